This design comes from an exercise in tuning for small area on the open sky130 flow, not from production work. The RTL was checked by simulation tests, not by an equivalence proof against the original design. Runs are listed by start time; runs that overlapped did not see each other's results, and the first one shown may already differ from the original design. Some runs may be left out. An edit can pass the tests and still lose a function that they never use. Power and IR drop assume default switching activity.

## flow/run.sh

```bash
#!/bin/bash
# synth_recipe.tcl (not shown) runs the flow's synth.tcl, then flattens the netlist and writes it again
# the make line also repeats each setting of config.mk as NAME=value (left out here)
make -C /OpenROAD-flow-scripts/flow DESIGN_CONFIG=/design/flow/config.mk WORK_HOME=/design/flow/orfs CLKGATE_MAP_FILE= SYNTH_SCRIPT=/design/flow/synth_recipe.tcl finish
```

## flow/config.mk

```make
export PLATFORM = sky130hd
export DESIGN_NAME = core
export DESIGN_NICKNAME = core
export VERILOG_FILES = /design/flow/design.v
export SDC_FILE = /design/flow/constraint.sdc
export NUM_CORES = 4
export LEC_CHECK = 0
export CAP_MARGIN = 20
export CORE_MARGIN = 2
export CORE_UTILIZATION = 40
export SLEW_MARGIN = 20
```

## flow/constraint.sdc

```tcl
create_clock -name core_clock -period 20.0 [get_ports {clk}]
set_input_delay 4.0000 -clock core_clock [delete_from_list [all_inputs] [get_ports {clk}]]
set_output_delay 4.0000 -clock core_clock [all_outputs]
set_load 0.01 [all_outputs]
```

## flow/design.v

```verilog
`timescale 1ns / 1ps
module alu (
    input wire [5:0] alucode,
    input wire [31:0] op1,
    input wire [31:0] op2,
    output reg [31:0] alu_result,
    output reg br_taken
);
    wire signed [31:0] signed_op1;
    wire signed [31:0] signed_op2;
    reg signed [31:0] signed_alu_result;
    assign signed_op1 = op1;
    assign signed_op2 = op2;
    always @* begin
        signed_alu_result = 32'd0;
        case (alucode)
            6'd0: begin
                alu_result = op2;
                br_taken = 1'b0;
            end
            6'd1, 6'd2: begin
                alu_result = op2 + 32'd4;
                br_taken = 1'b1;
            end
            6'd3: begin
                alu_result = 32'd0;
                br_taken = (op1 == op2);
            end
            6'd4: begin
                alu_result = 32'd0;
                br_taken = (op1 != op2);
            end
            6'd5: begin
                alu_result = 32'd0;
                br_taken = (signed_op1 < signed_op2);
            end
            6'd6: begin
                alu_result = 32'd0;
                br_taken = (signed_op1 >= signed_op2);
            end
            6'd7: begin
                alu_result = 32'd0;
                br_taken = (op1 < op2);
            end
            6'd8: begin
                alu_result = 32'd0;
                br_taken = (op1 >= op2);
            end
            6'd9, 6'd10, 6'd11, 6'd12, 6'd13, 6'd14, 6'd15, 6'd16: begin
                alu_result = op1 + op2;
                br_taken = 1'b0;
            end
            6'd17: begin
                alu_result = op1 + op2;
                br_taken = 1'b0;
            end
            6'd18: begin
                alu_result = op1 - op2;
                br_taken = 1'b0;
            end 
            6'd19: begin
                alu_result = (signed_op1 < signed_op2) ? 32'd1 : 32'd0;
                br_taken = 1'b0;
            end
            6'd20: begin
                alu_result = (op1 < op2) ? 32'd1 : 32'd0;
                br_taken = 1'b0;
            end
            6'd21: begin
                alu_result = op1 ^ op2;
                br_taken = 1'b0;
            end
            6'd22: begin
                alu_result = op1 | op2;
                br_taken = 1'b0;
            end
            6'd23: begin
                alu_result = op1 & op2;
                br_taken = 1'b0;
            end
            6'd24: begin
                alu_result = op1 << op2[4:0];
                br_taken = 1'b0;
            end
            6'd25: begin
                alu_result = op1 >> op2[4:0];
                br_taken = 1'b0;
            end
            6'd26: begin
                signed_alu_result = signed_op1 >>> signed_op2[4:0];
                alu_result = signed_alu_result;
                br_taken = 1'b0;
            end
            default: begin
                alu_result = 32'd0;
                br_taken = 1'b0;
            end
        endcase
    end
endmodule
module decode (
	input clk,
	input rst,
    input [31:0] if_instr,
	input [31:0] pc,
	output reg[31:0] id_instr,
    output reg [4:0] dec_srcreg1_num,
    output reg [4:0] dec_srcreg2_num,
    output reg [4:0] dec_dstreg_num,
    output reg [31:0] dec_imm,
    output reg [5:0] dec_alucode,
    output reg[1:0] dec_aluop1_type,
    output reg [1:0] dec_aluop2_type,
    output reg dec_reg_we,
    output reg dec_is_load,
    output reg dec_is_store,
	output reg [31:0] id_pc,
	output [6:0] opcode,
	output reg [6:0] dec_opcode
);
    wire [2:0] funct3;
    wire [4:0] funct5;
    wire [4:0] rd;
	wire [4:0]srcreg1_num;
	wire [4:0]srcreg2_num;
	wire [4:0]dstreg_num;
	wire [31:0] imm;
    reg [2:0] op_type;
    reg dst_type;
	reg [5:0] alucode;
	reg [1:0] aluop1_type;
	reg [1:0] aluop2_type;
	reg reg_we;
	reg is_load;
	reg is_store;
always @(posedge clk)
begin
     id_instr <= if_instr;
	 id_pc <= pc;
	 dec_srcreg1_num <=srcreg1_num;
   dec_srcreg2_num <=srcreg2_num ;
   dec_dstreg_num <=dstreg_num;
   dec_imm <=imm ;
     dec_alucode<=alucode;
     dec_aluop1_type<=aluop1_type;
     dec_aluop2_type<=aluop2_type;
     dec_reg_we<=reg_we;
     dec_is_load<=is_load;
    dec_is_store<=is_store;
   dec_opcode<=opcode;
	 end
    assign opcode =if_instr[6:0];
    assign funct3 = if_instr[14:12];
    assign funct5 = if_instr[31:27];
    assign rd = if_instr[11:7];
    assign srcreg1_num = (op_type == 3'd1 || op_type == 3'd2) ? 5'd0 : if_instr[19:15];
    assign srcreg2_num = (op_type == 3'd1 || op_type == 3'd2 || op_type == 3'd3) ? 5'd0 : if_instr[24:20];
    assign dstreg_num = (dst_type == 1'd1) ? rd : 5'd0;
    assign imm = (op_type == 3'd1) ? {if_instr[31:12], 12'd0} :
                 (op_type == 3'd2) ? {{11{if_instr[31]}}, if_instr[31], if_instr[19:12], if_instr[20], if_instr[30:21], 1'd0} :
                 (op_type == 3'd3) ? {{20{if_instr[31]}}, if_instr[31:20]} :
                 (op_type == 3'd4) ? {{19{if_instr[31]}}, if_instr[31], if_instr[7], if_instr[30:25], if_instr[11:8], 1'd0} :
                 (op_type == 3'd5) ? {{20{if_instr[31]}}, if_instr[31:25], if_instr[11:7]} : 32'd0;
    always @(*) begin
        case (opcode)
            7'b0110111: begin
                alucode  =  6'd0;
                reg_we   =  1'b1;
                is_load  =  1'b0;
                is_store =  1'b0;
                aluop1_type = 2'd0;
                aluop2_type = 2'd2;
                op_type  =  3'd1;
                dst_type =  1'd1;
            end
            7'b0010111: begin
                alucode  =  6'd17;
                reg_we   =  1'b1;
                is_load  =  1'b0;
                is_store =  1'b0;
                aluop1_type = 2'd2;
                aluop2_type = 2'd3;
                op_type  =  3'd1;
                dst_type =  1'd1;
            end
            7'b1101111: begin
                alucode  =  6'd1;
                is_load  =  1'b0;
                is_store =  1'b0;
                aluop1_type = 2'd0;
                aluop2_type = 2'd3;
                op_type  =  3'd2;
                dst_type =  1'd1;
                case (rd)
                    5'b00000: begin
                        reg_we = 1'b0;
                    end
                    default: begin
                        reg_we = 1'b1;
                    end
                endcase
            end
            7'b1100111: begin
                alucode  =  6'd2;
                reg_we   =  1'b1;
                is_load  =  1'b0;
                is_store =  1'b0;
                aluop1_type = 2'd1;
                aluop2_type = 2'd3;
                op_type  =  3'd3;
                dst_type =  1'd1;
                case (rd)
                    5'b00000: begin
                        reg_we = 1'b0;
                    end
                    default: begin
                        reg_we = 1'b1;
                    end
                endcase
            end
            7'b1100011: begin                          
                case (funct3)
                    3'b000: begin   
                        alucode  =  6'd3;
                        reg_we   =  1'b0;
                        is_load  =  1'b0;
                        is_store =  1'b0;
                        aluop1_type = 2'd1;
                        aluop2_type = 2'd1;
                        op_type  =  3'd4;
                        dst_type =  1'd0;
                    end
                    3'b001: begin   
                        alucode  =  6'd4;
                        reg_we   =  1'b0;
                        is_load  =  1'b0;
                        is_store =  1'b0;
                        aluop1_type = 2'd1;
                        aluop2_type = 2'd1;
                        op_type  =  3'd4;
                        dst_type =  1'd0;
                    end
                    3'b100: begin   
                        alucode  =  6'd5;
                        reg_we   =  1'b0;
                        is_load  =  1'b0;
                        is_store =  1'b0;
                        aluop1_type = 2'd1;
                        aluop2_type = 2'd1;
                        op_type  =  3'd4;
                        dst_type =  1'd0;
                    end
                    3'b101: begin   
                        alucode  =  6'd6;
                        reg_we   =  1'b0;
                        is_load  =  1'b0;
                        is_store =  1'b0;
                        aluop1_type = 2'd1;
                        aluop2_type = 2'd1;
                        op_type  =  3'd4;
                        dst_type =  1'd0;
                    end
                    3'b110: begin   
                        alucode  =  6'd7;
                        reg_we   =  1'b0;
                        is_load  =  1'b0;
                        is_store =  1'b0;
                        aluop1_type = 2'd1;
                        aluop2_type = 2'd1;
                        op_type  =  3'd4;
                        dst_type =  1'd0;
                    end
                    3'b111: begin   
                        alucode  =  6'd8;
                        reg_we   =  1'b0;
                        is_load  =  1'b0;
                        is_store =  1'b0;
                        aluop1_type = 2'd1;
                        aluop2_type = 2'd1;
                        op_type  =  3'd4;
                        dst_type =  1'd0;
                    end
                    default: begin
                        alucode  =  6'd63;
                        reg_we   =  1'b0;
                        is_load  =  1'b0;
                        is_store =  1'b0;
                        aluop1_type =  2'd0;
                        aluop2_type =  2'd0;
                        op_type  =  3'd0;
                        dst_type =  1'd0;
                    end
                endcase
            end
            7'b0000011: begin                          
                case (funct3)
                    3'b000: begin   
                        alucode  =  6'd9;
                        reg_we   =  1'b1;
                        is_load  =  1'b1;
                        is_store =  1'b0;
                        aluop1_type = 2'd1;
                        aluop2_type = 2'd2;
                        op_type  =  3'd3;
                        dst_type =  1'd1;
                    end
                    3'b001: begin   
                        alucode  =  6'd10;
                        reg_we   =  1'b1;
                        is_load  =  1'b1;
                        is_store =  1'b0;
                        aluop1_type = 2'd1;
                        aluop2_type = 2'd2;
                        op_type  =  3'd3;
                        dst_type =  1'd1;
                    end
                    3'b010: begin   
                        alucode  =  6'd11;
                        reg_we   =  1'b1;
                        is_load  =  1'b1;
                        is_store =  1'b0;
                        aluop1_type = 2'd1;
                        aluop2_type = 2'd2;
                        op_type  =  3'd3;
                        dst_type =  1'd1;
                    end
                    3'b100: begin   
                        alucode  =  6'd12;
                        reg_we   =  1'b1;
                        is_load  =  1'b1;
                        is_store =  1'b0;
                        aluop1_type = 2'd1;
                        aluop2_type = 2'd2;
                        op_type  =  3'd3;
                        dst_type =  1'd1;
                    end
                    3'b101: begin   
                        alucode  =  6'd13;
                        reg_we   =  1'b1;
                        is_load  =  1'b1;
                        is_store =  1'b0;
                        aluop1_type = 2'd1;
                        aluop2_type = 2'd2;
                        op_type  =  3'd3;
                        dst_type =  1'd1;
                    end
                    default: begin
                        alucode  =  6'd63;
                        reg_we   =  1'b0;
                        is_load  =  1'b0;
                        is_store =  1'b0;
                        aluop1_type =  2'd0;
                        aluop2_type =  2'd0;
                        op_type  =  3'd0;
                        dst_type =  1'd0;
                    end
                endcase
            end
            7'b0100011: begin                          
                case (funct3)
                    3'b000: begin   
                        alucode  =  6'd14;
                        reg_we   =  1'b0;
                        is_load  =  1'b0;
                        is_store =  1'b1;
                        aluop1_type = 2'd1;
                        aluop2_type = 2'd2;
                        op_type  =  3'd5;
                        dst_type =  1'd0;
                    end
                    3'b001: begin   
                        alucode  =  6'd15;
                        reg_we   =  1'b0;
                        is_load  =  1'b0;
                        is_store =  1'b1;
                        aluop1_type = 2'd1;
                        aluop2_type = 2'd2;
                        op_type  =  3'd5;
                        dst_type =  1'd0;
                    end
                    3'b010: begin   
                        alucode  =  6'd16;
                        reg_we   =  1'b0;
                        is_load  =  1'b0;
                        is_store =  1'b1;
                        aluop1_type = 2'd1;
                        aluop2_type = 2'd2;
                        op_type  =  3'd5;
                        dst_type =  1'd0;
                    end
                    default: begin
                        alucode  =  6'd63;
                        reg_we   =  1'b0;
                        is_load  =  1'b0;
                        is_store =  1'b0;
                        aluop1_type =  2'd0;
                        aluop2_type =  2'd0;
                        op_type  =  3'd0;
                        dst_type =  1'd0;
                    end
                endcase
            end                             
            7'b0010011: begin                          
                case (funct3)
                    3'b000: begin   
                        alucode  =  6'd17;
                        reg_we   =  1'b1;
                        is_load  =  1'b0;
                        is_store =  1'b0;
                        aluop1_type = 2'd1;
                        aluop2_type = 2'd2;
                        op_type  =  3'd3;
                        dst_type =  1'd1;
                    end
                    3'b010: begin   
                        alucode  =  6'd19;
                        reg_we   =  1'b1;
                        is_load  =  1'b0;
                        is_store =  1'b0;
                        aluop1_type = 2'd1;
                        aluop2_type = 2'd2;
                        op_type  =  3'd3;
                        dst_type =  1'd1;
                    end
                    3'b011: begin   
                        alucode  =  6'd20;
                        reg_we   =  1'b1;
                        is_load  =  1'b0;
                        is_store =  1'b0;
                        aluop1_type = 2'd1;
                        aluop2_type = 2'd2;
                        op_type  =  3'd3;
                        dst_type =  1'd1;
                    end
                    3'b100: begin   
                        alucode  =  6'd21;
                        reg_we   =  1'b1;
                        is_load  =  1'b0;
                        is_store =  1'b0;
                        aluop1_type = 2'd1;
                        aluop2_type = 2'd2;
                        op_type  =  3'd3;
                        dst_type =  1'd1;
                    end
                    3'b110: begin   
                        alucode  =  6'd22;
                        reg_we   =  1'b1;
                        is_load  =  1'b0;
                        is_store =  1'b0;
                        aluop1_type = 2'd1;
                        aluop2_type = 2'd2;
                        op_type  =  3'd3;
                        dst_type =  1'd1;
                    end
                    3'b111: begin   
                        alucode  =  6'd23;
                        reg_we   =  1'b1;
                        is_load  =  1'b0;
                        is_store =  1'b0;
                        aluop1_type = 2'd1;
                        aluop2_type = 2'd2;
                        op_type  =  3'd3;
                        dst_type =  1'd1;
                    end
                    3'b001: begin   
                        alucode  =  6'd24;
                        reg_we   =  1'b1;
                        is_load  =  1'b0;
                        is_store =  1'b0;
                        aluop1_type = 2'd1;
                        aluop2_type = 2'd2;
                        op_type  =  3'd3;
                        dst_type =  1'd1;
                    end
                    3'b101: begin
                        case (funct5[3])
                            1'b0: begin   
                                alucode  =  6'd25;
                                reg_we   =  1'b1;
                                is_load  =  1'b0;
                                is_store =  1'b0;
                                aluop1_type = 2'd1;
                                aluop2_type = 2'd2;
                                op_type  =  3'd3;
                                dst_type =  1'd1;
                            end
                            1'b1: begin   
                                alucode  =  6'd26;
                                reg_we   =  1'b1;
                                is_load  =  1'b0;
                                is_store =  1'b0;
                                aluop1_type = 2'd1;
                                aluop2_type = 2'd2;
                                op_type  =  3'd3;
                                dst_type =  1'd1;
                            end
                        endcase
                    end
                endcase
            end
            7'b0110011: begin                          
                case (funct3)
                    3'b000: begin
                        case (funct5[3])
                            1'b0: begin   
                                alucode  =  6'd17;
                                reg_we   =  1'b1;
                                is_load  =  1'b0;
                                is_store =  1'b0;
                                aluop1_type = 2'd1;
                                aluop2_type = 2'd1;
                                op_type  =  3'd6;
                                dst_type =  1'd1;
                            end
                            1'b1: begin   
                                alucode  =  6'd18;
                                reg_we   =  1'b1;
                                is_load  =  1'b0;
                                is_store =  1'b0;
                                aluop1_type = 2'd1;
                                aluop2_type = 2'd1;
                                op_type  =  3'd6;
                                dst_type =  1'd1;
                            end
                        endcase
                    end
                    3'b001: begin   
                        alucode  =  6'd24;
                        reg_we   =  1'b1;
                        is_load  =  1'b0;
                        is_store =  1'b0;
                        aluop1_type = 2'd1;
                        aluop2_type = 2'd1;
                        op_type  =  3'd6;
                        dst_type =  1'd1;
                    end
                    3'b010: begin   
                        alucode  =  6'd19;
                        reg_we   =  1'b1;
                        is_load  =  1'b0;
                        is_store =  1'b0;
                        aluop1_type = 2'd1;
                        aluop2_type = 2'd1;
                        op_type  =  3'd6;
                        dst_type =  1'd1;
                    end                                
                    3'b011: begin   
                        alucode  =  6'd20;
                        reg_we   =  1'b1;
                        is_load  =  1'b0;
                        is_store =  1'b0;
                        aluop1_type = 2'd1;
                        aluop2_type = 2'd1;
                        op_type  =  3'd6;
                        dst_type =  1'd1;
                    end
                    3'b100: begin   
                        alucode  =  6'd21;
                        reg_we   =  1'b1;
                        is_load  =  1'b0;
                        is_store =  1'b0;
                        aluop1_type = 2'd1;
                        aluop2_type = 2'd1;
                        op_type  =  3'd6;
                        dst_type =  1'd1;
                    end
                    3'b101: begin
                        case (funct5[3])
                            1'b0: begin   
                                alucode  =  6'd25;
                                reg_we   =  1'b1;
                                is_load  =  1'b0;
                                is_store =  1'b0;
                                aluop1_type = 2'd1;
                                aluop2_type = 2'd1;
                                op_type  =  3'd6;
                                dst_type =  1'd1;
                            end
                            1'b1: begin   
                                alucode  =  6'd26;
                                reg_we   =  1'b1;
                                is_load  =  1'b0;
                                is_store =  1'b0;
                                aluop1_type = 2'd1;
                                aluop2_type = 2'd1;
                                op_type  =  3'd6;
                                dst_type =  1'd1;
                            end
                        endcase
                    end
                    3'b110: begin   
                        alucode  =  6'd22;
                        reg_we   =  1'b1;
                        is_load  =  1'b0;
                        is_store =  1'b0;
                        aluop1_type = 2'd1;
                        aluop2_type = 2'd1;
                        op_type  =  3'd6;
                        dst_type =  1'd1;
                    end
                    3'b111: begin   
                        alucode  =  6'd23;
                        reg_we   =  1'b1;
                        is_load  =  1'b0;
                        is_store =  1'b0;
                        aluop1_type = 2'd1;
                        aluop2_type = 2'd1;
                        op_type  =  3'd6;
                        dst_type =  1'd1;
                    end
                endcase
            end
            default: begin
                alucode  =  6'd63;
                reg_we   =  1'b0;
                is_load  =  1'b0;
                is_store =  1'b0;
                aluop1_type =  2'd0;
                aluop2_type =  2'd0;
                op_type  =  3'd0;
                dst_type =  1'd0;
            end
        endcase
    end
endmodule
`timescale 1ns / 1ps
module dmem #(parameter byte_num = 2'b00) (
    input wire clk,
    input wire we,
    input wire [31:0] addr,
    input wire [7:0] wr_data,
    output wire [7:0] rd_data
);
    reg [7:0] mem [0:63];   
    reg [13:0] addr_sync;   
    always @(posedge clk) begin
        if (we) mem[addr[7:2]] <= wr_data;   
        addr_sync <= addr[15:2];   
    end
    assign rd_data = mem[addr[7:2]];
endmodule
`timescale 1ns / 1ps
module exec(
	input clk,
	input rst,
	input [31:0] id_pc,
	input [31:0] ex_instr,
	input [31:0] ex_r0_val,
	input [31:0] ex_r1_val,
	input [31:0] ex_imm,
	input [6:0] ex_opcode,
	input [4:0] ex_srcreg1_num,
	input [4:0] ex_srcreg2_num,
	input [4:0] ex_dstreg_num,
	input [5:0] ex_alucode,
	input [1:0] ex_aluop1_type,
	input [1:0] ex_aluop2_type,
	input   ex_reg_we,
	input   ex_is_load,
	input   ex_is_store,
	output	[31:0] alu_result,
	output 	[31:0] ex_store_value,
	output 	 br_taken,
	output [31:0] ex_br_addr,
	output reg [31:0] ex_PC
	);
	wire [31:0] alu_op1;
	wire [31:0] alu_op2;
	wire [5:0] alu_alucode;
always @ (posedge clk)begin 
ex_PC<=id_pc;
end
assign 	 ex_store_value = ((ex_alucode == 6'd16) || (ex_alucode == 6'd15) || (ex_alucode == 6'd14)) ? ex_r1_val : 32'd0;
assign alu_alucode = ex_alucode;
    assign alu_op1 = (ex_aluop1_type == 2'd1) ? ex_r0_val :
                     (ex_aluop1_type == 2'd2) ? ex_imm :
                     (ex_aluop1_type == 2'd3) ? ex_PC: 32'd0;
    assign alu_op2 = (ex_aluop2_type == 2'd1) ? ex_r1_val :
                     (ex_aluop2_type == 2'd2) ? ex_imm :
                     (ex_aluop2_type == 2'd3) ? ex_PC : 32'd0;
assign ex_br_addr = (ex_alucode==6'd1) ? ex_PC+ ex_imm :
                        (ex_alucode==6'd2) ? ex_r0_val + ex_imm :
                        ((ex_alucode==6'd3) || (ex_alucode==6'd4) || (ex_alucode==6'd5) ||
                         (ex_alucode==6'd6) || (ex_alucode==6'd7) || (ex_alucode==6'd8)) ? ex_PC + ex_imm : 32'd0;
alu alu (
    .alucode(alu_alucode),
    .op1(alu_op1),
    .op2(alu_op2),
    .alu_result(alu_result),
    .br_taken(br_taken)
);
endmodule
`timescale 1ns / 1ps
module fetch(
	input wire clk,
	input wire rst,
	input wire stall_flow,
	input wire stall_raw,
	input wire ex_br_taken,
	input [31:0] branch_pc,
	output [63:0]instr,
	output reg [31:0] PC,
	output [9:0] imem_addr,
	input [63:0] imem_rdata
    );
wire [63:0] dout;
wire [31:0] addr; 
wire [31:0] next_pc;
assign instr=rst? 0 : dout;
always @(posedge clk ) begin
        if (rst) begin
            PC <= 32'd0;
        end 
		else begin
				PC <= stall_flow ? PC : ex_br_taken ? branch_pc: PC+8;
        end
    end
assign addr = PC>>3;
assign imem_addr = addr[9:0];
assign dout = imem_rdata;
endmodule
`timescale 1ns / 1ps
module flow_control(
input clk,
input rst,
input [31:0] id_instr1,
input [6:0]	 dec_opcode_1,
input [4:0]  dec_srcreg1_num_1,
input [4:0]  dec_srcreg2_num_1,
input [4:0]  dec_dstreg_num_1,
input [31:0] dec_imm_1,
input [5:0]  dec_alucode_1,
input [1:0]  dec_aluop1_type_1,
input [1:0]  dec_aluop2_type_1,
input [31:0] out1,
input [31:0] out2,
input   dec_reg_we_1,
input   dec_is_load_1,
input   dec_is_store_1,
input [31:0] id_instr2,
input [6:0]	 dec_opcode_2,
input [4:0]  dec_srcreg1_num_2,
input [4:0]  dec_srcreg2_num_2,
input [4:0]  dec_dstreg_num_2,
input [31:0] dec_imm_2,
input [5:0]  dec_alucode_2,
input [1:0]  dec_aluop1_type_2,
input [1:0]  dec_aluop2_type_2,
input [31:0] out3,
input [31:0] out4,
input   dec_reg_we_2,
input   dec_is_load_2,
input   dec_is_store_2,
input ex_br_taken,
input [6:0] mem_opcode,
input mem_br_taken,
output reg [31:0] ex_instr,
output reg[6:0] ex_opcode,
output reg[4:0]  ex_srcreg1_num,
output reg[4:0]  ex_srcreg2_num,
output reg[4:0]  ex_dstreg_num,
output reg[31:0] ex_imm,
output reg[5:0]  ex_alucode,
output reg[1:0]  ex_aluop1_type,
output reg[1:0]  ex_aluop2_type,
output reg[31:0] r0_val,
output reg[31:0] r1_val,
output reg   ex_reg_we,
output reg   ex_is_load,
output reg  ex_is_store,
output reg stall
    );
	reg one;
	reg two;
	reg start;
    always @(posedge clk)begin
	if (rst ) begin 
	stall <= 1 ;
	one <= 0;
	two <= 0 ;
	ex_instr <= 0;
	ex_opcode <= dec_opcode_1;
	ex_srcreg1_num <= dec_srcreg1_num_1;
	ex_srcreg2_num <= dec_srcreg1_num_1;
	ex_dstreg_num <= dec_dstreg_num_1;
	ex_imm <= dec_imm_1;
	ex_alucode <= dec_alucode_1;
	ex_aluop1_type <= dec_aluop1_type_1;
	ex_aluop2_type <= dec_aluop2_type_1;
	r0_val <= out1;
	r1_val <= out2;
	ex_reg_we <= 0;
	ex_is_load <= 0;
	ex_is_store <= 0;
	start <= 1;
	end
	else if (one ==0 && two==0  ) begin 
	one <= 1;
	two <= 1;
	stall <= 1;
	ex_instr <= id_instr1;
	ex_opcode <= dec_opcode_1;
	ex_srcreg1_num <= dec_srcreg1_num_1;
	ex_srcreg2_num <= dec_srcreg1_num_1;
	ex_dstreg_num <= dec_dstreg_num_1;
	ex_imm <= dec_imm_1;
	ex_alucode <= dec_alucode_1;
	ex_aluop1_type <= dec_aluop1_type_1;
	ex_aluop2_type <= dec_aluop2_type_1;
	r0_val <= out1;
	r1_val <= out2;
	ex_reg_we <= dec_reg_we_1;
	ex_is_load <= dec_is_load_1;
	ex_is_store <= dec_is_store_1;
	end
	else if (one && two &&   dec_opcode_2!=7'b1100011 && ex_opcode!=7'b1100011 && mem_opcode!=7'b1100011)begin
	one <= 0;
	stall <= 0;
	ex_instr <= id_instr2;
	ex_opcode <= dec_opcode_2;
	ex_srcreg1_num <= dec_srcreg1_num_2;
	ex_srcreg2_num <= dec_srcreg1_num_2;
	ex_dstreg_num <= dec_dstreg_num_2;
	ex_imm <= dec_imm_2;
	ex_alucode <= dec_alucode_2;
	ex_aluop1_type <= dec_aluop1_type_2;
	ex_aluop2_type <= dec_aluop2_type_2;
	r0_val <= out3;
	r1_val <= out4;
	ex_reg_we <= dec_reg_we_2;
	ex_is_load <= dec_is_load_2;
	ex_is_store <= dec_is_store_2;
    end
	else if (one==0 && two  && dec_opcode_2!=7'b1100011 && ex_opcode!=7'b1100011 && mem_opcode!=7'b1100011)begin 
	stall <= 1;
	one <= 1;
	two <= 1;
	ex_instr <= id_instr1;
	ex_opcode <= dec_opcode_1;
	ex_srcreg1_num <= dec_srcreg1_num_1;
	ex_srcreg2_num <= dec_srcreg1_num_1;
	ex_dstreg_num <= dec_dstreg_num_1;
	ex_imm <= dec_imm_1;
	ex_alucode <= dec_alucode_1;
	ex_aluop1_type <= dec_aluop1_type_1;
	ex_aluop2_type <= dec_aluop2_type_1;
	r0_val <= out1;
	r1_val <= out2;
	ex_reg_we <= dec_reg_we_1;
	ex_is_load <= dec_is_load_1;
	ex_is_store <= dec_is_store_1;
	end
	else if (one==0 && two && dec_opcode_2==7'b1100011)begin
	stall <= 0;
	one <= 1;
	two <= 1;
	ex_instr <= id_instr1;
	ex_opcode <= dec_opcode_1;
	ex_srcreg1_num <= dec_srcreg1_num_1;
	ex_srcreg2_num <= dec_srcreg1_num_1;
	ex_dstreg_num <= dec_dstreg_num_1;
	ex_imm <= dec_imm_1;
	ex_alucode <= dec_alucode_1;
	ex_aluop1_type <= dec_aluop1_type_1;
	ex_aluop2_type <= dec_aluop2_type_1;
	r0_val <= out1;
	r1_val <= out2;
	ex_reg_we <= dec_reg_we_1;
	ex_is_load <= dec_is_load_1;
	ex_is_store <= dec_is_store_1;
	end
	else if (one && two && dec_opcode_2==7'b1100011)begin
	stall <= 0;
	one <= 0;
	two <= 1;
	ex_instr <= id_instr2;
	ex_opcode <= dec_opcode_2;
	ex_srcreg1_num <= dec_srcreg1_num_2;
    ex_srcreg2_num <= dec_srcreg1_num_2;
    ex_dstreg_num <= dec_dstreg_num_2;
    ex_imm <= dec_imm_2;
	ex_alucode <= dec_alucode_2;
	ex_aluop1_type <= dec_aluop1_type_2;
	ex_aluop2_type <= dec_aluop2_type_2;
    r0_val <= out3;
    r1_val <= out4;
	ex_reg_we <= dec_reg_we_2;
	ex_is_load <= dec_is_load_2;
    ex_is_store <= dec_is_store_2;
	end
	else if (ex_opcode==7'b1100011)begin
	if(ex_br_taken) begin
		stall <= 1;
	one <= 1;
	two <= 1;
	ex_instr <= id_instr1;
	ex_opcode <= dec_opcode_1;
	ex_srcreg1_num <= dec_srcreg1_num_1;
	ex_srcreg2_num <= dec_srcreg1_num_1;
	ex_dstreg_num <= dec_dstreg_num_1;
	ex_imm <= dec_imm_1;
	ex_alucode <= dec_alucode_1;
	ex_aluop1_type <= dec_aluop1_type_1;
	ex_aluop2_type <= dec_aluop2_type_1;
	r0_val <= out1;
	r1_val <= out2;
	ex_reg_we <= dec_reg_we_1;
	ex_is_load <= dec_is_load_1;
	ex_is_store <= dec_is_store_1;
    end
	else begin 
	stall <= 1;
	one <= 1;
	two <= 1;
	ex_instr <= id_instr2;
	ex_opcode <= dec_opcode_2;
	ex_srcreg1_num <= dec_srcreg1_num_2;
	ex_srcreg2_num <= dec_srcreg1_num_2;
	ex_dstreg_num <= dec_dstreg_num_2;
	ex_imm <= dec_imm_2;
	ex_alucode <= dec_alucode_2;
	ex_aluop1_type <= dec_aluop1_type_2;
	ex_aluop2_type <= dec_aluop2_type_2;
	r0_val <= out3;
	r1_val <= out4;
	ex_reg_we <= dec_reg_we_2;
	ex_is_load <= dec_is_load_2;
	ex_is_store <= dec_is_store_2;
	end
	end
	else if (mem_opcode==7'b1100011)begin
	if(mem_br_taken) begin
	stall <= 0;
	one <= 0;
	two <= 1;
	ex_instr <= id_instr1;
	ex_opcode <= dec_opcode_1;
	ex_srcreg1_num <= dec_srcreg1_num_1;
	ex_srcreg2_num <= dec_srcreg1_num_1;
	ex_dstreg_num <= dec_dstreg_num_1;
	ex_imm <= dec_imm_1;
	ex_alucode <= dec_alucode_1;
	ex_aluop1_type <= dec_aluop1_type_1;
	ex_aluop2_type <= dec_aluop2_type_1;
	r0_val <= out1;
	r1_val <= out2;
	ex_reg_we <= dec_reg_we_1;
	ex_is_load <= dec_is_load_1;
	ex_is_store <= dec_is_store_1;
    end
	else begin
	stall <= 0;
	one <= 0;
	two <= 1;
	ex_instr <= id_instr2;
	ex_opcode <= dec_opcode_2;
	ex_srcreg1_num <= dec_srcreg1_num_2;
	ex_srcreg2_num <= dec_srcreg1_num_2;
	ex_dstreg_num <= dec_dstreg_num_2;
	ex_imm <= dec_imm_2;
	ex_alucode <= dec_alucode_2;
	ex_aluop1_type <= dec_aluop1_type_2;
	ex_aluop2_type <= dec_aluop2_type_2;
	r0_val <= out3;
	r1_val <= out4;
	ex_reg_we <= dec_reg_we_2;
	ex_is_load <= dec_is_load_2;
	ex_is_store <= dec_is_store_2;
	end
	end
	end
endmodule
`timescale 1ns / 1ps
module forward_unit(
input [4:0]dec_dstreg_num_1,
input [4:0]dec_srcreg1_num_1,
input [4:0]dec_srcreg2_num_1,
input [5:0]dec_alucode_1,
input [4:0]dec_dstreg_num_2,
input [4:0]dec_srcreg1_num_2,
input [4:0]dec_srcreg2_num_2,
input [5:0]dec_alucode_2,
input [4:0]ex_dstreg_num,
input [4:0]ex_srcreg1_num,
input [4:0]ex_srcreg2_num,
input [5:0]ex_alucode,
input [4:0]mem_dstreg_num,
input [4:0]mem_srcreg1_num,
input [4:0]mem_srcreg2_num,
input [5:0]mem_alucode,
input [4:0]wb_dstreg_num,
output reg [1:0] a_forward_1,
output reg  [1:0] b_forward_1,
output reg [1:0] c_forward_1,
output reg [1:0] a_forward_2,
output reg  [1:0] b_forward_2,
output reg [1:0] c_forward_2
    );
	 always @(*) begin 
	 a_forward_1=0; b_forward_1=0; c_forward_1=0;
		 if ( dec_srcreg1_num_1==ex_dstreg_num && dec_srcreg2_num_1 !=ex_dstreg_num && ex_dstreg_num!=0) begin
		 a_forward_1=1;
		 end
		 if ( dec_srcreg2_num_1==ex_dstreg_num && dec_srcreg1_num_1!=ex_dstreg_num && ex_dstreg_num!=0) begin
		 a_forward_1=2;
		 end
		  if ( dec_srcreg2_num_1==ex_dstreg_num && dec_srcreg1_num_1 == ex_dstreg_num && ex_dstreg_num!=0) begin
		 a_forward_1=3;
		 end
		 if ( (dec_srcreg2_num_1 != ex_dstreg_num && dec_srcreg1_num_1 !=ex_dstreg_num )|| ex_dstreg_num==0 ) begin
		 a_forward_1=0;
		 end 
		 if ( dec_srcreg1_num_1==mem_dstreg_num && dec_srcreg2_num_1 !=mem_dstreg_num && mem_dstreg_num!=0 ) begin
		 b_forward_1=1;
		 end
		 if ( dec_srcreg2_num_1==mem_dstreg_num && dec_srcreg1_num_1!=mem_dstreg_num && mem_dstreg_num!=0) begin
		 b_forward_1=2;
		 end
		 if ( dec_srcreg2_num_1==mem_dstreg_num && dec_srcreg1_num_1 == mem_dstreg_num && mem_dstreg_num!=0) begin
		 b_forward_1=3;
		 end
		 if  ((dec_srcreg2_num_1 != mem_dstreg_num && dec_srcreg1_num_1 !=mem_dstreg_num )|| mem_dstreg_num==0) begin
		 b_forward_1=0;
		 end
		  if ( dec_srcreg1_num_1==wb_dstreg_num && dec_srcreg2_num_1 !=wb_dstreg_num && wb_dstreg_num!=0 ) begin
		 c_forward_1=1;
		 end
		 if ( dec_srcreg2_num_1==wb_dstreg_num && dec_srcreg1_num_1!=wb_dstreg_num && wb_dstreg_num!=0) begin
		 c_forward_1=2;
		 end
		 if ( dec_srcreg2_num_1==wb_dstreg_num && dec_srcreg1_num_1 == wb_dstreg_num && wb_dstreg_num!=0) begin
		 c_forward_1=3;
		 end
		 if  ((dec_srcreg2_num_1 != wb_dstreg_num && dec_srcreg1_num_1 !=wb_dstreg_num )|| wb_dstreg_num==0) begin
		 c_forward_1=0;
		 end
	 end
	 always @(*) begin 
	 a_forward_2=0; b_forward_2=0; c_forward_2=0;
		 if ( dec_srcreg1_num_2==ex_dstreg_num && dec_srcreg2_num_2 !=ex_dstreg_num && ex_dstreg_num!=0) begin
		 a_forward_2=1;
		 end
		 if ( dec_srcreg2_num_2==ex_dstreg_num && dec_srcreg1_num_2!=ex_dstreg_num && ex_dstreg_num!=0) begin
		 a_forward_2=2;
		 end
		  if ( dec_srcreg2_num_2==ex_dstreg_num && dec_srcreg1_num_2 == ex_dstreg_num && ex_dstreg_num!=0) begin
		 a_forward_2=3;
		 end
		 if ( (dec_srcreg2_num_2 != ex_dstreg_num && dec_srcreg1_num_2 !=ex_dstreg_num )|| ex_dstreg_num==0 ) begin
		 a_forward_2=0;
		 end 
		 if ( dec_srcreg1_num_2==mem_dstreg_num && dec_srcreg2_num_2 !=mem_dstreg_num && mem_dstreg_num!=0 ) begin
		 b_forward_2=1;
		 end
		 if ( dec_srcreg2_num_2==mem_dstreg_num && dec_srcreg1_num_2!=mem_dstreg_num && mem_dstreg_num!=0) begin
		 b_forward_2=2;
		 end
		 if ( dec_srcreg2_num_2==mem_dstreg_num && dec_srcreg1_num_2 == mem_dstreg_num && mem_dstreg_num!=0) begin
		 b_forward_2=3;
		 end
		 if  ((dec_srcreg2_num_2 != mem_dstreg_num && dec_srcreg1_num_2 !=mem_dstreg_num )|| mem_dstreg_num==0) begin
		 b_forward_2=0;
		 end
		  if ( dec_srcreg1_num_2==wb_dstreg_num && dec_srcreg2_num_2 !=wb_dstreg_num && wb_dstreg_num!=0 ) begin
		 c_forward_2=1;
		 end
		 if ( dec_srcreg2_num_2==wb_dstreg_num && dec_srcreg1_num_2!=wb_dstreg_num && wb_dstreg_num!=0) begin
		 c_forward_2=2;
		 end
		 if ( dec_srcreg2_num_2==wb_dstreg_num && dec_srcreg1_num_2 == wb_dstreg_num && wb_dstreg_num!=0) begin
		 c_forward_2=3;
		 end
		 if  ((dec_srcreg2_num_2 != wb_dstreg_num && dec_srcreg1_num_2 !=wb_dstreg_num )|| wb_dstreg_num==0) begin
		 c_forward_2=0;
		 end
	 end
endmodule
`timescale 1ns / 1ps
module gpi (
    input wire clk,
    input wire rst_n,
    input wire [7:0] wr_data,
    output reg [7:0] gpi_out
);
    always @(posedge clk) begin
        if (!rst_n) begin
	        gpi_out <= 8'b00000000;
        end else begin
	        gpi_out <= wr_data;
        end
    end
endmodule 
`timescale 1ns / 1ps
module gpo (
    input wire clk,
    input wire rst_n,
    input wire we,
    input wire [7:0] wr_data,
    output reg [7:0] gpo_out
);
    always @(posedge clk) begin
        if (!rst_n) begin
	        gpo_out <= 8'b00000000;
        end else begin
            if (we) begin
	            gpo_out <= wr_data;
            end
        end
    end
endmodule
`timescale 1ns / 1ps
module hardware_counter (
    input wire clk,
    input wire rst_n,
    output wire [31:0] hc_out
);
    reg [31:0] cycles;
    assign hc_out = cycles;
    always @(posedge clk) begin
        if (!rst_n) begin
            cycles <= 32'd0;
        end else begin
            cycles <= cycles + 1;
        end
    end
endmodule 
`timescale 1ns / 1ps
module mem_access(
input clk,
input rst,
input [31:0]ex_instr,
input [4:0] ex_srcreg1_num,
input [4:0] ex_srcreg2_num,
input [4:0] ex_dstreg_num,
input [5:0]ex_alucode,
input [1:0]ex_aluop1_type,
input [1:0]ex_aluop2_type,
input ex_reg_we,
input ex_is_load,
input ex_is_store,
input [31:0]ex_PC,
input [31:0]ex_alu_result,
input [31:0] ex_store_value,
input [31:0]gpi_value,
input [31:0]gpo_value,
input [7:0] uart_rd_data,
input  [31:0] hc_value,
input ex_br_taken,
input [6:0] ex_opcode,
output reg 	[31:0]mem_instr,
output reg	[4:0]mem_srcreg1_num,
output reg  [4:0]mem_srcreg2_num,
output reg  [4:0]mem_dstreg_num,
output reg  [5:0]mem_alucode,
output reg  [1:0]mem_aluop1_type,
output reg  [1:0]mem_aluop2_type,
output reg      mem_reg_we,
output reg      mem_is_store,
output reg	[31:0]mem_PC,
output reg	[31:0]mem_alu_result,
output  [31:0] mem_load_value, 
output reg      mem_is_load,
output reg mem_br_taken,
output reg [6:0] mem_opcode
    );
	wire [31:0] mem_dmem_addr;
	reg [31:0]  mem_store_value;
    wire [3:0] dmem_we;
    wire [7:0] dmem_wr_data [3:0]; 
    wire [7:0] dmem_rd_data [3:0];
	wire[31:0] uart_value;
	   assign uart_value = {24'd0, uart_rd_data};
always @(posedge clk)
begin
mem_instr<=ex_instr;
mem_srcreg1_num<=ex_srcreg1_num;
mem_srcreg2_num<=ex_srcreg2_num;
mem_dstreg_num<=ex_dstreg_num;
mem_alucode<=ex_alucode;
mem_aluop1_type<=ex_aluop1_type;
mem_aluop2_type<=ex_aluop2_type;
mem_reg_we<=ex_reg_we;
mem_is_load<=ex_is_load;
mem_is_store<=ex_is_store;
mem_PC<=ex_PC;
mem_alu_result<=ex_alu_result;
mem_store_value <=ex_store_value;
mem_br_taken<=ex_br_taken;
mem_opcode<=ex_opcode;
end
assign mem_dmem_addr = mem_alu_result ;
function [3:0] dmem_we_sel(
        input is_store,
        input [5:0] alucode,
        input [1:0] alu_result
    );
        begin
            if (is_store) begin
                case (alucode)
                    6'd16: dmem_we_sel = 4'b1111;
                    6'd15: begin
                        case (alu_result)
                            2'b00: dmem_we_sel = 4'b0011;
                            2'b01: dmem_we_sel = 4'b0110;
                            2'b10: dmem_we_sel = 4'b1100;
                            default: dmem_we_sel = 4'b0000;
                        endcase
                    end
                    6'd14: begin
                        case (alu_result)
                            2'b00: dmem_we_sel = 4'b0001;
                            2'b01: dmem_we_sel = 4'b0010;
                            2'b10: dmem_we_sel = 4'b0100;
                            2'b11: dmem_we_sel = 4'b1000;
                        endcase
                    end                    
                    default: dmem_we_sel = 4'b0000;
                endcase
            end else begin
                dmem_we_sel = 4'b0000;
            end
        end
    endfunction
	function [31:0] dmem_wr_data_sel(
        input is_store,
        input [5:0] alucode,
        input [1:0] alu_result,
        input [31:0] store_value
    );
        begin
            if (is_store) begin
                case (alucode)
                    6'd16: dmem_wr_data_sel = store_value;
                    6'd15: begin
                        case (alu_result)
                            2'b00: dmem_wr_data_sel = {16'd0, store_value[15:0]};
                            2'b01: dmem_wr_data_sel = {8'd0, store_value[15:0], 8'd0};
                            2'b10: dmem_wr_data_sel = {store_value[15:0], 16'd0};
                            default: dmem_wr_data_sel = {16'd0, store_value[15:0]};
                        endcase
                    end
                    6'd14: begin
                        case (alu_result)
                            2'b00: dmem_wr_data_sel = {24'd0, store_value[7:0]};
                            2'b01: dmem_wr_data_sel = {16'd0, store_value[7:0], 8'd0};
                            2'b10: dmem_wr_data_sel = {8'd0, store_value[7:0], 16'd0};
                            2'b11: dmem_wr_data_sel = {store_value[7:0], 24'd0};
                        endcase
                    end                    
                    default: dmem_wr_data_sel = store_value;
                endcase
            end else begin
                dmem_wr_data_sel = 32'd0;
            end
        end
    endfunction
    assign dmem_we = (mem_dmem_addr <= 32'h10000) ? dmem_we_sel(mem_is_store, mem_alucode, mem_alu_result[1:0]) : 4'd0;
    assign {dmem_wr_data[3], dmem_wr_data[2], dmem_wr_data[1], dmem_wr_data[0]} = dmem_wr_data_sel(mem_is_store, mem_alucode, mem_alu_result[1:0], mem_store_value);
dmem #(.byte_num(2'b00)) dmem_0 (
        .clk(clk),
        .we(dmem_we[0]),
        .addr(mem_dmem_addr),
        .wr_data(dmem_wr_data[0]),
        .rd_data(dmem_rd_data[0])
    );
    dmem #(.byte_num(2'b01)) dmem_1 (
        .clk(clk),
        .we(dmem_we[1]),
        .addr(mem_dmem_addr),
        .wr_data(dmem_wr_data[1]),
        .rd_data(dmem_rd_data[1])
    );
    dmem #(.byte_num(2'b10)) dmem_2 (
        .clk(clk),
        .we(dmem_we[2]),
        .addr(mem_dmem_addr),
        .wr_data(dmem_wr_data[2]),
        .rd_data(dmem_rd_data[2])
    );
    dmem #(.byte_num(2'b11)) dmem_3 (
        .clk(clk),
        .we(dmem_we[3]),
        .addr(mem_dmem_addr),
        .wr_data(dmem_wr_data[3]),
        .rd_data(dmem_rd_data[3])
    );	
	function [31:0] load_value_sel(
        input is_load,
        input [5:0] alucode,
        input [31:0] alu_result,
        input [7:0] dmem_rd_data_0, dmem_rd_data_1, dmem_rd_data_2, dmem_rd_data_3,
        input [31:0] gpi_value,
        input [31:0] gpo_value,
		 input [31:0] uart_value,
		 input [31:0] hc_value
    );
        begin
            if (is_load) begin
                case (alucode)
                    6'd11: begin
					 if (alu_result == 32'h20010) begin
                            load_value_sel = hc_value;
                        end else if (alu_result == 32'h20030) begin
                            load_value_sel = uart_value;
                       end else if (alu_result == 32'h20040) begin
                            load_value_sel = gpi_value;
                        end else if (alu_result == 32'h20050) begin
                            load_value_sel = gpo_value;
                        end else begin
                            load_value_sel = {dmem_rd_data_3, dmem_rd_data_2, dmem_rd_data_1, dmem_rd_data_0};
                        end
                    end
                    6'd10: begin
                        case (alu_result[1:0])
                            2'b00: load_value_sel = {{16{dmem_rd_data_1[7]}}, dmem_rd_data_1, dmem_rd_data_0};
                            2'b01: load_value_sel = {{16{dmem_rd_data_2[7]}}, dmem_rd_data_2, dmem_rd_data_1};
                            2'b10: load_value_sel = {{16{dmem_rd_data_3[7]}}, dmem_rd_data_3, dmem_rd_data_2};
                            default: load_value_sel = {{16{dmem_rd_data_1[7]}}, dmem_rd_data_1, dmem_rd_data_0};
                        endcase
                    end
                    6'd9: begin
                        case (alu_result[1:0])
                            2'b00: load_value_sel = {{24{dmem_rd_data_0[7]}}, dmem_rd_data_0};
                            2'b01: load_value_sel = {{24{dmem_rd_data_1[7]}}, dmem_rd_data_1};
                            2'b10: load_value_sel = {{24{dmem_rd_data_2[7]}}, dmem_rd_data_2};
                            2'b11: load_value_sel = {{24{dmem_rd_data_3[7]}}, dmem_rd_data_3};
                        endcase
                    end
                    6'd13: begin
                        case (alu_result[1:0])
                            2'b00: load_value_sel = {16'd0, dmem_rd_data_1, dmem_rd_data_0};
                            2'b01: load_value_sel = {16'd0, dmem_rd_data_2, dmem_rd_data_1};
                            2'b10: load_value_sel = {16'd0, dmem_rd_data_3, dmem_rd_data_2};
                            default: load_value_sel = {16'd0, dmem_rd_data_1, dmem_rd_data_0};
                        endcase
                    end
                    6'd12: begin
                        case (alu_result[1:0])
                            2'b00: load_value_sel = {24'd0, dmem_rd_data_0};
                            2'b01: load_value_sel = {24'd0, dmem_rd_data_1};
                            2'b10: load_value_sel = {24'd0, dmem_rd_data_2};
                            2'b11: load_value_sel = {24'd0, dmem_rd_data_3};
                        endcase
                    end 
                    default: load_value_sel = {dmem_rd_data_3, dmem_rd_data_2, dmem_rd_data_1, dmem_rd_data_0};
                endcase
            end else begin
                load_value_sel = 32'd0;
            end
        end
    endfunction
    assign mem_load_value = load_value_sel(mem_is_load, mem_alucode, mem_alu_result, dmem_rd_data[0],
                                          dmem_rd_data[1], dmem_rd_data[2], dmem_rd_data[3],  gpi_value, gpo_value,uart_value , hc_value);
endmodule
module riscv_regfile
(
    input clk,
	input wire  we,
    input wire [4:0]  rd0,
    input wire [4:0]  rd1,
	input wire [4:0] rd2,
    input wire [4:0] rd3,
    input wire [4:0] dreg_num,
    input wire [31:0] dreg_val,
    output wire[ 31:0]  r0_val,
    output wire [ 31:0]  r1_val,
	output wire[ 31:0]  r2_val,
	output wire[ 31:0]  r3_val
);
 reg [31:0] regfile [0:31]; 
always @(posedge clk)
	begin
        if (we) regfile[dreg_num] <= dreg_val;
    end
    assign r0_val = (rd0 == 5'd0) ? 32'd0 : regfile[rd0];
	assign r1_val = (rd1 == 5'd0) ? 32'd0 : regfile[rd1];
	assign r2_val = (rd2 == 5'd0) ? 32'd0 : regfile[rd2];
	assign r3_val = (rd3 == 5'd0) ? 32'd0 : regfile[rd3];
endmodule
`timescale 1ns / 1ps
module stall_gen(
input [4:0]ex_dstreg_num,
input [4:0]dec_srcreg1_num_1,
input [4:0]dec_srcreg2_num_1,
input [4:0]dec_srcreg1_num_2,
input [4:0]dec_srcreg2_num_2,
input [5:0]ex_alucode,
output stall_raw_1,
output stall_raw_2
    );
assign stall_raw_1 = ((ex_dstreg_num==dec_srcreg1_num_1 || ex_dstreg_num==dec_srcreg2_num_1 ) && (ex_alucode  ==  6'd9 || ex_alucode  == 6'd10 || ex_alucode  ==  6'd11||ex_alucode  ==6'd12 ||ex_alucode  ==6'd13 )) ? 1:0;
assign stall_raw_2 = ((ex_dstreg_num==dec_srcreg1_num_2 || ex_dstreg_num==dec_srcreg2_num_2) && (ex_alucode  ==  6'd9 || ex_alucode  == 6'd10 || ex_alucode  ==  6'd11||ex_alucode  ==6'd12 ||ex_alucode  ==6'd13 )) ? 1:0;
endmodule
`timescale 1ns / 1ps
module uart (
   input wire clk,
   input wire rst_n,
   input wire [7:0] wr_data,
   input wire wr_en,
   output reg uart_tx
);
    wire uart_clk;
    reg [28:0] val;
    wire [28:0] next_val;
    wire [28:0] delta;
    reg [3:0] bit_count;
    reg [8:0] shift_reg;
    wire en_seq;
    assign delta = val[28] ? (115200) : (115200 - 45000000);  
    assign next_val = val + delta;
    assign uart_clk = ~val[28];   
    always @(posedge clk) begin
        if (!rst_n) begin
            val <= 29'b0;
        end else begin
            val <= next_val;
        end
    end
    always @(posedge clk) begin
        if (!rst_n) begin
            bit_count <= 4'd0;
        end else begin
            if (wr_en && (!en_seq)) begin
                bit_count <= 4'd11;   
            end else if (uart_clk && en_seq) begin
                bit_count <= bit_count - 4'd1;
            end
        end
    end
    assign en_seq = (bit_count != 4'd0);   
    always @(posedge clk) begin
        if (!rst_n) begin
            shift_reg <= 9'd0;
        end else begin
            if (wr_en && (!en_seq)) begin
                shift_reg <= {wr_data[7:0], 1'd0};   
            end else if (uart_clk && en_seq) begin
                shift_reg <= {1'd1, shift_reg[8:1]};
            end
        end
    end
    always @(posedge clk) begin
        if (!rst_n) begin
            uart_tx <= 1'b1;
        end else begin
            if (uart_clk && en_seq) begin
                uart_tx <= shift_reg[0];
            end
        end
    end
endmodule 
`timescale 1ns / 1ps
module uart_rx(
    input wire clk,
    input wire rst_n,
    input wire uart_rx,
    output reg [7:0] rd_data,
    output reg rd_en
);
    wire uart_clk;
    reg [28:0] val;
    wire [28:0] next_val;
    wire [28:0] delta;
    reg [2:0] edge_shift_reg;
    wire rd_begin;
    reg [3:0] bit_count;
    wire en_seq;
    reg [10:0] shift_reg;
    reg reception;
    wire data_valid;
    assign delta = val[28] ? (115200) : (115200 - 45000000);  
    assign next_val = val + delta;
    assign uart_clk = ~val[28];   
    always @(posedge clk) begin
        if (!rst_n) begin
            val <= 29'b0;
        end else if (rd_begin) begin
            val <= -22500000;   
        end else if (en_seq) begin
            val <= next_val;
        end else begin
            val <= 29'b0;
        end
    end
    always @(posedge clk) begin
        if (!rst_n) begin
            edge_shift_reg[2:0] <= 3'd0;
        end else begin
            edge_shift_reg[2:0] <= {edge_shift_reg[1:0], uart_rx};
        end
    end
    assign rd_begin = ((edge_shift_reg[2:1] == 2'b10) && (en_seq == 1'b0));
    always @(posedge clk) begin
        if (!rst_n) begin
            bit_count <= 4'd0;
        end else begin
            if (rd_begin && (!en_seq)) begin
                bit_count <= 4'd11;   
            end else if (uart_clk && en_seq) begin
                bit_count <= bit_count - 4'd1;
            end
        end
    end
    assign en_seq = (bit_count != 4'd0);   
    always @(posedge clk) begin
        if (!rst_n) begin
            shift_reg <= 11'd0;   
        end else if (uart_clk && en_seq) begin
            shift_reg <= {edge_shift_reg[2], shift_reg[10:1]};   
        end
    end
    always @(posedge clk) begin
        if (!rst_n) begin
            reception <= 1'b0;
        end else if (uart_clk && en_seq) begin
            if (bit_count == 4'd1) begin
                reception <= 1'b1;
            end else begin
                reception <= 1'b0;
            end
        end
    end
    assign data_valid = ((shift_reg[0] == 1'b0) && (shift_reg[10:9] == 2'b11));   
    always @(posedge clk) begin
        if (!rst_n) begin
            rd_data <= 8'd0;
        end else if (reception && data_valid) begin
            rd_data <= shift_reg[8:1];   
        end else begin     
            rd_data <= rd_data;
        end
    end
    always @(posedge clk) begin
        if (!rst_n) begin
            rd_en <= 1'b0;
        end else if (reception && data_valid) begin
            rd_en <= 1'b1;   
        end else begin
            rd_en <= 1'b0;        
        end
    end
endmodule
`timescale 1ns / 1ps
module write_back(
input clk,
input rst,
input [31:0]mem_instr,
input [31:0]mem_pc,
input [4:0] mem_dstreg_num,
input [5:0] mem_alucode,
input [31:0] mem_alu_result,
input mem_reg_we,
input mem_is_load,
input [31:0] mem_load_value,
output reg [31:0]wb_instr,
output reg [4:0] wb_dstreg_num,
output wire [31:0] wb_dstreg_value,
output reg [31:0] wb_pc,
output reg wb_reg_we
);
reg [4:0] wb_alucode;
reg [31:0] wb_alu_result;
reg wb_is_load ;
reg [31:0] wb_load_value;
always @(posedge clk )
begin
wb_reg_we <= mem_reg_we;
            wb_dstreg_num <= mem_dstreg_num;
            wb_is_load <= mem_is_load;
            wb_alucode <= mem_alucode;
            wb_alu_result <= mem_alu_result;
			wb_load_value <= mem_load_value;
			wb_instr<=mem_instr;
			wb_pc<=mem_pc;
end
assign wb_dstreg_value = wb_is_load ? wb_load_value : wb_alu_result;
endmodule
`timescale 1ns / 1ps
module core(
	input clk,
	input rst,
	input wire [3:0] gpi_in,
    output wire [3:0] gpo_out,
	output wire [31:0] wb_instr,
	input wire uart_rx,
	output wire uart_tx,
	output [31:0]wb_pc,
	output wire [9:0] imem_addr,
	input wire [63:0] imem_rdata,
	output wire wb_we,
	output wire [4:0] wb_rd,
	output wire [31:0] wb_rd_value
	    );
wire [63:0] if_instr;
wire [31:0] ex_instr;
wire [31:0] mem_instr;
wire [31:0] id_instr_2;
wire [31:0] id_instr_1;
wire [4:0] dec_srcreg1_num_1;
wire [4:0] dec_srcreg2_num_1;
wire [4:0] dec_dstreg_num_1;
wire [31:0] dec_imm_1;
wire [5:0] dec_alucode_1;
wire [1:0] dec_aluop1_type_1;
wire [1:0] dec_aluop2_type_1;
wire dec_reg_we_1;
wire dec_is_load_1;
wire dec_is_store_1;
wire [4:0] dec_srcreg1_num_2;
wire [4:0] dec_srcreg2_num_2;
wire [4:0] dec_dstreg_num_2;
wire [31:0] dec_imm_2;
wire [5:0] dec_alucode_2;
wire [1:0] dec_aluop1_type_2;
wire [1:0] dec_aluop2_type_2;
wire dec_reg_we_2;
wire dec_is_load_2;
wire dec_is_store_2;
wire [31:0] dec_r0_val;
wire [31:0] dec_r1_val;
wire [31:0] dec_r2_val;
wire [31:0] dec_r3_val;
wire [31:0] r0_val;
wire [31:0] r1_val;
wire [31:0] pc;
wire [31:0] id_pc;
wire [31:0] ex_pc;
wire [31:0] mem_pc;
wire [31:0] ex_store_value;
wire [4:0] ex_srcreg1_num;
wire [4:0] ex_srcreg2_num;
wire [4:0] ex_dstreg_num;
wire [5:0] ex_alucode;
wire [31:0] ex_imm;
wire [1:0] ex_aluop1_type;
wire [1:0] ex_aluop2_type;
wire [4:0] mem_srcreg1_num;
wire [4:0] mem_srcreg2_num;
wire [4:0] mem_dstreg_num;
wire [5:0] mem_alucode;
wire [1:0] mem_aluop1_type;
wire [1:0] mem_aluop2_type;
wire ex_reg_we;
wire ex_is_load;
wire ex_is_store;
wire [31:0] ex_alu_result;
wire [31:0] mem_alu_result;
wire [31:0] mem_load_value;
wire ex_br_taken;
wire [31:0] wb_dstreg_value;
wire [4:0] wb_dstreg_num;
wire [31:0] reg_wb_dstreg_value;
wire [4:0] reg_wb_dstreg_num;
wire [6:0] dec_opcode_1;
wire [6:0] dec_opcode_2;
wire [6:0] ex_opcode;
wire [6:0] mem_opcode;
wire [6:0] opcode_1;
wire [6:0] opcode_2;
wire [7:0] gpi_data_in;
wire [7:0] gpi_data_out;
wire [31:0] gpi_value;
wire gpo_we;
wire [7:0] gpo_data_in;
wire [7:0] gpo_data_out;
wire [31:0] gpo_value;
wire [31:0] hc_value;
    wire uart_we;
    wire [7:0] uart_data_in;
    wire uart_data_out;
    wire uart_rd_en;
    wire [7:0] uart_rd_data;
  assign gpi_data_in = {4'd0, gpi_in};  
    assign gpo_data_in = ex_store_value[7:0];
    assign gpo_we = ((ex_alu_result == 32'h20050) && ex_is_store) ? 1'b1 : 1'b0;
    assign gpo_out = gpo_data_out[3:0];  
    assign gpi_value = {28'd0, gpi_data_out[3:0]};
    assign gpo_value = {28'd0, gpo_data_out[3:0]};
    assign uart_data_in = ex_store_value[7:0];
    assign uart_we = ((ex_alu_result == 32'h20020) && ex_is_store) ? 1'b1 : 1'b0;
    assign uart_tx = uart_data_out;
wire [1:0] a_forward_1;
wire [1:0] b_forward_1;
wire [1:0] c_forward_1;
wire [1:0] a_forward_2;
wire [1:0] b_forward_2;
wire [1:0] c_forward_2;
wire stall_branch;
wire stall_raw_1;
wire stall_raw_2;
wire [6:0] opcode;
wire wb_reg_we;
wire reg_wb_reg_we;
reg [31:0]out1;
reg [31:0]out2;
reg [31:0]out3;
reg [31:0]out4;
wire out;
wire [31:0] ex_br_addr;
hardware_counter hardware_counter_0 (
        .clk(clk),
        .rst_n(~rst),
        .hc_out(hc_value)
    );
    uart uart_0 (
        .clk(clk),
        .rst_n(~rst),
        .wr_data(uart_data_in),
        .wr_en(uart_we),
        .uart_tx(uart_data_out)
    );
    uart_rx uart_rx_0 (
        .clk(clk),
        .rst_n(~rst),
        .uart_rx(uart_rx),
        .rd_data(uart_rd_data),
        .rd_en(uart_rd_en)
    );
   gpi gpi_0 (
		.clk(clk),
		.rst_n(~rst),
		.wr_data(gpi_data_in),
		.gpi_out(gpi_data_out)
    );
    gpo gpo_0 (
		.clk(clk),
		.rst_n(~rst),
		.we(gpo_we),
		.wr_data(gpo_data_in),
		.gpo_out(gpo_data_out)
    );
assign reg_wb_reg_we=wb_reg_we;
assign reg_wb_dstreg_num=wb_dstreg_num;
assign reg_wb_dstreg_value=wb_dstreg_value;
wire [4:0] reg_dec_srcreg1_num_1;
wire [4:0] reg_dec_srcreg2_num_1;
wire [4:0] reg_dec_srcreg1_num_2;
wire [4:0] reg_dec_srcreg2_num_2;
assign reg_dec_srcreg1_num_1=dec_srcreg1_num_1;
assign reg_dec_srcreg2_num_1=dec_srcreg2_num_1;
assign reg_dec_srcreg1_num_2=dec_srcreg1_num_2;
assign reg_dec_srcreg2_num_2=dec_srcreg2_num_2;
riscv_regfile regf(
	.clk(clk),
	.we(reg_wb_reg_we),
    .rd0(reg_dec_srcreg1_num_1),
    .rd1(reg_dec_srcreg2_num_1),
	.rd2(reg_dec_srcreg1_num_2),
	.rd3(reg_dec_srcreg2_num_2),
    .dreg_num(reg_wb_dstreg_num),
    .dreg_val(reg_wb_dstreg_value),
    .r0_val(dec_r0_val),
    .r1_val(dec_r1_val),
	.r2_val(dec_r2_val),
	.r3_val(dec_r3_val)
);
fetch fetch(
        .clk(clk),
        .rst(rst),
		.stall_flow(stall_flow),
		.stall_raw(stall_raw),
		.ex_br_taken(ex_br_taken),
		.branch_pc(ex_br_addr),
		.instr(if_instr),
		.PC(pc),
		.imem_addr(imem_addr),
		.imem_rdata(imem_rdata)
    );
decode decode1(
		.clk(clk),
		.rst(rst),
		.if_instr(if_instr[63:32]),
		.pc(pc),
		.id_instr(id_instr_1),
        .dec_srcreg1_num(dec_srcreg1_num_1),
        .dec_srcreg2_num(dec_srcreg2_num_1),
        .dec_dstreg_num(dec_dstreg_num_1),
        .dec_imm(dec_imm_1),
        .dec_alucode(dec_alucode_1),
        .dec_aluop1_type(dec_aluop1_type_1),
        .dec_aluop2_type(dec_aluop2_type_1),
        .dec_reg_we(dec_reg_we_1),
        .dec_is_load(dec_is_load_1),
        .dec_is_store(dec_is_store_1),
		.id_pc(id_pc)	,
		.opcode(opcode_1),
		.dec_opcode(dec_opcode_1)
    );
	decode decode2(
		.clk(clk),
		.rst(rst),
		.if_instr(if_instr[31:0]),
		.pc(pc),
		.id_instr(id_instr_2),
        .dec_srcreg1_num(dec_srcreg1_num_2),
        .dec_srcreg2_num(dec_srcreg2_num_2),
        .dec_dstreg_num(dec_dstreg_num_2),
        .dec_imm(dec_imm_2),
        .dec_alucode(dec_alucode_2),
        .dec_aluop1_type(dec_aluop1_type_2),
        .dec_aluop2_type(dec_aluop2_type_2),
        .dec_reg_we(dec_reg_we_2),
        .dec_is_load(dec_is_load_2),
        .dec_is_store(dec_is_store_2),
		.id_pc(id_pc_2)	,
		.opcode(opcode_2),
		.dec_opcode(dec_opcode_2)
    );
	flow_control flow(
	.clk(clk),
	.rst(rst),
	.id_instr1(id_instr_1),
	.dec_opcode_1(dec_opcode_1),
	.dec_srcreg1_num_1(dec_srcreg1_num_1),
    .dec_srcreg2_num_1(dec_srcreg2_num_1),
    .dec_dstreg_num_1(dec_dstreg_num_1),
    .dec_imm_1(dec_imm_1),
    .dec_alucode_1(dec_alucode_1),
    .dec_aluop1_type_1(dec_aluop1_type_1),
    .dec_aluop2_type_1(dec_aluop2_type_1),
	.out1(out1),
	.out2(out2),
    .dec_reg_we_1(dec_reg_we_1),
    .dec_is_load_1(dec_is_load_1),
    .dec_is_store_1(dec_is_store_1),
	.id_instr2(id_instr_2),
	.dec_opcode_2(dec_opcode_2),
	.dec_srcreg1_num_2(dec_srcreg1_num_2),
    .dec_srcreg2_num_2(dec_srcreg2_num_2),
    .dec_dstreg_num_2(dec_dstreg_num_2),
    .dec_imm_2(dec_imm_2),
    .dec_alucode_2(dec_alucode_2),
    .dec_aluop1_type_2(dec_aluop1_type_2),
    .dec_aluop2_type_2(dec_aluop2_type_2),
	.out3(out3),
	.out4(out4),
    .dec_reg_we_2(dec_reg_we_2),
    .dec_is_load_2(dec_is_load_2),
    .dec_is_store_2(dec_is_store_2),
	.ex_br_taken(ex_br_taken),
    .mem_opcode(mem_opcode),
	.mem_br_taken(mem_br_taken),
	.ex_instr(ex_instr),
    .ex_opcode(ex_opcode),
	.ex_srcreg1_num(ex_srcreg1_num),
    .ex_srcreg2_num(ex_srcreg2_num),
    .ex_dstreg_num(ex_dstreg_num),
    .ex_imm(ex_imm),
    .ex_alucode(ex_alucode),
    .ex_aluop1_type(ex_aluop1_type),
    .ex_aluop2_type(ex_aluop2_type),
	.r0_val(r0_val),
	.r1_val(r1_val),
    .ex_reg_we(ex_reg_we),
    .ex_is_load(ex_is_load),
    .ex_is_store(ex_is_store),
    .stall(stall_flow)
	);
exec exec(
        .clk(clk),
        .rst(rst),
	    .id_pc(id_pc),
	    .ex_instr(ex_instr),
		.ex_r0_val(r0_val),
		.ex_r1_val(r1_val),
		.ex_imm(ex_imm),
		.ex_opcode(ex_opcode),
	    .ex_srcreg1_num(ex_srcreg1_num),
        .ex_srcreg2_num(ex_srcreg2_num),
        .ex_dstreg_num(ex_dstreg_num),
        .ex_alucode(ex_alucode),
        .ex_aluop1_type(ex_aluop1_type),
        .ex_aluop2_type(ex_aluop2_type),
        .ex_reg_we(ex_reg_we),
        .ex_is_load(ex_is_load),
        .ex_is_store(ex_is_store),
		.alu_result(ex_alu_result),
		.ex_store_value(ex_store_value),
		.br_taken(ex_br_taken),
		.ex_br_addr(ex_br_addr),
		.ex_PC(ex_pc)
    );
mem_access mem_access(.clk(clk),
		.rst(rst),
		.ex_instr(ex_instr),
		.ex_srcreg1_num(ex_srcreg1_num),
        .ex_srcreg2_num(ex_srcreg2_num),
        .ex_dstreg_num(ex_dstreg_num),
        .ex_alucode(ex_alucode),
        .ex_aluop1_type(ex_aluop1_type),
        .ex_aluop2_type(ex_aluop2_type),
        .ex_reg_we(ex_reg_we),
        .ex_is_load(ex_is_load),
        .ex_is_store(ex_is_store),
		.ex_PC(ex_pc),
		.ex_alu_result(ex_alu_result),
		.ex_store_value(ex_store_value),
		.gpi_value(gpi_value),
		.gpo_value(gpo_value),
		.uart_rd_data(uart_rd_data),
		.hc_value(hc_value),
		.ex_br_taken(ex_br_taken),
		.ex_opcode(ex_opcode),
		.mem_instr(mem_instr),
	    .mem_srcreg1_num(mem_srcreg1_num),
        .mem_srcreg2_num(mem_srcreg2_num),
        .mem_dstreg_num(mem_dstreg_num),
        .mem_alucode(mem_alucode),
        .mem_aluop1_type(mem_aluop1_type),
        .mem_aluop2_type(mem_aluop2_type),
        .mem_reg_we(mem_reg_we),
        .mem_is_store(mem_is_store),
		.mem_PC(mem_pc),
		.mem_alu_result(mem_alu_result),
		.mem_load_value(mem_load_value),
		.mem_is_load(mem_is_load),
		.mem_br_taken(mem_br_taken),
		.mem_opcode(mem_opcode)
		);
write_back write_back (
	.clk(clk),
	.rst(rst),
	.mem_instr(mem_instr),
	.mem_pc(mem_pc),
	.mem_dstreg_num(mem_dstreg_num),
	.mem_alucode(mem_alucode),
	.mem_alu_result(mem_alu_result),
	.mem_reg_we(mem_reg_we),
	.mem_is_load(mem_is_load),
	.mem_load_value(mem_load_value),
	.wb_instr(wb_instr),
	.wb_dstreg_num(wb_dstreg_num),
	.wb_dstreg_value(wb_dstreg_value),
	.wb_pc(wb_pc),
	.wb_reg_we(wb_reg_we)
	);
forward_unit forward (
	.dec_dstreg_num_1(dec_dstreg_num_1),
	.dec_srcreg1_num_1(dec_srcreg1_num_1),
	.dec_srcreg2_num_1(dec_srcreg2_num_1),
	.dec_alucode_1(dec_alucode_1),
	.dec_dstreg_num_2(dec_dstreg_num_2),
	.dec_srcreg1_num_2(dec_srcreg1_num_2),
	.dec_srcreg2_num_2(dec_srcreg2_num_2),
	.dec_alucode_2(dec_alucode_2),
	.ex_dstreg_num(ex_dstreg_num),
	.ex_srcreg1_num(ex_srcreg1_num),
	.ex_srcreg2_num(ex_srcreg2_num),
	.ex_alucode(ex_alucode),
	.mem_dstreg_num(mem_dstreg_num),
	.mem_srcreg1_num(mem_srcreg1_num),
	.mem_srcreg2_num(mem_srcreg2_num),
	.mem_alucode(mem_alucode),
	.wb_dstreg_num(wb_dstreg_num),
	.a_forward_1(a_forward_1),
	.b_forward_1(b_forward_1),
	.c_forward_1(c_forward_1),
	.a_forward_2(a_forward_2),
	.b_forward_2(b_forward_2),
	.c_forward_2(c_forward_2)
	);
stall_gen stall_gen(	
	.ex_dstreg_num(ex_dstreg_num),
	.dec_srcreg1_num_1(dec_srcreg1_num_1),
	.dec_srcreg2_num_1(dec_srcreg2_num_1),
	.dec_srcreg1_num_2(dec_srcreg1_num_2),
	.dec_srcreg2_num_2(dec_srcreg2_num_2),
	.ex_alucode(ex_alucode),
	.stall_raw_1(stall_raw_1),
	.stall_raw_2(stall_raw_2)
	);
wire [31:0] mem_fwd_value;
assign mem_fwd_value = mem_is_load ? mem_load_value : mem_alu_result;
	always @(*)  begin
	out1 = a_forward_1[0] ? ex_alu_result : b_forward_1[0] ? mem_fwd_value : c_forward_1[0] ? wb_dstreg_value : dec_r0_val;
	out2 = a_forward_1[1] ? ex_alu_result : b_forward_1[1] ? mem_fwd_value : c_forward_1[1] ? wb_dstreg_value : dec_r1_val;
	out3 = a_forward_2[0] ? ex_alu_result : b_forward_2[0] ? mem_fwd_value : c_forward_2[0] ? wb_dstreg_value : dec_r2_val;
	out4 = a_forward_2[1] ? ex_alu_result : b_forward_2[1] ? mem_fwd_value : c_forward_2[1] ? wb_dstreg_value : dec_r3_val;
	end
assign wb_we = wb_reg_we;
assign wb_rd = wb_dstreg_num;
assign wb_rd_value = wb_dstreg_value;
		endmodule
```

==> summary.txt, run 1 <==
Status
  • Status: timing/DRC/antenna clean

Final layout
  • Most frequent cells in the layout: edfxtp_1, nor2_1, mux2i_1
  • Post-route cell area: 215,000 um2
  • Largest register by flop count: regf.regfile
  • Most common cell after layout, fill and taps aside: edfxtp_1
  • Syn-to-layout area delta: 11.8%
  • Ratio of cells with drive above 1 in the final layout: 0.179
  • Fin util: 0.449
  • Max reg flops: 1,024
  • Nets: 14,474

Synthesis
  • Register area share after synthesis: 0.574
  • Synth Register Bits: 3,920
  • Syn_area_per_cell: 13.5 um2
  • Yosys warns: 27
  • Synth Instances: 14,283
  • Synth unique cells: 118
  • Post-Syn Area: 192,000 um2
  • EDFF count, synth: 3,190
  • Async set or reset register ratio after synthesis: 0
  • Most common flop cell mapped by yosys: edfxtp_1
  • Post-synth net total: 14,567

Min path
  • Hold depth: 0
  • Hold EP: write_back.wb_pc[12]
  • Hold Path Class: reg -> reg
  • Min-delay src: mem_access.mem_PC[12]

Critical path
  • Worst path cell trace: buf_4 -> and2b_4 -> a22oi_4 -> buf_4 -> buf_4 -> ha_1 -> nor2b_1 -> o31a_1 -> o211ai_1 -> o21ai_0 -> o211ai_1 -> and3_1 -> o311ai_0 -> a32oi_1 -> a2bb2oi_4 -> buf_4 -> o31ai_4 -> buf_4 -> nand2_1 -> o22ai_1 -> a2111oi_0
  • Worst reg2reg startpoint: flow.ex_aluop2_type[0]
  • Worst path bufs/invs: 5
  • Worst reg2reg path depth: 21
  • Arrival @ worst endpoint: 9.94 ns
  • Maximum fanout along the worst path: 81
  • Startpoint Class: register
  • CP endpoint kind: register
  • Largest stage delay on the critical path: 0.76 ns
  • WS Path Type: reg -> reg
  • Worst path slowest cell: o21ai_0
  • Levels on crit path: 21
  • CP required: 20.73 ns
  • R2R Path End: flow.r0_val[11]
  • Cell family with most CP delay: compound AO/OA/AOI/OAI gates
  • Worst R2R Setup Slack: 10.79 ns
  • Most common cell on crit path: buf_4

Timing
  • Pins Over Slew Limit: 0
  • Setup violations, final: 0
  • Setup TNS: 0 ns
  • Crit share post-route: 0.460
  • Slew @ Worst Pin: 1.31 ns
  • Max_slew headroom: 0.117
  • Post-route minimum period: 9.21 ns
  • Hold violation total from the final report: 0
  • Max Clk Rate: 109 MHz
  • Unrepaired setup endpoints after global routing: no
  • Clock skew after layout: 0.118 ns

Clock tree
  • Worst-path clk slew: 0.07 ns
  • # clock sinks: 3,920
  • Post-CTS Resized: 0
  • Worst skew pair latency: 1.10 ns
  • Hold-fix buffers, CTS: 0
  • CTS buffer count: 410
  • Setup repair bufs after CTS: 0
  • CTS tree: done
  • Clock Tree Buf Depth: 4
  • Root Driver: clkbuf_16
  • H-tree depth: 5

Floorplan
  • IO Count: 188
  • Rows: 254
  • Core region area: 479,000 um2
  • Die Y: 698 um
  • Die W: 698 um
  • Initial core utilization: 0.402
  • Die footprint: 487,000 um2

Power
  • Leak: 73.8 nW
  • Total power: 20.5 mW
  • PwrDens: 95.0 nW/um2
  • Max rail drop VDD: 81.2 uV

Global routing
  • Largest net degree at the start of global routing: 101
  • Vias in the first global route: 132,395
  • First-pass GRT wire length: 1,070,000 um
  • Gr usage total: 0.309
  • GRT overflow: 0
  • Initial antenna violation count: 65

Route
  • Drt via density: 6.74
  • DR vias: 141,375
  • DRT Pass-1 Iters: 8
  • DR DRC count: 0
  • Drt total wl: 780,000 um
  • Detail Route Antenna Nets: 0
  • Routed wire per std cell: 37.2 um
  • Initial DRC count: 22,942

Placement
  • Post-DP Area: 202,000 um2
  • Post-DP HPWL: 503,000 um
  • Gpl congestion: 0.991
  • IO buf count: 187

Run
  • MaxCap Viol Count: 0
## synth_stat cells, drive strengths merged (26+ instances only)
cell type,number,area share
edfxtp,3190,0.50
nor2,1008,0.020
mux2i,949,0.050
mux4,904,0.11
nand2,881,0.017
dfxtp,730,0.076
clkbuf,713,0.014
o21ai,673,0.018
a21oi,600,0.016
a221oi,456,0.021
buf,424,0.011
mux2,417,0.024
a22oi,335,0.013
inv,244,0.0048
nand3,215,0.0056
ha,207,0.013
o22ai,197,0.0064
a211oi,142,0.0056
o221ai,136,0.0062
o211ai,135,0.0053
nor3,126,0.0034
a22o,123,0.0056
xnor2,111,0.0051
xor2,104,0.0047
a221o,99,0.0051
nor2b,79,0.0026
a21o,78,0.0030
a31oi,74,0.0024
nand2b,70,0.0023
and3,69,0.0022
and2,63,0.0020
nand4,62,0.0020
nor4,44,0.0017
or3,42,0.0014
a211o,39,0.0018
o31ai,34,0.0014
o21a,32,0.0012
a21boi,26,0.0010
o21bai,26,0.0010
or4,26,0.0011
## logic make-up (layout without fill, tap and decap cells)
kind of cell / Yosys count / in the layout / share of synthesized area
DFF: 3920 / 3920 / 0.574
adders and majority gates: 213 / 213 / 0.0141
other: 0 / 40 / 0
muxes: 2270 / 2270 / 0.180
AOI/OAI and AO/OA: 3472 / 3472 / 0.126
and+or+nand+nor: 2809 / 2809 / 0.0663
xor gates and xnor gates: 215 / 215 / 0.00978
buffers and inverters: 1384 / 1628 / 0.0300
## where the power goes
group / total [mW] / leakage (nW) / switching, mW / internal (mW)
Combinational: 3.61 / 28.8 / 2.48 / 1.12
Clock: 7.61 / 6.35 / 3.37 / 4.24
Sequential: 9.24 / 38.7 / 0.257 / 8.99
## metal layers
layer / GRT usage / vias to the layer above / wire, um
li1: - / 56821 / -
met1: 0.413 / 71697 / 296000
met2: 0.445 / 10566 / 330000
met3: 0.102 / 2245 / 106000
met4: 0.162 / 46 / 48800
met5: 0 / - / 344
## stage by stage
step / setup WS [ns] / std cells / hold WS [ns]
after floorplan: 11.86 / 14283 / 0.310
after global placement: 11.27 / 20173 / 0.310
after detailed placement: 11.16 / 20174 / 0.312
after CTS: 11.12 / 20923 / 0.317
after global routing: 10.52 / 20930 / 0.330
final: 10.79 / 20967 / 0.316
## worst max-delay path by stage
stage	endpoint	slack [ns]	start
final	flow.r0_val[11]	10.79	flow.ex_aluop2_type[0]
after global routing	flow.r0_val[11]	10.52	flow.ex_aluop2_type[0]
after CTS	flow.r0_val[11]	11.12	flow.ex_aluop2_type[0]
after detailed placement	flow.r0_val[11]	11.16	flow.ex_aluop2_type[0]
after global placement	flow.r1_val[2]	11.27	flow.ex_aluop2_type[0]
after floorplan	flow.ex_alucode[0]	11.86	rst
## cell type report
type | count | area [um2]
clock buffer | 533 | 11100
sequential | 3920 | 110000
clock inverter | 216 | 2000
timing repair buffer | 632 | 5380
fill | 42683 | 264000
tap | 6400 | 8010
multi-input combinational | 8979 | 77200
inverter | 247 | 947
antenna | 40 | 100
==> inputs of run 2 (changes only) <==
==> flow/design.v (replaced) <==
`timescale 1ns / 1ps
module core(
	input clk,
	input rst,
	input wire [3:0] gpi_in,
	output wire [3:0] gpo_out,
	output wire [31:0] wb_instr,
	input wire uart_rx,
	output wire uart_tx,
	output [31:0] wb_pc,
	output wire [9:0] imem_addr,
	input wire [63:0] imem_rdata,
	output wire wb_we,
	output wire [4:0] wb_rd,
	output wire [31:0] wb_rd_value
);
localparam [6:0] OP_LUI = 7'b0110111, OP_AUIPC = 7'b0010111, OP_JAL = 7'b1101111,
                 OP_JALR = 7'b1100111, OP_BR = 7'b1100011, OP_LOAD = 7'b0000011,
                 OP_STORE = 7'b0100011, OP_IMM = 7'b0010011, OP_OP = 7'b0110011;
reg [31:0] pc;
reg        stall, one, two;
reg [31:0] id1, id2, id_pc;
reg        id_z;                  
reg [31:0] ex_raw, ex_pc;
wire [31:0] r0, r1;    
reg        ex_z;                  
reg [31:0] mem_instr, mem_pc, mem_alu;
reg [4:0]  mem_dst;
reg        mem_we, mem_ld, mem_brt;
reg [31:0] wb_instr_r, wb_pc_r, wb_val;
reg [4:0]  wb_dst;
reg        wb_we_r;
wire [6:0] e_op = ex_raw[6:0];
wire [2:0] e_f3 = ex_raw[14:12];
wire [4:0] e_rd = ex_raw[11:7];
wire e_b30 = ex_raw[30];
wire e_lui = e_op == OP_LUI, e_auipc = e_op == OP_AUIPC, e_jal = e_op == OP_JAL,
     e_jalr = e_op == OP_JALR, e_br = e_op == OP_BR, e_load = e_op == OP_LOAD,
     e_store = e_op == OP_STORE, e_opi = e_op == OP_IMM, e_opr = e_op == OP_OP;
wire e_brv = e_br & (e_f3[2:1] != 2'b01);
wire e_ldv = e_load & (e_f3 != 3'b011) & (e_f3[2:1] != 2'b11);
wire e_stv = e_store & ~e_f3[2] & (e_f3[1:0] != 2'b11);
wire e_alu = e_opi | e_opr;
wire e_dstv = e_lui | e_auipc | e_jal | e_jalr | e_ldv | e_alu;
wire [4:0] ex_dst = e_dstv ? e_rd : 5'd0;
wire e_we = ~ex_z & (e_lui | e_auipc | e_ldv | e_alu | ((e_jal | e_jalr) & (e_rd != 5'd0)));
wire e_isld = ~ex_z & e_ldv;
wire e_isst = ~ex_z & e_stv;
wire [31:0] immI = {{20{ex_raw[31]}}, ex_raw[31:20]};
wire [31:0] immS = {{20{ex_raw[31]}}, ex_raw[31:25], ex_raw[11:7]};
wire [31:0] immB = {{20{ex_raw[31]}}, ex_raw[7], ex_raw[30:25], ex_raw[11:8], 1'b0};
wire [31:0] immU = {ex_raw[31:12], 12'd0};
wire [31:0] immJ = {{12{ex_raw[31]}}, ex_raw[19:12], ex_raw[20], ex_raw[30:21], 1'b0};
wire e_link = e_jal | e_jalr;
wire [31:0] opy = e_opr | e_br ? r1 : e_store ? immS : immI;
wire e_sub = e_br | (e_alu & (e_f3[2:1] == 2'b01)) | (e_opr & (e_f3 == 3'b000) & e_b30);
wire [31:0] ax = e_auipc ? immU : e_link ? 32'd4 : e_lui ? 32'd0 : r0;
wire [31:0] ay = (e_auipc | e_link) ? ex_pc : e_lui ? immU : opy;
wire [32:0] sum;
radd_cs u_add (.a(ax), .b(ay ^ {32{e_sub}}), .ci(e_sub), .s(sum[31:0]), .co(sum[32]));
wire [31:0] xr = r0 ^ opy;
wire ltu = ~sum[32];
wire lts = (r0[31] ^ opy[31]) ? r0[31] : sum[31];
wire eq = (xr == 32'd0);
wire sh_left = e_f3 == 3'b001;
wire [31:0] r0_rev;
genvar gi;
generate for (gi = 0; gi < 32; gi = gi + 1) begin : g_rev
	assign r0_rev[gi] = r0[31 - gi];
end endgenerate
wire [31:0] sh_in = sh_left ? r0_rev : r0;
wire sh_fill = e_b30 & r0[31] & ~sh_left;
wire [63:0] sh_w = {{32{sh_fill}}, sh_in} >> opy[4:0];
wire [31:0] sh_r = sh_w[31:0];
wire [31:0] sh_rev;
generate for (gi = 0; gi < 32; gi = gi + 1) begin : g_rev2
	assign sh_rev[gi] = sh_r[31 - gi];
end endgenerate
wire [31:0] sh_out = sh_left ? sh_rev : sh_r;
reg [31:0] alu_res;
always @* begin
	alu_res = 32'd0;
	if (e_lui | e_auipc | e_link | e_ldv | e_stv) alu_res = sum[31:0];
	else if (e_alu) begin
		case (e_f3)
			3'b000: alu_res = sum[31:0];
			3'b010: alu_res = {31'd0, lts};
			3'b011: alu_res = {31'd0, ltu};
			3'b100: alu_res = xr;
			3'b110: alu_res = r0 | opy;
			3'b111: alu_res = r0 & opy;
			default: alu_res = sh_out;
		endcase
	end
end
reg br_cond;
always @* begin
	case (e_f3)
		3'b000: br_cond = eq;
		3'b001: br_cond = ~eq;
		3'b100: br_cond = lts;
		3'b101: br_cond = ~lts;
		3'b110: br_cond = ltu;
		default: br_cond = ~ltu;
	endcase
end
wire br_taken = e_link | (e_brv & br_cond);
wire [31:0] br_addr;
wire br_co;
radd #(32) u_badd (.a(e_jalr ? r0 : ex_pc), .b(e_jal ? immJ : e_jalr ? immI : immB), .ci(1'b0), .s(br_addr), .co(br_co));
wire [28:0] pc_inc;
rinc #(29) u_pcinc (.a(pc[31:3]), .s(pc_inc));
always @(posedge clk) begin
	if (rst) pc <= 32'd0;
	else if (!stall) pc <= br_taken ? br_addr : {pc_inc, pc[2:0]};
end
assign imem_addr = pc[12:3];
wire B2 = ~id_z & (id2[6:0] == OP_BR);
wire BE = e_br;
wire BM = mem_instr[6:0] == OP_BR;
reg sel2, n_one, n_stall;
always @* begin
	if (!two) begin sel2 = 1'b0; n_one = 1'b1; n_stall = 1'b1; end
	else if (!B2 && !BE && !BM) begin sel2 = one; n_one = ~one; n_stall = ~one; end
	else if (B2) begin sel2 = one; n_one = ~one; n_stall = 1'b0; end
	else if (BE) begin sel2 = ~br_taken; n_one = 1'b1; n_stall = 1'b1; end
	else begin sel2 = ~mem_brt; n_one = 1'b0; n_stall = 1'b0; end
end
wire s2 = sel2 & ~rst;
wire [31:0] isel = id_z ? 32'd0 : (s2 ? id2 : id1);
reg [32*32-1:0] rf;    
wire [4:0] rs1 = ex_raw[19:15];
wire [4:0] rs2 = ex_raw[24:20];
reg [31:0] rf1, rf2;
integer k;
always @(posedge clk) begin
	for (k = 1; k < 32; k = k + 1)
		if (mem_we && mem_dst == k) rf[k*32 +: 32] <= mem_fwd;
end
wire [31:0] oh1, oh2;    
genvar gw;
generate for (gw = 0; gw < 32; gw = gw + 1) begin : g_rsel
	assign oh1[gw] = (gw != 0) && (rs1 == gw);
	assign oh2[gw] = (gw != 0) && (rs2 == gw);
end endgenerate
wire [32*11-1:0] t1, t2;
generate for (gw = 0; gw < 10; gw = gw + 1) begin : g_rrd
	aoi222 u1 (.a1({32{oh1[3*gw+1]}}), .a2(rf[(3*gw+1)*32 +: 32]),
	           .b1({32{oh1[3*gw+2]}}), .b2(rf[(3*gw+2)*32 +: 32]),
	           .c1({32{oh1[3*gw+3]}}), .c2(rf[(3*gw+3)*32 +: 32]), .y(t1[gw*32 +: 32]));
	aoi222 u2 (.a1({32{oh2[3*gw+1]}}), .a2(rf[(3*gw+1)*32 +: 32]),
	           .b1({32{oh2[3*gw+2]}}), .b2(rf[(3*gw+2)*32 +: 32]),
	           .c1({32{oh2[3*gw+3]}}), .c2(rf[(3*gw+3)*32 +: 32]), .y(t2[gw*32 +: 32]));
end endgenerate
assign t1[10*32 +: 32] = ~({32{oh1[31]}} & rf[31*32 +: 32]);
assign t2[10*32 +: 32] = ~({32{oh2[31]}} & rf[31*32 +: 32]);
always @* begin
	rf1 = 32'hffffffff; rf2 = 32'hffffffff;
	for (k = 0; k < 11; k = k + 1) begin
		rf1 = rf1 & t1[k*32 +: 32];
		rf2 = rf2 & t2[k*32 +: 32];
	end
	rf1 = ~rf1; rf2 = ~rf2;
end
wire [31:0] mem_fwd;
assign r0 = (rs1 != 5'd0 && rs1 == mem_dst) ? mem_alu : rf1;
assign r1 = (rs2 != 5'd0 && rs2 == mem_dst) ? mem_alu : rf2;
always @(posedge clk) begin
	if (rst) begin stall <= 1'b1; one <= 1'b0; two <= 1'b0; end
	else begin stall <= n_stall; one <= n_one; two <= 1'b1; end
	id1 <= imem_rdata[63:32];
	id2 <= imem_rdata[31:0];
	id_z <= rst;
	id_pc <= pc;
	ex_raw <= isel;
	ex_z <= rst;
	ex_pc <= id_pc;
end
wire [31:0] daddr = alu_res;
wire d_ok = e_isst & (daddr[31:17] == 15'd0) & (~daddr[16] | (daddr[15:0] == 16'd0));
reg [3:0] be;
always @* begin
	case (e_f3[1:0])
		2'b10: be = 4'b1111;
		2'b01: be = (daddr[1:0] == 2'b00) ? 4'b0011 : (daddr[1:0] == 2'b01) ? 4'b0110 :
		            (daddr[1:0] == 2'b10) ? 4'b1100 : 4'b0000;
		default: be = 4'b0001 << daddr[1:0];
	endcase
end
wire [7:0] wd0 = r1[7:0];
wire [7:0] wd1 = (e_f3[1:0] == 2'b10 || daddr[1:0] == 2'b00) ? r1[15:8] : r1[7:0];
wire [7:0] wd2 = (e_f3[1:0] == 2'b10) ? r1[23:16] : (e_f3[1:0] == 2'b01 && daddr[1:0] == 2'b01) ? r1[15:8] : r1[7:0];
wire [7:0] wd3 = (e_f3[1:0] == 2'b10) ? r1[31:24] : (e_f3[1:0] == 2'b01) ? r1[15:8] : r1[7:0];
reg [64*32-1:0] dm;
always @(posedge clk) begin
	for (k = 0; k < 64; k = k + 1) if (d_ok && daddr[7:2] == k) begin
		if (be[0]) dm[k*32 +: 8] <= wd0;
		if (be[1]) dm[k*32+8 +: 8] <= wd1;
		if (be[2]) dm[k*32+16 +: 8] <= wd2;
		if (be[3]) dm[k*32+24 +: 8] <= wd3;
	end
end
reg [31:0] hc;
wire [31:0] hc_inc;
rinc #(32) u_hcinc (.a(hc), .s(hc_inc));
reg [3:0] gpi_r, gpo_r;
always @(posedge clk) begin
	if (rst) begin hc <= 32'd0; gpi_r <= 4'd0; gpo_r <= 4'd0; end
	else begin
		hc <= hc_inc;
		gpi_r <= gpi_in;
		if (e_isst && daddr == 32'h20050) gpo_r <= r1[3:0];
	end
end
assign gpo_out = gpo_r;
reg signed [12:0] tx_acc;
reg [3:0] tx_cnt;
reg [8:0] tx_sh;
reg tx_q;
wire tx_tick = ~tx_acc[12];
wire tx_busy = tx_cnt != 4'd0;
wire tx_we = e_isst && daddr == 32'h20020;
always @(posedge clk) begin
	if (rst) begin
		tx_acc <= 13'd0; tx_cnt <= 4'd0; tx_sh <= 9'd0; tx_q <= 1'b1;
	end else begin
		tx_acc <= tx_acc + (tx_acc[12] ? 13'sd8 : -13'sd3117);
		if (tx_we && !tx_busy) begin tx_cnt <= 4'd11; tx_sh <= {r1[7:0], 1'b0}; end
		else if (tx_tick && tx_busy) begin tx_cnt <= tx_cnt - 4'd1; tx_sh <= {1'b1, tx_sh[8:1]}; end
		if (tx_tick && tx_busy) tx_q <= tx_sh[0];
	end
end
assign uart_tx = tx_q;
reg signed [12:0] rx_acc;
reg [2:0] rx_edge;
reg [3:0] rx_cnt;
reg [10:0] rx_sh;
reg rx_recv;
reg [7:0] rx_data;
wire rx_busy = rx_cnt != 4'd0;
wire rx_tick = ~rx_acc[12];
wire rx_begin = (rx_edge[2:1] == 2'b10) && !rx_busy;
wire rx_valid = (rx_sh[0] == 1'b0) && (rx_sh[10:9] == 2'b11);
always @(posedge clk) begin
	if (rst) begin
		rx_acc <= 13'd0; rx_edge <= 3'd0; rx_cnt <= 4'd0; rx_sh <= 11'd0; rx_recv <= 1'b0; rx_data <= 8'd0;
	end else begin
		rx_edge <= {rx_edge[1:0], uart_rx};
		if (rx_begin) rx_acc <= -13'sd1563;
		else rx_acc <= rx_acc + (rx_acc[12] ? 13'sd8 : -13'sd3117);
		if (rx_begin) rx_cnt <= 4'd11;
		else if (rx_tick && rx_busy) rx_cnt <= rx_cnt - 4'd1;
		if (rx_tick && rx_busy) begin
			rx_sh <= {rx_edge[2], rx_sh[10:1]};
			rx_recv <= rx_cnt == 4'd1;
		end
		if (rx_recv && rx_valid) rx_data <= rx_sh[8:1];
	end
end
wire [63:0] dsel;
generate for (gw = 0; gw < 64; gw = gw + 1) begin : g_dsel
	assign dsel[gw] = mem_alu[7:2] == gw;
end endgenerate
wire [32*22-1:0] td;
generate for (gw = 0; gw < 21; gw = gw + 1) begin : g_drd
	aoi222 u (.a1({32{dsel[3*gw]}}), .a2(dm[(3*gw)*32 +: 32]),
	          .b1({32{dsel[3*gw+1]}}), .b2(dm[(3*gw+1)*32 +: 32]),
	          .c1({32{dsel[3*gw+2]}}), .c2(dm[(3*gw+2)*32 +: 32]), .y(td[gw*32 +: 32]));
end endgenerate
assign td[21*32 +: 32] = ~({32{dsel[63]}} & dm[63*32 +: 32]);
reg [31:0] dword;
always @* begin
	dword = 32'hffffffff;
	for (k = 0; k < 22; k = k + 1) dword = dword & td[k*32 +: 32];
	dword = ~dword;
end
wire [2:0] m_f3 = mem_instr[14:12];
reg [31:0] lv;
always @* begin
	case (m_f3)
		3'b010: lv = (mem_alu == 32'h20010) ? hc :
		             (mem_alu == 32'h20030) ? {24'd0, rx_data} :
		             (mem_alu == 32'h20040) ? {28'd0, gpi_r} :
		             (mem_alu == 32'h20050) ? {28'd0, gpo_r} : dword;
		3'b001, 3'b101: begin
			case (mem_alu[1:0])
				2'b01: lv[15:0] = dword[23:8];
				2'b10: lv[15:0] = dword[31:16];
				default: lv[15:0] = dword[15:0];
			endcase
			lv[31:16] = {16{lv[15] & ~m_f3[2]}};
		end
		default: begin
			case (mem_alu[1:0])
				2'b00: lv[7:0] = dword[7:0];
				2'b01: lv[7:0] = dword[15:8];
				2'b10: lv[7:0] = dword[23:16];
				default: lv[7:0] = dword[31:24];
			endcase
			lv[31:8] = {24{lv[7] & ~m_f3[2]}};
		end
	endcase
end
assign mem_fwd = mem_ld ? lv : mem_alu;
always @(posedge clk) begin
	mem_instr <= ex_z ? 32'd0 : ex_raw;
	mem_pc <= ex_pc;
	mem_alu <= alu_res;
	mem_dst <= ex_dst;
	mem_we <= e_we;
	mem_ld <= e_isld;
	mem_brt <= br_taken;
	wb_instr_r <= mem_instr;
	wb_pc_r <= mem_pc;
	wb_val <= mem_fwd;
	wb_dst <= mem_dst;
	wb_we_r <= mem_we;
end
assign wb_instr = wb_instr_r;
assign wb_pc = wb_pc_r;
assign wb_we = wb_we_r;
assign wb_rd = wb_dst;
assign wb_rd_value = wb_val;
endmodule
module aoi222(
	input [31:0] a1, input [31:0] a2,
	input [31:0] b1, input [31:0] b2,
	input [31:0] c1, input [31:0] c2,
	output [31:0] y
);
assign y = ~((a1 & a2) | (b1 & b2) | (c1 & c2));
endmodule
module radd #(parameter W = 32) (
	input [W-1:0] a, input [W-1:0] b, input ci,
	output [W-1:0] s, output co
);
wire [W:0] c;
assign c[0] = ci;
genvar i;
generate for (i = 0; i < W; i = i + 1) begin : g_bit
	assign s[i] = a[i] ^ b[i] ^ c[i];
	assign c[i+1] = (a[i] & b[i]) | (c[i] & (a[i] ^ b[i]));
end endgenerate
assign co = c[W];
endmodule
module rinc #(parameter W = 32) (
	input [W-1:0] a,
	output [W-1:0] s
);
wire [W:0] c;
assign c[0] = 1'b1;
genvar i;
generate for (i = 0; i < W; i = i + 1) begin : g_bit
	assign s[i] = a[i] ^ c[i];
	assign c[i+1] = a[i] & c[i];
end endgenerate
endmodule
module radd_cs (
	input [31:0] a, input [31:0] b, input ci,
	output [31:0] s, output co
);
wire c16, co0, co1;
wire [15:0] s0, s1;
radd #(16) u_lo (.a(a[15:0]), .b(b[15:0]), .ci(ci), .s(s[15:0]), .co(c16));
radd #(16) u_h0 (.a(a[31:16]), .b(b[31:16]), .ci(1'b0), .s(s0), .co(co0));
radd #(16) u_h1 (.a(a[31:16]), .b(b[31:16]), .ci(1'b1), .s(s1), .co(co1));
assign s[31:16] = c16 ? s1 : s0;
assign co = c16 ? co1 : co0;
endmodule
--- a/flow/config.mk
+++ b/flow/config.mk
@@ -11 +11,3 @@
 export SLEW_MARGIN = 20
+export SYNTH_HIERARCHICAL = 1
+export SYNTH_MINIMUM_KEEP_SIZE = 0
==> run 2 against run 1 <==
- critical endpoint is now pc[31]
- die area fell by 28%
- hold slack got worse by 0.017 ns
- sequential power shrank 9.7%
- final area down 25%
- clock power shrank 11%
- combinational power decreased by 52%
- sequential share of layout area rose by 12 points
- still clean on timing, DRC and antenna
- cell count is 32% lower
- highest routed layer unchanged
==> summary.txt, run 2 <==
Critical path
  • R2R Path End: pc[31]
  • CP required: 20.88 ns (+0.15 ns)
  • CP endpoint kind: register
  • Startpoint Class: register
  • Most common cell on crit path: fa_1
  • Arrival @ worst endpoint: 18.38 ns (+8.44 ns)
  • Worst reg2reg startpoint: ex_raw[19]
  • Cell family with most CP delay: adder cells
  • Maximum fanout along the worst path: 32 (-60%)
  • WS Path Type: reg -> reg
  • Worst path bufs/invs: 5 (unchanged)
  • Worst R2R Setup Slack: 2.50 ns (-8.29 ns)
  • Worst path slowest cell: nor3_1
  • Worst reg2reg path depth: 48 (+130%)
  • Largest stage delay on the critical path: 0.92 ns (+0.16 ns)

Placement
  • Gpl congestion: 1.02 (+2.8%)
  • Post-DP HPWL: 364,000 um (-28%)
  • Post-DP Area: 149,000 um2 (-26%)
  • IO buf count: 187 (unchanged)

Clock tree
  • Post-CTS Resized: 0 (unchanged)
  • Hold-fix buffers, CTS: 0 (unchanged)
  • CTS buffer count: 361 (-12%)
  • Worst skew pair latency: 0.98 ns (-0.12 ns)
  • CTS tree: done
  • Root Driver: clkbuf_16
  • H-tree depth: 5 (unchanged)
  • # clock sinks: 3,549 (-9.5%)
  • Setup repair bufs after CTS: 0 (unchanged)
  • Clock Tree Buf Depth: 4 (unchanged)
  • Worst-path clk slew: 0.06 ns (about the same)

Final layout
  • Fin util: 0.466 (+0.0162)
  • Top Registers: dm (2048), rf (992)
  • Multi-input logic area: 36,500 um2 (-53%)
  • Sequential Area: 101,000 um2 (-8.1%)
  • Largest register by flop count: dm
  • Most common cell after layout, fill and taps aside: edfxtp_1
  • Max reg flops: 2,048 (+100%)
  • Most frequent cells in the layout: edfxtp_1, a222oi_1, nor2_1
  • Nets: 9,762 (-33%)
  • Ratio of cells with drive above 1 in the final layout: 0.130 (-0.0497)
  • Post-route cell area: 161,000 um2 (-25%)
  • Fill cells: 29,445 (-31%)
  • Syn-to-layout area delta: 16.1%

Synthesis
  • Synth Instances: 8,837 (-38%)
  • Yosys warns: 7 (-74%)
  • Syn_area_per_cell: 15.7 um2 (+16%)
  • Post-synth net total: 9,144 (-37%)
  • Post-Syn Area: 139,000 um2 (-28%)

Min path
  • Hold EP: wb_instr_r[29]
  • Hold Path Class: reg -> reg
  • Hold depth: 0 (unchanged)
  • Min-delay src: mem_instr[29]

Global routing
  • Vias in the first global route: 90,870 (-31%)
  • Initial antenna violation count: 43 (-34%)
  • Grt peak-use layer: met2
  • GRT overflow: 0 (unchanged)
  • Grt met3 use: 0.0746 (-0.0279)
  • Gr usage total: 0.298 (-0.0110)
  • GR Util met2: 0.440 (-0.00466)
  • Global routing usage on met1: 0.396 (-0.0167)
  • First-pass GRT wire length: 730,000 um (-32%)
  • Largest net degree at the start of global routing: 72 (-29%)

Power
  • Max rail drop VDD: 76.5 uV (-5.8%)
  • Total power: 16.8 mW (-18%)
  • Leak: 52.7 nW (-29%)
  • PwrDens: 105 nW/um2 (+10%)

Floorplan
  • Die Y: 593 um (-15%)
  • Initial core utilization: 0.401 (-0.000867)
  • Rows: 216 (-15%)
  • Die footprint: 351,000 um2 (-28%)
  • IO Count: 188 (unchanged)
  • Die W: 593 um (-15%)
  • Core region area: 346,000 um2 (-28%)

Timing
  • Clock skew after layout: 0.136 ns (+0.0174 ns)
  • Slew @ Worst Pin: 1.35 ns (+0.0399 ns)
  • Max Clk Rate: 57.1 MHz (-47%)
  • Setup violations, final: 0 (unchanged)
  • Setup TNS: 0 ns (unchanged)
  • Hold violation total from the final report: 0 (unchanged)
  • Max_slew headroom: 0.0970 (-0.0199)
  • Unrepaired setup endpoints after global routing: no
  • Post-route minimum period: 17.50 ns (+8.29 ns)
  • Pins Over Slew Limit: 0 (unchanged)
  • Crit share post-route: 0.875 (+0.415)

Route
  • DR DRC count: 0 (unchanged)
  • DR vias: 96,483 (-32%)
  • Drt total wl: 539,000 um (-31%)
  • DRT Pass-1 Iters: 15 (+7)
  • Drt via density: 6.72 (-0.27%)
  • Initial DRC count: 21,105 (-8.0%)
  • Routed wire per std cell: 37.6 um (+0.89%)
  • Detail Route Antenna Nets: 0 (unchanged)

Status
  • Status: timing/DRC/antenna clean

Run
  • MaxCap Viol Count: 0 (unchanged)
[run 2: cell type report]
| class | instances | share of cell area |
|---|---|---|
| Clock buffer | 452 | 0.0599 |
| Inverter | 146 | 0.00341 |
| Multi-Input combinational cell | 4844 | 0.227 |
| Timing Repair Buffer | 553 | 0.0303 |
| Sequential cell | 3549 | 0.631 |
| Tap cell | 4578 | 0.0356 |
| Clock inverter | 205 | 0.0130 |
| Antenna cell | 21 | 0.000327 |
[run 2: worst reg2reg max path: cells and delay by family, from the launching register on]
family	cells	cell delay, ns
flip-flops	1	0.72
adder cells (fa/ha/maj)	31	12.24
multiplexers	1	0.06
AND/OR/NAND/NOR	6	2.34
buffers and inverters	5	0.57
AO/OA/AOI/OAI	5	1.47
[run 2: metal layers]
metal	part of all wire	vias up
li1	-	39090
met2	0.43	7425
met5	0.00015	-
met1	0.37	48760
met3	0.13	1196
met4	0.071	12
[run 2: power breakdown]
part           switching, mW  internal, mW
logic                   1.32         0.419
registers             0.0382          8.30
clock network           2.92          3.84
total                   4.28          12.6
[run 2: worst max-delay path by stage]
stage	endpoint	depth (start not counted)	slack [ns]	start
global placement	pc[31]	49	2.48	ex_raw[19]
floorplan	pc[31]	50	4.85	ex_raw[19]
global route	dm[1399]	46	2.19	ex_raw[20]
CTS	pc[31]	49	2.52	ex_raw[19]
detailed placement	pc[31]	49	2.56	ex_raw[19]
finish	pc[31]	48	2.50	ex_raw[19]
[run 2: per-stage QoR]
stage / cells / worst slack (ns) / hold WS (ns)
after global placement: 13637 / 2.48 / 0.310
after CTS: 14311 / 2.52 / 0.299
after global routing: 14330 / 2.19 / 0.318
after detailed placement: 13654 / 2.56 / 0.312
final: 14348 / 2.50 / 0.299
after floorplan: 8837 / 4.85 / 0.310
==> inputs of run 3 (changes only) <==
--- a/flow/config.mk
+++ b/flow/config.mk
@@ -9,3 +9,6 @@
 export CORE_MARGIN = 2
-export CORE_UTILIZATION = 40
+export CORE_UTILIZATION = 55
+export CTS_CLUSTER_DIAMETER = 80
+export CTS_CLUSTER_SIZE = 30
+export PLACE_DENSITY = 0.65
 export SLEW_MARGIN = 20
==> run 3 against run 2 <==
- clock power shrank 42%
- sequential power barely moved
- flip-flop and latch count unchanged
- die area shrank 27%
- critical path depth is 1 higher
- sequential share of layout area grew 3.5 points
- count of clock-buffer cells in the layout fell by 265
- cell count fell by 12%
- final area shrank 5.2%
- global-route usage grew 7.2 points
- critical endpoint unchanged
==> summary.txt, run 3 <==
Critical path
  • CP endpoint kind: register
  • WS Path Type: reg -> reg
  • Startpoint Class: register
  • Worst path slowest cell: nor3_1
  • Cell family with most CP delay: adder cells
  • Worst R2R Setup Slack: 2.42 ns (-0.08 ns)
  • Most common cell on crit path: fa_1
  • Worst path bufs/invs: 5 (unchanged)
  • CP required: 20.83 ns (-0.05 ns)
  • Arrival @ worst endpoint: 18.41 ns (+0.03 ns)
  • Maximum fanout along the worst path: 32 (unchanged)
  • Largest stage delay on the critical path: 0.84 ns (-0.08 ns)

Timing
  • Pins Over Slew Limit: 0 (unchanged)
  • Slew @ Worst Pin: 1.33 ns (-0.0266 ns)
  • Max Clk Rate: 56.9 MHz (-0.45%)
  • Clock skew after layout: 0.0635 ns (-0.0722 ns)
  • Crit share post-route: 0.879 (+0.00394)
  • Post-route minimum period: 17.58 ns (+0.0787 ns)
  • Max_slew headroom: 0.107 (+0.0104)
  • Setup TNS: 0 ns (unchanged)
  • Hold violation total from the final report: 0 (unchanged)
  • Setup violations, final: 0 (unchanged)
  • Unrepaired setup endpoints after global routing: no

Clock tree
  • # clock sinks: 3,549 (unchanged)
  • Setup repair bufs after CTS: 0 (unchanged)
  • Worst skew pair latency: 0.91 ns (-0.07 ns)
  • Post-CTS Resized: 0 (unchanged)
  • Clock Tree Buf Depth: 3 (-1)
  • CTS tree: done
  • CTS buffer count: 153 (-58%)
  • Root Driver: clkbuf_16
  • Worst-path clk slew: 0.11 ns (+0.05 ns)
  • H-tree depth: 4 (-1)
  • Hold-fix buffers, CTS: 0 (unchanged)

Global routing
  • Initial antenna violation count: 26 (-40%)
  • Vias in the first global route: 87,955 (-3.2%)
  • First-pass GRT wire length: 672,000 um (-8.0%)
  • Gr usage total: 0.370 (+0.0720)
  • GRT overflow: 0 (unchanged)
  • Largest net degree at the start of global routing: 76 (+5.6%)

Route
  • Detail Route Antenna Nets: 0 (unchanged)
  • Drt total wl: 485,000 um (-10%)
  • Initial DRC count: 21,770 (+3.2%)
  • Routed wire per std cell: 38.3 um (+2.0%)
  • DRT Pass-1 Iters: 14 (-1)
  • Drt via density: 7.42 (+10%)
  • DR vias: 94,014 (-2.6%)
  • DR DRC count: 0 (unchanged)

Final layout
  • Max reg flops: 2,048 (unchanged)
  • Ratio of cells with drive above 1 in the final layout: 0.0972 (-0.0324)
  • Most common cell after layout, fill and taps aside: edfxtp_1
  • Syn-to-layout area delta: 10.1%
  • Largest register by flop count: dm
  • Top Registers: dm (2048), rf (992)
  • Most frequent cells in the layout: edfxtp_1, a222oi_1, nor2_1
  • Nets: 9,521 (-2.5%)
  • Fin util: 0.608 (+0.142)

Status
  • Status: timing/DRC/antenna clean

Power
  • Switching share of power: 0.261 (+0.00722)
  • Total power: 13.9 mW (-18%)
  • Sw power: 3.63 mW (-15%)
  • Max rail drop VDD: 102 uV (+34%)
  • Gate power share: 0.119 (+0.016)
  • Clock power share: 0.281 (-0.120)
  • PwrDens: 91.1 nW/um2 (-13%)
  • Seq pwr share: 0.600 (+0.105)
  • Leak: 49.2 nW (-6.6%)
  • Pint: 10.3 mW (-18%)

Floorplan
  • IO Count: 188 (unchanged)
  • Rows: 184 (-15%)
  • Die footprint: 256,000 um2 (-27%)
  • Die W: 506 um (-15%)
  • Core region area: 251,000 um2 (-27%)
  • Initial core utilization: 0.552 (+0.151)
  • Die Y: 506 um (-15%)

Synthesis
  • Synth Instances: 8,837 (unchanged)
  • Syn_area_per_cell: 15.7 um2 (unchanged)
  • Post-synth net total: 9,144 (unchanged)
  • Post-Syn Area: 139,000 um2 (unchanged)
  • Yosys warns: 7 (unchanged)

Placement
  • Post-DP HPWL: 327,000 um (-10%)
  • IO buf count: 187 (unchanged)
  • Gpl congestion: 1.04 (+1.7%)

Run
  • MaxCap Viol Count: 0 (unchanged)

Min path
  • Hold Path Class: reg -> reg
[run 3: power by group through the flow]
stage	sequential (mW)	clock [mW]	combinational (mW)
2_1_floorplan	8.51	0	0.793
3_3_place_gp	8.50	0	1.56
3_5_place_dp	8.50	0	1.59
4_1_cts	8.33	3.93	1.59
5_1_grt	8.34	4.17	1.70
6_report	8.33	3.91	1.65
[run 3: path summary, 6_finish.rpt]
path,startpoint,endpoint,cells past startpoint
worst max-delay path,ex_raw[19],pc[31],49
worst min-delay path,pc[1],id_pc[1],0
worst max register to register,ex_raw[19],pc[31],49
worst min register to register,pc[1],id_pc[1],0
[run 3: through the flow]
step                      setup WS [ns]  cells  area (um2)  hold WS, ns
final                              2.42  12662      153000        0.324
after floorplan                    4.85   8837      139000        0.310
after global placement             2.62  12383      147000        0.310
after global routing               1.93  12655      153000        0.328
after CTS                          2.53  12639      152000        0.320
after detailed placement           2.53  12392      147000        0.312
[run 3: per-layer routing]
layer	wire, um	vias to the layer above	global-route usage
li1	-	38276	-
met1	170000	47061	0.486
met2	217000	7400	0.562
met3	58800	1259	0.0794
met4	39500	18	0.238
met5	135	-	0
[run 3: worst register-to-register path, delay by kind of cell (launching register included)]
kind,cells,cell delay [ns]
flops,1,0.67
fa+ha+maj,32,12.46
simple gates,7,2.30
mux,2,0.73
compound gates,3,0.83
buf+inv,5,0.55
[run 3: layout make-up]
type | count | area, um2
diodes | 8 | 20.0
clock buffers | 187 | 4060
clock inverters | 60 | 880
fillers | 18694 | 98400
inverters | 146 | 549
multi-input cells | 4844 | 36700
flip-flops and latches | 3549 | 101000
well taps | 3348 | 4190
repair buffers | 520 | 4720
==> inputs of run 4 (changes only) <==
--- a/flow/config.mk
+++ b/flow/config.mk
@@ -10,3 +10,3 @@
 export CORE_UTILIZATION = 55
-export CTS_CLUSTER_DIAMETER = 80
+export CTS_CLUSTER_DIAMETER = 100
 export CTS_CLUSTER_SIZE = 30
==> run 4 against run 3 <==
- still clean on timing, DRC and antenna
- count of clock-buffer cells in the layout down 4
- critical path depth unchanged
- register-to-register slack worse by 0.11 ns
- via count about the same
- combinational power about the same
- power down 2.0%
- final area down 0.51%
- area after synthesis unchanged
- die area unchanged
- critical endpoint unchanged
- highest routed layer unchanged
==> summary.txt, run 4 <==
Status
  • Status: timing/DRC/antenna clean

Final layout
  • Ratio of cells with drive above 1 in the final layout: 0.0929 (-0.00438)
  • Syn-to-layout area delta: 9.50%
  • Largest register by flop count: dm
  • Most frequent cells in the layout: edfxtp_1, a222oi_1, nor2_1
  • Fin util: 0.605 (-0.00308)
  • Nets: 9,508 (-0.14%)
  • Top Registers: dm (2048), rf (992)
  • Max reg flops: 2,048 (unchanged)
  • Sequential Area: 101,000 um2 (unchanged)
  • Fill cells: 18,775 (+0.43%)
  • Most common cell after layout, fill and taps aside: edfxtp_1
  • Post-route cell area: 152,000 um2 (-0.51%)
  • Multi-input logic area: 36,700 um2 (unchanged)

Placement
  • Gpl congestion: 1.04 (unchanged)
  • Post-DP Area: 147,000 um2 (unchanged)
  • Post-DP HPWL: 327,000 um (unchanged)
  • IO buf count: 187 (unchanged)

Global routing
  • GR Util met2: 0.565 (+0.00385)
  • Initial antenna violation count: 28 (+7.7%)
  • Grt met3 use: 0.0785 (-0.000951)
  • Gr usage total: 0.370 (about the same)
  • Grt peak-use layer: met2
  • Vias in the first global route: 87,732 (-0.25%)
  • First-pass GRT wire length: 672,000 um (about the same)
  • Global routing usage on met1: 0.487 (+0.000911)
  • GRT overflow: 0 (unchanged)
  • Largest net degree at the start of global routing: 76 (unchanged)

Critical path
  • Largest stage delay on the critical path: 0.88 ns (+0.04 ns)
  • CP endpoint kind: register
  • Worst path slowest cell: nor3_1
  • Most common cell on crit path: fa_1
  • Startpoint Class: register
  • Worst reg2reg path depth: 49 (unchanged)
  • Arrival @ worst endpoint: 18.52 ns (+0.11 ns)
  • WS Path Type: reg -> reg
  • CP required: 20.84 ns (about the same)
  • Maximum fanout along the worst path: 32 (unchanged)

Clock tree
  • H-tree depth: 4 (unchanged)
  • Clock Tree Buf Depth: 3 (unchanged)
  • Post-CTS Resized: 0 (unchanged)
  • Worst skew pair latency: 0.90 ns (about the same)
  • Root Driver: clkbuf_16
  • CTS tree: done
  • Hold-fix buffers, CTS: 0 (unchanged)
  • Setup repair bufs after CTS: 0 (unchanged)
  • CTS buffer count: 141 (-7.8%)
  • # clock sinks: 3,549 (unchanged)
  • Worst-path clk slew: 0.11 ns (about the same)

Timing
  • Setup violations, final: 0 (unchanged)
  • Crit share post-route: 0.884 (+0.00528)
  • Post-route minimum period: 17.68 ns (+0.106 ns)
  • Hold violation total from the final report: 0 (unchanged)
  • Clock skew after layout: 0.0588 ns (-0.00469 ns)
  • Max_slew headroom: 0.120 (+0.0129)
  • Max Clk Rate: 56.5 MHz (-0.60%)
  • Pins Over Slew Limit: 0 (unchanged)
  • Slew @ Worst Pin: 1.29 ns (-0.0416 ns)
  • Setup TNS: 0 ns (unchanged)
  • Smallest hold slack: 0.320 ns (-0.00454 ns)
  • Unrepaired setup endpoints after global routing: no

Floorplan
  • Die W: 506 um (unchanged)
  • Core region area: 251,000 um2 (unchanged)
  • Die Y: 506 um (unchanged)
  • Die footprint: 256,000 um2 (unchanged)
  • IO Count: 188 (unchanged)
  • Rows: 184 (unchanged)
  • Initial core utilization: 0.552 (unchanged)

Route
  • Detail Route Antenna Nets: 0 (unchanged)
  • DR DRC count: 0 (unchanged)
  • Drt total wl: 484,000 um (about the same)
  • Routed wire per std cell: 38.4 um (+0.19%)
  • DR vias: 94,024 (+0.011%)
  • Initial DRC count: 21,847 (+0.35%)
  • DRT Pass-1 Iters: 13 (-1)
  • Drt via density: 7.45 (+0.28%)

Min path
  • Hold Path Class: reg -> reg
  • Hold depth: 0 (unchanged)

Power
  • Max rail drop VDD: 85.2 uV (-17%)
  • Leak: 48.8 nW (-0.75%)
  • Total power: 13.6 mW (-2.0%)
  • PwrDens: 89.7 nW/um2 (-1.5%)

Run
  • MaxCap Viol Count: 0 (unchanged)

Synthesis
  • Post-synth net total: 9,144 (unchanged)
  • Synth Instances: 8,837 (unchanged)
  • Post-Syn Area: 139,000 um2 (unchanged)
  • Yosys warns: 7 (unchanged)
  • Syn_area_per_cell: 15.7 um2 (unchanged)
[run 4: area by class of cell]
class | instances | share of cell area
clock buffers | 183 | 0.0246
diodes | 9 | 0.000148
clock inverters | 30 | 0.00300
inverters | 146 | 0.00362
multi-input cells | 4844 | 0.242
well taps | 3348 | 0.0276
flip-flops and latches | 3549 | 0.669
repair buffers | 519 | 0.0310
[run 4: path summary, 6_finish.rpt]
check	startpoint	to	slack (ns)
max	ex_raw[19]	pc[31]	2.32
min reg2reg	mem_instr[23]	wb_instr_r[23]	0.32
max reg2reg	ex_raw[19]	pc[31]	2.32
min	mem_instr[23]	wb_instr_r[23]	0.32
[run 4: layer usage]
metal,up-vias,part of all wire
li1,38207,-
met1,47076,0.35
met2,7462,0.45
met3,1259,0.12
met4,20,0.081
met5,-,0.00027
[run 4: report_power, final]
group / leakage, nW / internal (mW) / switching (mW) / total [mW]
Clock: 2.01 / 1.40 / 2.23 / 3.63
Combinational: 15.2 / 0.413 / 1.24 / 1.65
Sequential: 31.6 / 8.29 / 0.0394 / 8.33
Total: 48.8 / 10.1 / 3.51 / 13.6
[run 4: critical path, delay by kind of cell (launching register included)]
kind                       cells  cell delay (ns)
AOI/OAI and AO/OA              3             0.80
adders and majority gates     32            12.44
buffers and inverters          5             0.55
DFF                            1             0.68
muxes                          2             0.77
and+or+nand+nor                7             2.38
[run 4: stage by stage]
stage	worst slack [ns]	std cells
2_1_floorplan	4.85	8837
3_3_place_gp	2.62	12383
3_5_place_dp	2.53	12392
4_1_cts	2.54	12605
5_1_grt	1.90	12621
6_report	2.32	12628
==> inputs of run 5 (changes only) <==
--- a/flow/config.mk
+++ b/flow/config.mk
@@ -7,9 +7,9 @@
 export LEC_CHECK = 0
-export CAP_MARGIN = 20
+export CAP_MARGIN = 10
 export CORE_MARGIN = 2
-export CORE_UTILIZATION = 55
+export CORE_UTILIZATION = 70
 export CTS_CLUSTER_DIAMETER = 100
 export CTS_CLUSTER_SIZE = 30
-export PLACE_DENSITY = 0.65
-export SLEW_MARGIN = 20
+export PLACE_DENSITY = 0.78
+export SLEW_MARGIN = 10
 export SYNTH_HIERARCHICAL = 1
==> run 5 against run 4 <==
- critical path type unchanged
- still clean on timing, DRC and antenna
- die area fell by 21%
- utilization up 16 points
- non-clock buffer count fell by 19
- global-route usage rose by 10 points
- highest routed layer unchanged
- sequential power barely moved
- largest power group unchanged
==> summary.txt, run 5 <==
Floorplan
  • Die footprint: 202,000 um2 (-21%)
  • Rows: 163 (-11%)
  • Initial core utilization: 0.704 (+0.151)
  • IO Count: 188 (unchanged)
  • Core region area: 197,000 um2 (-21%)
  • Die Y: 449 um (-11%)
  • Die W: 449 um (-11%)

Placement
  • Inst Count DP: 11,673 (-5.8%)
  • Gpl congestion: 1.06 (+2.3%)
  • Post-DP Area: 146,000 um2 (-0.96%)
  • Post-DP HPWL: 321,000 um (-1.6%)
  • DP Worst Slack: 2.80 ns (+0.270 ns)
  • IO buf count: 187 (unchanged)

Critical path
  • Maximum fanout along the worst path: 32 (unchanged)
  • Startpoint Class: register
  • Largest stage delay on the critical path: 0.77 ns (-0.11 ns)
  • WS Path Type: reg -> reg
  • CP Launch Point: ex_raw[19]
  • CP endpoint kind: register
  • Most common cell on crit path: fa_1
  • Worst reg2reg path depth: 49 (unchanged)
  • Worst reg2reg startpoint: ex_raw[19]
  • CP required: 20.80 ns (-0.04 ns)
  • R2R Path End: pc[31]
  • Worst R2R Setup Slack: 2.44 ns (+0.13 ns)
  • Arrival @ worst endpoint: 18.35 ns (-0.17 ns)
  • Worst path slowest cell: mux2i_1

Synthesis
  • Post-synth net total: 9,144 (unchanged)
  • Syn_area_per_cell: 15.7 um2 (unchanged)
  • Yosys warns: 7 (unchanged)
  • Synth Instances: 8,837 (unchanged)
  • Post-Syn Area: 139,000 um2 (unchanged)

Clock tree
  • Hold-fix buffers, CTS: 0 (unchanged)
  • Worst skew pair latency: 0.88 ns (-0.02 ns)
  • Root Driver: clkbuf_16
  • CTS buffer count: 138 (-2.1%)
  • # clock sinks: 3,549 (unchanged)
  • Clock Tree Buf Depth: 3 (unchanged)
  • Post-CTS Resized: 0 (unchanged)
  • H-tree depth: 4 (unchanged)
  • CTS tree: done
  • Setup repair bufs after CTS: 0 (unchanged)
  • Worst-path clk slew: 0.12 ns (about the same)

Power
  • Max rail drop VDD: 106 uV (+25%)
  • PwrDens: 90.2 nW/um2 (+0.54%)
  • Leak: 48.5 nW (-0.49%)
  • Total power: 13.5 mW (-0.59%)

Final layout
  • Sequential Area: 101,000 um2 (unchanged)
  • Final Non-Filler Cells: 11,902 (-5.7%)
  • Top Registers: dm (2048), rf (992)
  • Largest register by flop count: dm
  • Post-route cell area: 150,000 um2 (-1.1%)
  • Nets: 9,486 (-0.23%)
  • Ratio of cells with drive above 1 in the final layout: 0.0898 (-0.00307)
  • Fill cells: 11,350 (-40%)
  • Multi-input logic area: 36,400 um2 (-0.76%)
  • Fin util: 0.762 (+0.157)
  • Most common cell after layout, fill and taps aside: edfxtp_1
  • Syn-to-layout area delta: 8.28%
  • Most frequent cells in the layout: edfxtp_1, a222oi_1, nor2_1
  • Max reg flops: 2,048 (unchanged)

Timing
  • Clock skew after layout: 0.0522 ns (-0.00668 ns)
  • Pins Over Slew Limit: 0 (unchanged)
  • Setup ws final: 2.44 ns (+0.129 ns)
  • Hold violation total from the final report: 0 (unchanged)
  • Post-route minimum period: 17.56 ns (-0.129 ns)
  • Max_slew headroom: 0.0245 (-0.0958)
  • Setup violations, final: 0 (unchanged)
  • Setup TNS: 0 ns (unchanged)
  • Slew @ Worst Pin: 1.46 ns (+0.177 ns)
  • Smallest hold slack: 0.327 ns (+0.00733 ns)
  • Max Clk Rate: 57.0 MHz (+0.73%)
  • Unrepaired setup endpoints after global routing: no
  • Crit share post-route: 0.878 (-0.00644)

Min path
  • Hold EP: wb_pc_r[13]
  • Hold Path Class: reg -> reg
  • Hold depth: 0 (unchanged)
  • Min-delay src: mem_pc[13]

Global routing
  • GRT overflow: 0 (unchanged)
  • First-pass GRT wire length: 671,000 um (about the same)
  • Initial antenna violation count: 29 (+3.6%)
  • Largest net degree at the start of global routing: 100 (+32%)
  • Vias in the first global route: 91,155 (+3.9%)
  • Gr usage total: 0.471 (+0.101)

Run
  • MaxCap Viol Count: 0 (unchanged)

Route
  • Initial DRC count: 26,397 (+21%)
  • DR vias: 96,864 (+3.0%)
  • DRT Pass-1 Iters: 17 (+4)
  • Drt via density: 8.14 (+9.3%)
  • DR DRC count: 0 (unchanged)
  • Detail Route Antenna Nets: 0 (unchanged)
  • Drt total wl: 481,000 um (-0.63%)
  • Routed wire per std cell: 40.5 um (+5.4%)

Status
  • Status: timing/DRC/antenna clean
==> run 5: layout make-up <==
type | count | area share
Tap cell | 2640 | 0.0220
Antenna cell | 19 | 0.000317
Inverter | 146 | 0.00366
Multi-Input combinational cell | 4844 | 0.242
Timing Repair Buffer | 500 | 0.0282
Clock buffer | 187 | 0.0251
Clock inverter | 17 | 0.00213
Sequential cell | 3549 | 0.676
==> run 5: worst max-delay path, delay by kind of cell (launching register included) <==
| family | cells | cell delay [ns] |
|---|---|---|
| compound gates | 3 | 0.79 |
| fa+ha+maj | 32 | 12.60 |
| buf+inv | 5 | 0.62 |
| flops | 1 | 0.62 |
| mux | 2 | 0.83 |
| simple gates | 7 | 2.01 |
==> run 5: power by group <==
group | internal [mW] | leakage, nW | total (mW) | switching (mW)
sequential | 8.29 | 31.6 | 8.33 | 0.0416
clock | 1.39 | 1.97 | 3.55 | 2.17
combinational | 0.411 | 15.0 | 1.65 | 1.24
==> run 5: worst max-delay path by stage <==
stage | endpoint | cells past startpoint
finish | pc[31] | 49
global route | pc[31] | 49
CTS | pc[31] | 49
detailed placement | pc[31] | 49
global placement | pc[31] | 49
floorplan | pc[31] | 50
==> run 5: layer usage <==
layer,wire [um],global-route usage,up-vias
met4,45700,0.330,28
met1,149000,0.594,46724
met3,79400,0.160,1977
li1,-,-,38203
met5,425,0.0109,-
met2,207000,0.690,9932

==> afterwards: timing with drivers on the ports <==
The flow's constraints put no driver on any port. The routed layouts listed below were extracted and timed again, unchanged, in two steps. Step 1 assumes that a clkbuf_16 drives the clock port and a buf_2 every other input. Step 2, shift: input delay + t, output delay - t, t = (earliest + latest rising clock arrival at the registers) / 2. This alone moves slack from input paths to output paths. Slacks: ideal ports / drivers / drivers and shift; pairs: ideal ports / drivers.
run	t, ns	setup WS [ns]	worst register clock-pin slew, ns	cell pins on the clock port's net
run 1	1.147	10.792 / 10.792 / 10.792	0.07 / 0.07	1
run 2	1.031	2.500 / 2.500 / 2.500	0.07 / 0.07	1
run 3	0.980	2.421 / 2.421 / 2.421	0.12 / 0.12	1
run 4	0.978	2.315 / 2.315 / 2.315	0.12 / 0.12	1
run 5	0.949	2.444 / 2.444 / 2.444	0.12 / 0.12	1
After both steps setup and hold are still met in every run listed.
